What follows belongs to an exercise in optimizing a design on an open flow for small area; a production flow would make more cautious choices. The RTL was checked by simulation tests, not by an equivalence proof against the original design. The runs stand in the order in which they began. Some may have run side by side, so a run need not build on the results above it, and the first need not be the original design. Not every run is shown, and edits may drop behaviour that the tests do not exercise. No activity file was given, so power comes from the tool's default toggle rates.

File: design/flow/run.sh
#!/bin/bash
# synth_recipe.tcl (not shown) runs the flow's synth.tcl, then flattens the netlist and writes it again
# the make line also repeats each setting of config.mk as NAME=value (left out here)
make -C /OpenROAD-flow-scripts/flow DESIGN_CONFIG=/design/flow/config.mk WORK_HOME=/design/flow/orfs CLKGATE_MAP_FILE= SYNTH_SCRIPT=/design/flow/synth_recipe.tcl finish
File: design/flow/config.mk
export PLATFORM = sky130hd
export DESIGN_NAME = crossroad_pixel_pipe
export DESIGN_NICKNAME = crossroad_pixel_pipe
export VERILOG_FILES = /design/flow/design.v
export SDC_FILE = /design/flow/constraint.sdc
export NUM_CORES = 4
export LEC_CHECK = 0
export CAP_MARGIN = 20
export CORE_MARGIN = 2
export CORE_UTILIZATION = 40
export SLEW_MARGIN = 20
File: design/flow/constraint.sdc
create_clock -name core_clock -period 40.0 [get_ports {clk}]
set_input_delay 8.0000 -clock core_clock [delete_from_list [all_inputs] [get_ports {clk}]]
set_output_delay 8.0000 -clock core_clock [all_outputs]
set_load 0.01 [all_outputs]
File: design/flow/design.v
module crossroad_pattern (
    input  wire [9:0] x,
    input  wire [9:0] y,
    input  wire       video_on,
    input  wire [2:0] light_ns,
    input  wire [2:0] light_ew,
    input  wire [7:0] pip_cam_r,
    input  wire [7:0] pip_cam_g,
    input  wire [7:0] pip_cam_b,
    input  wire       pip_cam_valid,
    input  wire [1:0] pip_zoom,
    input  wire [3:0] ns_tens,
    input  wire [3:0] ns_ones,
    input  wire [3:0] ew_tens,
    input  wire [3:0] ew_ones,
    input  wire [3:0] mode_num,
    input  wire [9:0] car_n_y,   
    input  wire [9:0] car_s_y,   
    input  wire [9:0] car_w_x,   
    input  wire [9:0] car_e_x,   
    input  wire       viol_n,
    input  wire       viol_s,
    input  wire       viol_w,
    input  wire       viol_e,
    input  wire [7:0] anim,
    input  wire [7:0] boom_amp,
    output reg  [7:0] r,
    output reg  [7:0] g,
    output reg  [7:0] b
);
    localparam [9:0] V_ROAD_X_L = 10'd260;
    localparam [9:0] V_ROAD_X_R = 10'd380;    
    localparam [9:0] H_ROAD_Y_T = 10'd180;
    localparam [9:0] H_ROAD_Y_B = 10'd300;    
    localparam [9:0] SIDEWALK_W = 10'd16;
    localparam [9:0] CAR_SIZE = 10'd10;
    localparam [9:0] V_ROAD_CENTER_X = (V_ROAD_X_L + V_ROAD_X_R) >> 1;
    localparam [9:0] H_ROAD_CENTER_Y = (H_ROAD_Y_T + H_ROAD_Y_B) >> 1;
    localparam [9:0] V_LANE_EAST_CENTER_X  =
        V_ROAD_X_L + ((V_ROAD_X_R - V_ROAD_X_L) * 3) / 4;   
    localparam [9:0] H_LANE_SOUTH_CENTER_Y =
        H_ROAD_Y_T + ((H_ROAD_Y_B - H_ROAD_Y_T) * 3) / 4;   
    localparam [9:0] V_LANE_WEST_CENTER_X  =
        V_ROAD_X_L + ((V_ROAD_X_R - V_ROAD_X_L) * 1) / 4;   
    localparam [9:0] H_LANE_NORTH_CENTER_Y =
        H_ROAD_Y_T + ((H_ROAD_Y_B - H_ROAD_Y_T) * 1) / 4;   
    localparam [9:0] CAR_NS_LEN = 10'd20;
    localparam [9:0] CAR_NS_WID = 10'd12;
    localparam [9:0] CAR_EW_LEN = 10'd20;
    localparam [9:0] CAR_EW_WID = 10'd12;
    localparam [9:0] X_MAX = 10'd640;
    localparam [9:0] Y_MAX = 10'd480;
    localparam [9:0] PIP_MARGIN = 10'd8;
    localparam [9:0] ROAD_W     = V_ROAD_X_R - V_ROAD_X_L;   
    localparam [9:0] ROAD_H     = H_ROAD_Y_B - H_ROAD_Y_T;   
    localparam [9:0] STRIPE_PERIOD = 10'd12;
    localparam [9:0] STRIPE_WIDTH  = 10'd6;
    localparam [9:0] TL_LONG   = 10'd30;
    localparam [9:0] TL_SHORT  = 10'd10;
    localparam [9:0] TL_SEG    = 10'd10;
    localparam [9:0] TL_MARGIN = 10'd4;
    localparam [9:0] TLN_X = 10'd320 - (TL_LONG >> 1);
    localparam [9:0] TLN_Y = H_ROAD_Y_T - SIDEWALK_W - TL_SHORT - TL_MARGIN;
    localparam [9:0] TLS_X = 10'd320 - (TL_LONG >> 1);
    localparam [9:0] TLS_Y = H_ROAD_Y_B + SIDEWALK_W + TL_MARGIN;
    localparam [9:0] TLW_X = V_ROAD_X_L - SIDEWALK_W - TL_SHORT - TL_MARGIN;
    localparam [9:0] TLW_Y = 10'd240 - (TL_LONG >> 1);
    localparam [9:0] TLE_X = V_ROAD_X_R + SIDEWALK_W + TL_MARGIN;
    localparam [9:0] TLE_Y = 10'd240 - (TL_LONG >> 1);
    localparam [9:0] HUD_X_MIN = 10'd500;
    localparam [9:0] HUD_X_MAX = 10'd640;
    localparam [9:0] HUD_Y_MIN = 10'd0;
    localparam [9:0] HUD_Y_MAX = 10'd150;
    localparam [9:0] DIGIT_WIDTH   = 10'd14;
    localparam [9:0] DIGIT_HEIGHT  = 10'd22;
    localparam [9:0] DIGIT_GAP     = 10'd4;
    localparam [9:0] DIGIT_SPACING = 10'd16;
    localparam [9:0] SEG_WIDTH     = 10'd4;
    localparam [10:0] TOTAL_DIGIT_AREA_WIDTH = (11'd5 * {1'b0,DIGIT_WIDTH}) + (11'd4 * {1'b0,DIGIT_GAP});
    localparam [10:0] HUD_CENTER_X           = ({1'b0,HUD_X_MIN} + {1'b0,HUD_X_MAX}) >> 1;
    localparam [10:0] START_X                = HUD_CENTER_X - (TOTAL_DIGIT_AREA_WIDTH >> 1);
    localparam [10:0] GLYPH0_X = START_X;
    localparam [10:0] GLYPH1_X = GLYPH0_X + {1'b0,DIGIT_WIDTH} + {1'b0,DIGIT_GAP};
    localparam [10:0] GLYPH2_X = GLYPH1_X + {1'b0,DIGIT_WIDTH} + {1'b0,DIGIT_GAP};
    localparam [10:0] GLYPH3_X = GLYPH2_X + {1'b0,DIGIT_WIDTH} + {1'b0,DIGIT_GAP};
    localparam [10:0] GLYPH4_X = GLYPH3_X + {1'b0,DIGIT_WIDTH} + {1'b0,DIGIT_GAP};
    localparam [9:0] NS_Y    = HUD_Y_MIN + 10'd8;
    localparam [9:0] EW_Y    = NS_Y   + DIGIT_HEIGHT + DIGIT_SPACING;
    localparam [9:0] MODE_Y  = EW_Y   + DIGIT_HEIGHT + DIGIT_SPACING;
    localparam [9:0] ALARM_Y = MODE_Y + DIGIT_HEIGHT + DIGIT_SPACING;
    localparam [10:0] NS_TENS_X   = GLYPH0_X;
    localparam [10:0] NS_ONES_X   = GLYPH1_X;
    localparam [10:0] NS_EW_SEP_X = GLYPH2_X;
    localparam [10:0] EW_TENS_X   = GLYPH3_X;
    localparam [10:0] EW_ONES_X   = GLYPH4_X;
    function [7:0] add_sat8;
        input [7:0] a;
        input [7:0] b2;
        integer sum;
        begin
            sum = a + b2;
            if (sum > 255) add_sat8 = 8'hFF;
            else           add_sat8 = sum[7:0];
        end
    endfunction
    function [7:0] sub_sat8;
        input [7:0] a;
        input [7:0] b2;
        integer diff;
        begin
            diff = a - b2;
            if (diff < 0)  sub_sat8 = 8'h00;
            else           sub_sat8 = diff[7:0];
        end
    endfunction
    function [7:0] tri_wave8;
        input [7:0] t;
        begin
            if (t[7]) tri_wave8 = 8'hFF - t;
            else      tri_wave8 = t;
        end
    endfunction
    function [0:0] segment_a;
        input [9:0] px, py, dx, dy;
        begin
            segment_a = (py >= dy && py < dy + SEG_WIDTH &&
                         px >= dx && px < dx + DIGIT_WIDTH);
        end
    endfunction
    function [0:0] segment_b;
        input [9:0] px, py, dx, dy;
        begin
            segment_b = (px >= dx + DIGIT_WIDTH - SEG_WIDTH && px < dx + DIGIT_WIDTH &&
                         py >= dy && py < dy + (DIGIT_HEIGHT/2) + 1);
        end
    endfunction
    function [0:0] segment_c;
        input [9:0] px, py, dx, dy;
        begin
            segment_c = (px >= dx + DIGIT_WIDTH - SEG_WIDTH && px < dx + DIGIT_WIDTH &&
                         py >= dy + (DIGIT_HEIGHT/2) - 1 && py < dy + DIGIT_HEIGHT);
        end
    endfunction
    function [0:0] segment_d;
        input [9:0] px, py, dx, dy;
        begin
            segment_d = (py >= dy + DIGIT_HEIGHT - SEG_WIDTH && py < dy + DIGIT_HEIGHT &&
                         px >= dx && px < dx + DIGIT_WIDTH);
        end
    endfunction
    function [0:0] segment_e;
        input [9:0] px, py, dx, dy;
        begin
            segment_e = (px >= dx && px < dx + SEG_WIDTH &&
                         py >= dy + (DIGIT_HEIGHT/2) - 1 && py < dy + DIGIT_HEIGHT);
        end
    endfunction
    function [0:0] segment_f;
        input [9:0] px, py, dx, dy;
        begin
            segment_f = (px >= dx && px < dx + SEG_WIDTH &&
                         py >= dy && py < dy + (DIGIT_HEIGHT/2) + 1);
        end
    endfunction
    function [0:0] segment_g;
        input [9:0] px, py, dx, dy;
        begin
            segment_g = (py >= dy + (DIGIT_HEIGHT/2) - (SEG_WIDTH/2) - 1 &&
                         py <  dy + (DIGIT_HEIGHT/2) + (SEG_WIDTH/2) + 1 &&
                         px >= dx && px < dx + DIGIT_WIDTH);
        end
    endfunction
    function [6:0] digit_pattern;
        input [3:0] digit;
        begin
            case(digit)
                4'd0: digit_pattern = 7'b1111110;
                4'd1: digit_pattern = 7'b0110000;
                4'd2: digit_pattern = 7'b1101101;
                4'd3: digit_pattern = 7'b1111001;
                4'd4: digit_pattern = 7'b0110011;
                4'd5: digit_pattern = 7'b1011011;
                4'd6: digit_pattern = 7'b1011111;
                4'd7: digit_pattern = 7'b1110000;
                4'd8: digit_pattern = 7'b1111111;
                4'd9: digit_pattern = 7'b1111011;
                default: digit_pattern = 7'b0000000;
            endcase
        end
    endfunction
    function [6:0] mode_pattern;
        input [3:0] mode;
        begin
            case(mode)
                4'd1: mode_pattern = 7'b0110000;
                4'd2: mode_pattern = 7'b1101101;
                4'd3: mode_pattern = 7'b1111001;
                4'd4: mode_pattern = 7'b0110011;
                default: mode_pattern = 7'b0000000;
            endcase
        end
    endfunction
    function [6:0] char_pattern;
        input [3:0] ch;
        begin
            case (ch)
                4'd0: char_pattern = 7'b1110110;  
                4'd1: char_pattern = 7'b1011011;  
                4'd2: char_pattern = 7'b1001111;  
                4'd3: char_pattern = 7'b0111011;  
                4'd4: char_pattern = 7'b1110110;  
                4'd5: char_pattern = 7'b0111101;  
                4'd6: char_pattern = 7'b1111110;  
                default: char_pattern = 7'b0000000;
            endcase
        end
    endfunction
    function [0:0] draw_digit;
        input [9:0] px, py;
        input [9:0] dx, dy;
        input [3:0] digit;
        reg [6:0] pattern;
        reg seg_a_on, seg_b_on, seg_c_on, seg_d_on, seg_e_on, seg_f_on, seg_g_on;
        begin
            pattern   = digit_pattern(digit);
            seg_a_on  = pattern[6] && segment_a(px, py, dx, dy);
            seg_b_on  = pattern[5] && segment_b(px, py, dx, dy);
            seg_c_on  = pattern[4] && segment_c(px, py, dx, dy);
            seg_d_on  = pattern[3] && segment_d(px, py, dx, dy);
            seg_e_on  = pattern[2] && segment_e(px, py, dx, dy);
            seg_f_on  = pattern[1] && segment_f(px, py, dx, dy);
            seg_g_on  = pattern[0] && segment_g(px, py, dx, dy);
            draw_digit = seg_a_on || seg_b_on || seg_c_on ||
                         seg_d_on || seg_e_on || seg_f_on || seg_g_on;
        end
    endfunction
    function [0:0] draw_mode;
        input [9:0] px, py;
        input [9:0] dx, dy;
        input [3:0] mode;
        reg [6:0] pattern;
        reg seg_a_on, seg_b_on, seg_c_on, seg_d_on, seg_e_on, seg_f_on, seg_g_on;
        begin
            pattern   = mode_pattern(mode);
            seg_a_on  = pattern[6] && segment_a(px, py, dx, dy);
            seg_b_on  = pattern[5] && segment_b(px, py, dx, dy);
            seg_c_on  = pattern[4] && segment_c(px, py, dx, dy);
            seg_d_on  = pattern[3] && segment_d(px, py, dx, dy);
            seg_e_on  = pattern[2] && segment_e(px, py, dx, dy);
            seg_f_on  = pattern[1] && segment_f(px, py, dx, dy);
            seg_g_on  = pattern[0] && segment_g(px, py, dx, dy);
            draw_mode = seg_a_on || seg_b_on || seg_c_on ||
                        seg_d_on || seg_e_on || seg_f_on || seg_g_on;
        end
    endfunction
    function [0:0] draw_char;
        input [9:0] px, py;
        input [9:0] dx, dy;
        input [3:0] ch;
        reg [6:0] pattern;
        reg seg_a_on, seg_b_on, seg_c_on, seg_d_on, seg_e_on, seg_f_on, seg_g_on;
        begin
            pattern   = char_pattern(ch);
            seg_a_on  = pattern[6] && segment_a(px, py, dx, dy);
            seg_b_on  = pattern[5] && segment_b(px, py, dx, dy);
            seg_c_on  = pattern[4] && segment_c(px, py, dx, dy);
            seg_d_on  = pattern[3] && segment_d(px, py, dx, dy);
            seg_e_on  = pattern[2] && segment_e(px, py, dx, dy);
            seg_f_on  = pattern[1] && segment_f(px, py, dx, dy);
            seg_g_on  = pattern[0] && segment_g(px, py, dx, dy);
            draw_char = seg_a_on || seg_b_on || seg_c_on ||
                        seg_d_on || seg_e_on || seg_f_on || seg_g_on;
        end
    endfunction
    function [0:0] draw_colon;
        input [9:0] px, py;
        input [9:0] dx, dy;
        begin
            if (px >= dx + DIGIT_WIDTH/2 - 2 && px < dx + DIGIT_WIDTH/2 + 2 &&
               ((py >= dy + DIGIT_HEIGHT/3 - 2      && py < dy + DIGIT_HEIGHT/3 + 2) ||
                (py >= dy + (2*DIGIT_HEIGHT)/3 - 2 && py < dy + (2*DIGIT_HEIGHT)/3 + 2))) begin
                draw_colon = 1'b1;
            end else begin
                draw_colon = 1'b0;
            end
        end
    endfunction
    function [0:0] draw_char_mod;
        input [9:0] px, py;
        input [9:0] dx, dy;
        input [3:0] ch;
        integer cx, cy;
        integer x0, y0;
        reg [2:0] row;
        reg [2:0] col;
        reg [4:0] row_bits;
        localparam FONT_W = 5;
        localparam FONT_H = 7;
        localparam SCALE  = 2;
        localparam PIX_W  = FONT_W*SCALE;    
        localparam PIX_H  = FONT_H*SCALE;    
        begin
            draw_char_mod = 1'b0;
            cx = 0; cy = 0;
            x0 = 0; y0 = 0;
            row = 3'd0;
            col = 3'd0;
            row_bits = 5'b00000;
            x0 = dx + (DIGIT_WIDTH  - PIX_W)/2;
            y0 = dy + (DIGIT_HEIGHT - PIX_H)/2;
            cx = px - x0;
            cy = py - y0;
            if (cx >= 0 && cx < PIX_W && cy >= 0 && cy < PIX_H) begin
                col = (cx >> 1);
                row = (cy >> 1);
                case (ch)
                    4'd4: begin  
                        case (row)
                            3'd0: row_bits = 5'b11111;
                            3'd1: row_bits = 5'b10001;
                            3'd2: row_bits = 5'b11011;
                            3'd3: row_bits = 5'b10101;
                            3'd4: row_bits = 5'b10001;
                            3'd5: row_bits = 5'b10001;
                            3'd6: row_bits = 5'b10001;
                            default: row_bits = 5'b00000;
                        endcase
                    end
                    4'd6: begin  
                        case (row)
                            3'd0: row_bits = 5'b01110;
                            3'd1: row_bits = 5'b10001;
                            3'd2: row_bits = 5'b10001;
                            3'd3: row_bits = 5'b10001;
                            3'd4: row_bits = 5'b10001;
                            3'd5: row_bits = 5'b10001;
                            3'd6: row_bits = 5'b01110;
                            default: row_bits = 5'b00000;
                        endcase
                    end
                    4'd5: begin  
                        case (row)
                            3'd0: row_bits = 5'b11110;
                            3'd1: row_bits = 5'b10001;
                            3'd2: row_bits = 5'b10001;
                            3'd3: row_bits = 5'b10001;
                            3'd4: row_bits = 5'b10001;
                            3'd5: row_bits = 5'b10001;
                            3'd6: row_bits = 5'b11110;
                            default: row_bits = 5'b00000;
                        endcase
                    end
                    default: row_bits = 5'b00000;
                endcase
                if (row_bits[4-col])
                    draw_char_mod = 1'b1;
            end
        end
    endfunction
    integer dx_i, dy_i, d_i, ring_pos, diff_i;
    reg [7:0] glow_phase;
    reg [7:0] glow_lvl;
    reg [7:0] glow2;
    reg [9:0] pip_w;
    reg [9:0] pip_h;
    reg [9:0] pip_x0;
    reg [9:0] pip_y0;
    reg [9:0] pip_x;
    reg [9:0] pip_y;
    always @* begin
        glow_phase = 8'd0;
        glow_lvl   = 8'd0;
        glow2      = 8'd0;
        pip_w  = 10'd1;
        pip_h  = 10'd1;
        pip_x0 = X_MAX - 10'd1;
        pip_y0 = Y_MAX - 10'd1;
        pip_x  = 10'd0;
        pip_y  = 10'd0;
        dx_i     = 0;
        dy_i     = 0;
        d_i      = 0;
        ring_pos = 0;
        diff_i   = 0;
        if (!video_on) begin
            r = 8'd0; g = 8'd0; b = 8'd0;
        end else begin
            r = 8'd6;  g = 8'd10; b = 8'd18;
            if ( (((x + {2'b0,anim}) & 10'd31) == 10'd0) ||
                 (((y + {2'b0,anim}) & 10'd31) == 10'd0) ) begin
                r = add_sat8(r, 8'd10);
                g = add_sat8(g, 8'd18);
                b = add_sat8(b, 8'd30);
            end
            if ( ((((x ^ y) + {2'b0,anim}) & 10'd63) == 10'd0) ) begin
                b = add_sat8(b, 8'd10);
            end
            glow_phase = tri_wave8(anim);
            glow_lvl   = (glow_phase >> 4);                  
            glow2      = add_sat8((glow_phase >> 2), (boom_amp >> 3));  
            pip_w  = (ROAD_W >> pip_zoom);
            pip_h  = (ROAD_H >> pip_zoom);
            if (pip_w == 10'd0) pip_w = 10'd1;
            if (pip_h == 10'd0) pip_h = 10'd1;
            pip_x0 = X_MAX - pip_w - PIP_MARGIN;
            pip_y0 = Y_MAX - pip_h - PIP_MARGIN;
            if (x >= V_ROAD_X_L - SIDEWALK_W && x < V_ROAD_X_L && y < Y_MAX) begin
                r = 8'd70; g = 8'd80; b = 8'd95;
            end
            if (x >= V_ROAD_X_R && x < V_ROAD_X_R + SIDEWALK_W && y < Y_MAX) begin
                r = 8'd70; g = 8'd80; b = 8'd95;
            end
            if (y >= H_ROAD_Y_T - SIDEWALK_W && y < H_ROAD_Y_T && x < X_MAX) begin
                r = 8'd70; g = 8'd80; b = 8'd95;
            end
            if (y >= H_ROAD_Y_B && y < H_ROAD_Y_B + SIDEWALK_W && x < X_MAX) begin
                r = 8'd70; g = 8'd80; b = 8'd95;
            end
            if (x >= V_ROAD_X_L && x < V_ROAD_X_R) begin
                r = 8'd24; g = 8'd24; b = 8'd26;
            end
            if (y >= H_ROAD_Y_T && y < H_ROAD_Y_B) begin
                r = 8'd24; g = 8'd24; b = 8'd26;
            end
            if (x >= V_ROAD_X_L && x < V_ROAD_X_R &&
                y >= H_ROAD_Y_T - SIDEWALK_W && y < H_ROAD_Y_T) begin
                if ( ((x - V_ROAD_X_L) % STRIPE_PERIOD) < STRIPE_WIDTH ) begin
                    r = 8'd235; g = 8'd240; b = 8'd255;
                end
            end
            if (x >= V_ROAD_X_L && x < V_ROAD_X_R &&
                y >= H_ROAD_Y_B && y < H_ROAD_Y_B + SIDEWALK_W) begin
                if ( ((x - V_ROAD_X_L) % STRIPE_PERIOD) < STRIPE_WIDTH ) begin
                    r = 8'd235; g = 8'd240; b = 8'd255;
                end
            end
            if (x >= V_ROAD_X_L - SIDEWALK_W && x < V_ROAD_X_L &&
                y >= H_ROAD_Y_T && y < H_ROAD_Y_B) begin
                if ( ((y - H_ROAD_Y_T) % STRIPE_PERIOD) < STRIPE_WIDTH ) begin
                    r = 8'd235; g = 8'd240; b = 8'd255;
                end
            end
            if (x >= V_ROAD_X_R && x < V_ROAD_X_R + SIDEWALK_W &&
                y >= H_ROAD_Y_T && y < H_ROAD_Y_B) begin
                if ( ((y - H_ROAD_Y_T) % STRIPE_PERIOD) < STRIPE_WIDTH ) begin
                    r = 8'd235; g = 8'd240; b = 8'd255;
                end
            end
            if (x >= 10'd318 && x < 10'd322 && y < Y_MAX) begin
                r = 8'd20;
                g = add_sat8(8'd180, glow_lvl);
                b = add_sat8(8'd200, glow_lvl);
            end
            if (y >= 10'd238 && y < 10'd242 && x < X_MAX) begin
                r = 8'd20;
                g = add_sat8(8'd180, glow_lvl);
                b = add_sat8(8'd200, glow_lvl);
            end
            if (x >= V_LANE_WEST_CENTER_X - (CAR_NS_WID >> 1) &&
                x <  V_LANE_WEST_CENTER_X + (CAR_NS_WID >> 1) &&
                y >= car_n_y && y < car_n_y + CAR_NS_LEN) begin
                r = 8'd40; g = 8'd90; b = 8'd220;
                if (y < car_n_y + (CAR_NS_LEN/3)) begin
                    r = 8'd170; g = 8'd230; b = 8'd255;
                end
                if ( (y >= car_n_y + (CAR_NS_LEN*2/3)) &&
                     ( (x <  V_LANE_WEST_CENTER_X - (CAR_NS_WID>>1) + 2) ||
                       (x >= V_LANE_WEST_CENTER_X + (CAR_NS_WID>>1) - 2) ) ) begin
                    r = 8'd20; g = 8'd20; b = 8'd20;
                end
            end
            if (x >= V_LANE_EAST_CENTER_X - (CAR_NS_WID >> 1) &&
                x <  V_LANE_EAST_CENTER_X + (CAR_NS_WID >> 1) &&
                y >= car_s_y && y < car_s_y + CAR_NS_LEN) begin
                r = 8'd200; g = 8'd60; b = 8'd220;
                if (y > car_s_y + (CAR_NS_LEN*2/3)) begin
                    r = 8'd255; g = 8'd210; b = 8'd255;
                end
                if ( (y <= car_s_y + (CAR_NS_LEN/3)) &&
                     ( (x <  V_LANE_EAST_CENTER_X - (CAR_NS_WID>>1) + 2) ||
                       (x >= V_LANE_EAST_CENTER_X + (CAR_NS_WID>>1) - 2) ) ) begin
                    r = 8'd20; g = 8'd20; b = 8'd20;
                end
            end
            if (y >= H_LANE_NORTH_CENTER_Y - (CAR_EW_WID >> 1) &&
                y <  H_LANE_NORTH_CENTER_Y + (CAR_EW_WID >> 1) &&
                x >= car_w_x && x < car_w_x + CAR_EW_LEN) begin
                r = 8'd240; g = 8'd120; b = 8'd30;
                if (x < car_w_x + (CAR_EW_LEN/3)) begin
                    r = 8'd255; g = 8'd230; b = 8'd180;
                end
                if ( (x >= car_w_x + (CAR_EW_LEN*2/3)) &&
                     ( (y <  H_LANE_NORTH_CENTER_Y - (CAR_EW_WID>>1) + 2) ||
                       (y >= H_LANE_NORTH_CENTER_Y + (CAR_EW_WID>>1) - 2) ) ) begin
                    r = 8'd20; g = 8'd20; b = 8'd20;
                end
            end
            if (y >= H_LANE_SOUTH_CENTER_Y - (CAR_EW_WID >> 1) &&
                y <  H_LANE_SOUTH_CENTER_Y + (CAR_EW_WID >> 1) &&
                x >= car_e_x && x < car_e_x + CAR_EW_LEN) begin
                r = 8'd60; g = 8'd220; b = 8'd160;
                if (x > car_e_x + (CAR_EW_LEN*2/3)) begin
                    r = 8'd200; g = 8'd255; b = 8'd230;
                end
                if ( (x <= car_e_x + (CAR_EW_LEN/3)) &&
                     ( (y <  H_LANE_SOUTH_CENTER_Y - (CAR_EW_WID>>1) + 2) ||
                       (y >= H_LANE_SOUTH_CENTER_Y + (CAR_EW_WID>>1) - 2) ) ) begin
                    r = 8'd20; g = 8'd20; b = 8'd20;
                end
            end
            if (light_ns[2] &&
                x >= TLN_X - 3 && x < TLN_X + TL_SEG + 3 &&
                y >= TLN_Y - 3 && y < TLN_Y + TL_SHORT + 3) begin
                r = add_sat8(r, 8'd30 + (glow2 >> 1));
            end
            if (light_ns[1] &&
                x >= TLN_X + TL_SEG - 3 && x < TLN_X + (TL_SEG*2) + 3 &&
                y >= TLN_Y - 3 && y < TLN_Y + TL_SHORT + 3) begin
                r = add_sat8(r, 8'd18 + (glow2 >> 2));
                g = add_sat8(g, 8'd18 + (glow2 >> 2));
            end
            if (light_ns[0] &&
                x >= TLN_X + (TL_SEG*2) - 3 && x < TLN_X + (TL_SEG*3) + 3 &&
                y >= TLN_Y - 3 && y < TLN_Y + TL_SHORT + 3) begin
                g = add_sat8(g, 8'd30 + (glow2 >> 1));
            end
            if (light_ns[2] &&
                x >= TLS_X - 3 && x < TLS_X + TL_SEG + 3 &&
                y >= TLS_Y - 3 && y < TLS_Y + TL_SHORT + 3) begin
                r = add_sat8(r, 8'd30 + (glow2 >> 1));
            end
            if (light_ns[1] &&
                x >= TLS_X + TL_SEG - 3 && x < TLS_X + (TL_SEG*2) + 3 &&
                y >= TLS_Y - 3 && y < TLS_Y + TL_SHORT + 3) begin
                r = add_sat8(r, 8'd18 + (glow2 >> 2));
                g = add_sat8(g, 8'd18 + (glow2 >> 2));
            end
            if (light_ns[0] &&
                x >= TLS_X + (TL_SEG*2) - 3 && x < TLS_X + (TL_SEG*3) + 3 &&
                y >= TLS_Y - 3 && y < TLS_Y + TL_SHORT + 3) begin
                g = add_sat8(g, 8'd30 + (glow2 >> 1));
            end
            if (light_ew[2] &&
                x >= TLW_X - 3 && x < TLW_X + TL_SHORT + 3 &&
                y >= TLW_Y - 3 && y < TLW_Y + TL_SEG + 3) begin
                r = add_sat8(r, 8'd30 + (glow2 >> 1));
            end
            if (light_ew[1] &&
                x >= TLW_X - 3 && x < TLW_X + TL_SHORT + 3 &&
                y >= TLW_Y + TL_SEG - 3 && y < TLW_Y + (TL_SEG*2) + 3) begin
                r = add_sat8(r, 8'd18 + (glow2 >> 2));
                g = add_sat8(g, 8'd18 + (glow2 >> 2));
            end
            if (light_ew[0] &&
                x >= TLW_X - 3 && x < TLW_X + TL_SHORT + 3 &&
                y >= TLW_Y + (TL_SEG*2) - 3 && y < TLW_Y + (TL_SEG*3) + 3) begin
                g = add_sat8(g, 8'd30 + (glow2 >> 1));
            end
            if (light_ew[2] &&
                x >= TLE_X - 3 && x < TLE_X + TL_SHORT + 3 &&
                y >= TLE_Y - 3 && y < TLE_Y + TL_SEG + 3) begin
                r = add_sat8(r, 8'd30 + (glow2 >> 1));
            end
            if (light_ew[1] &&
                x >= TLE_X - 3 && x < TLE_X + TL_SHORT + 3 &&
                y >= TLE_Y + TL_SEG - 3 && y < TLE_Y + (TL_SEG*2) + 3) begin
                r = add_sat8(r, 8'd18 + (glow2 >> 2));
                g = add_sat8(g, 8'd18 + (glow2 >> 2));
            end
            if (light_ew[0] &&
                x >= TLE_X - 3 && x < TLE_X + TL_SHORT + 3 &&
                y >= TLE_Y + (TL_SEG*2) - 3 && y < TLE_Y + (TL_SEG*3) + 3) begin
                g = add_sat8(g, 8'd30 + (glow2 >> 1));
            end
            if (x >= TLN_X && x < TLN_X + TL_LONG && y >= TLN_Y && y < TLN_Y + TL_SHORT) begin
                r = 8'd28; g = 8'd28; b = 8'd30;
            end
            if (x >= TLS_X && x < TLS_X + TL_LONG && y >= TLS_Y && y < TLS_Y + TL_SHORT) begin
                r = 8'd28; g = 8'd28; b = 8'd30;
            end
            if (x >= TLW_X && x < TLW_X + TL_SHORT && y >= TLW_Y && y < TLW_Y + TL_LONG) begin
                r = 8'd28; g = 8'd28; b = 8'd30;
            end
            if (x >= TLE_X && x < TLE_X + TL_SHORT && y >= TLE_Y && y < TLE_Y + TL_LONG) begin
                r = 8'd28; g = 8'd28; b = 8'd30;
            end
            if (light_ns[2] &&
                x >= TLN_X + 1 && x < TLN_X + TL_SEG - 1 &&
                y >= TLN_Y + 1 && y < TLN_Y + TL_SHORT - 1) begin
                r = 8'd255; g = 8'd20;  b = 8'd20;
            end
            if (light_ns[1] &&
                x >= TLN_X + TL_SEG + 1 && x < TLN_X + (TL_SEG*2) - 1 &&
                y >= TLN_Y + 1 && y < TLN_Y + TL_SHORT - 1) begin
                r = 8'd255; g = 8'd230; b = 8'd40;
            end
            if (light_ns[0] &&
                x >= TLN_X + (TL_SEG*2) + 1 && x < TLN_X + (TL_SEG*3) - 1 &&
                y >= TLN_Y + 1 && y < TLN_Y + TL_SHORT - 1) begin
                r = 8'd30;  g = 8'd255; b = 8'd80;
            end
            if (light_ns[2] &&
                x >= TLS_X + 1 && x < TLS_X + TL_SEG - 1 &&
                y >= TLS_Y + 1 && y < TLS_Y + TL_SHORT - 1) begin
                r = 8'd255; g = 8'd20;  b = 8'd20;
            end
            if (light_ns[1] &&
                x >= TLS_X + TL_SEG + 1 && x < TLS_X + (TL_SEG*2) - 1 &&
                y >= TLS_Y + 1 && y < TLS_Y + TL_SHORT - 1) begin
                r = 8'd255; g = 8'd230; b = 8'd40;
            end
            if (light_ns[0] &&
                x >= TLS_X + (TL_SEG*2) + 1 && x < TLS_X + (TL_SEG*3) - 1 &&
                y >= TLS_Y + 1 && y < TLS_Y + TL_SHORT - 1) begin
                r = 8'd30;  g = 8'd255; b = 8'd80;
            end
            if (light_ew[2] &&
                x >= TLW_X + 1 && x < TLW_X + TL_SHORT - 1 &&
                y >= TLW_Y + 1 && y < TLW_Y + TL_SEG - 1) begin
                r = 8'd255; g = 8'd20;  b = 8'd20;
            end
            if (light_ew[1] &&
                x >= TLW_X + 1 && x < TLW_X + TL_SHORT - 1 &&
                y >= TLW_Y + TL_SEG + 1 && y < TLW_Y + (TL_SEG*2) - 1) begin
                r = 8'd255; g = 8'd230; b = 8'd40;
            end
            if (light_ew[0] &&
                x >= TLW_X + 1 && x < TLW_X + TL_SHORT - 1 &&
                y >= TLW_Y + (TL_SEG*2) + 1 && y < TLW_Y + (TL_SEG*3) - 1) begin
                r = 8'd30;  g = 8'd255; b = 8'd80;
            end
            if (light_ew[2] &&
                x >= TLE_X + 1 && x < TLE_X + TL_SHORT - 1 &&
                y >= TLE_Y + 1 && y < TLE_Y + TL_SEG - 1) begin
                r = 8'd255; g = 8'd20;  b = 8'd20;
            end
            if (light_ew[1] &&
                x >= TLE_X + 1 && x < TLE_X + TL_SHORT - 1 &&
                y >= TLE_Y + TL_SEG + 1 && y < TLE_Y + (TL_SEG*2) - 1) begin
                r = 8'd255; g = 8'd230; b = 8'd40;
            end
            if (light_ew[0] &&
                x >= TLE_X + 1 && x < TLE_X + TL_SHORT - 1 &&
                y >= TLE_Y + (TL_SEG*2) + 1 && y < TLE_Y + (TL_SEG*3) - 1) begin
                r = 8'd30;  g = 8'd255; b = 8'd80;
            end
            if (x >= HUD_X_MIN && x < HUD_X_MAX &&
                y >= HUD_Y_MIN && y < HUD_Y_MAX) begin
                r = 8'd16; g = 8'd18; b = 8'd22;
                if (x == HUD_X_MIN || x == HUD_X_MAX-1 || y == HUD_Y_MIN || y == HUD_Y_MAX-1) begin
                    r = 8'd60; g = 8'd70; b = 8'd90;
                    if ( (((x + {2'b0,anim}) & 10'd15) == 10'd0) ||
                         (((y + {2'b0,anim}) & 10'd15) == 10'd0) ) begin
                        r = add_sat8(r, 8'd40);
                        g = add_sat8(g, 8'd40);
                        b = add_sat8(b, 8'd60);
                    end
                end
                if ( (((y + {2'b0,anim}) % 10'd6) == 10'd0) ) begin
                    r = add_sat8(r, 8'd10);
                    g = add_sat8(g, 8'd14);
                    b = add_sat8(b, 8'd22);
                end
                if ( ((y + {2'b0,anim}) & 10'd31) == 10'd0 ) begin
                    r = add_sat8(r, 8'd18);
                    g = add_sat8(g, 8'd25);
                    b = add_sat8(b, 8'd35);
                end
                if (draw_char (x, y, NS_TENS_X[9:0], NS_Y, 4'd0)) begin r=8'd220; g=8'd235; b=8'd255; end
                if (draw_char (x, y, NS_ONES_X[9:0], NS_Y, 4'd1)) begin r=8'd220; g=8'd235; b=8'd255; end
                if (draw_colon(x, y, NS_EW_SEP_X[9:0], NS_Y))       begin r=8'd220; g=8'd235; b=8'd255; end
                if (draw_digit(x, y, EW_TENS_X[9:0], NS_Y, ns_tens)) begin r=8'd220; g=8'd235; b=8'd255; end
                if (draw_digit(x, y, EW_ONES_X[9:0], NS_Y, ns_ones)) begin r=8'd220; g=8'd235; b=8'd255; end
                if (draw_char (x, y, NS_TENS_X[9:0], EW_Y, 4'd2)) begin r=8'd220; g=8'd235; b=8'd255; end
                if (draw_char (x, y, NS_ONES_X[9:0], EW_Y, 4'd3)) begin r=8'd220; g=8'd235; b=8'd255; end
                if (draw_colon(x, y, NS_EW_SEP_X[9:0], EW_Y))       begin r=8'd220; g=8'd235; b=8'd255; end
                if (draw_digit(x, y, EW_TENS_X[9:0], EW_Y, ew_tens)) begin r=8'd220; g=8'd235; b=8'd255; end
                if (draw_digit(x, y, EW_ONES_X[9:0], EW_Y, ew_ones)) begin r=8'd220; g=8'd235; b=8'd255; end
                if (draw_char_mod(x, y, NS_TENS_X[9:0], MODE_Y, 4'd4)) begin r=8'd220; g=8'd235; b=8'd255; end
                if (draw_char_mod(x, y, NS_ONES_X[9:0], MODE_Y, 4'd6)) begin r=8'd220; g=8'd235; b=8'd255; end
                if (draw_char_mod(x, y, NS_EW_SEP_X[9:0], MODE_Y, 4'd5)) begin r=8'd220; g=8'd235; b=8'd255; end
                if (draw_colon   (x, y, EW_TENS_X[9:0], MODE_Y)) begin r=8'd220; g=8'd235; b=8'd255; end
                if (draw_mode    (x, y, EW_ONES_X[9:0], MODE_Y, mode_num)) begin r=8'd255; g=8'd120; b=8'd140; end
                if (draw_char(x, y, NS_TENS_X[9:0], ALARM_Y, 4'd0)) begin
                    if (viol_n) begin r=8'd255; g=8'd40;  b=8'd40; end
                    else        begin r=8'd170; g=8'd180; b=8'd200; end
                end
                if (draw_char(x, y, NS_ONES_X[9:0], ALARM_Y, 4'd1)) begin
                    if (viol_s) begin r=8'd255; g=8'd40;  b=8'd40; end
                    else        begin r=8'd170; g=8'd180; b=8'd200; end
                end
                if (draw_char(x, y, EW_TENS_X[9:0], ALARM_Y, 4'd3)) begin
                    if (viol_w) begin r=8'd255; g=8'd40;  b=8'd40; end
                    else        begin r=8'd170; g=8'd180; b=8'd200; end
                end
                if (draw_char(x, y, EW_ONES_X[9:0], ALARM_Y, 4'd2)) begin
                    if (viol_e) begin r=8'd255; g=8'd40;  b=8'd40; end
                    else        begin r=8'd170; g=8'd180; b=8'd200; end
                end
            end
            pip_x = x - pip_x0;
            pip_y = y - pip_y0;
            if (x >= pip_x0 && x < pip_x0 + pip_w &&
                y >= pip_y0 && y < pip_y0 + pip_h) begin
                if (x == pip_x0 || x == pip_x0 + pip_w - 1 ||
                    y == pip_y0 || y == pip_y0 + pip_h - 1) begin
                    r = 8'd60; g = 8'd80; b = 8'd110;
                end else if (pip_cam_valid) begin
                    r = pip_cam_r;
                    g = pip_cam_g;
                    b = pip_cam_b;
                end else begin
                    r = 8'd12; g = 8'd18; b = 8'd26;  
                end
            end
            if (boom_amp != 8'd0) begin
                if ((x >= V_ROAD_X_L && x < V_ROAD_X_R) ||
                    (y >= H_ROAD_Y_T && y < H_ROAD_Y_B)) begin
                    r = add_sat8(r, boom_amp);
                    g = add_sat8(g, (boom_amp >> 2));
                    b = sub_sat8(b, (boom_amp >> 3));
                end
                dx_i = (x >= 10'd320) ? (x - 10'd320) : (10'd320 - x);
                dy_i = (y >= 10'd240) ? (y - 10'd240) : (10'd240 - y);
                d_i  = dx_i + dy_i;
                ring_pos = (anim << 1);  
                diff_i   = (d_i >= ring_pos) ? (d_i - ring_pos) : (ring_pos - d_i);
                if (diff_i < 4) begin
                    r = add_sat8(r, (boom_amp >> 1));
                    g = add_sat8(g, (boom_amp >> 3));
                    b = add_sat8(b, (boom_amp >> 2));
                end
            end
        end
    end
endmodule
module crossroad_pixel_pipe (
    input  wire       clk,
    input  wire [9:0] x,
    input  wire [9:0] y,
    input  wire       video_on,
    input  wire [2:0] light_ns,
    input  wire [2:0] light_ew,
    input  wire [7:0] pip_cam_r,
    input  wire [7:0] pip_cam_g,
    input  wire [7:0] pip_cam_b,
    input  wire       pip_cam_valid,
    input  wire [1:0] pip_zoom,
    input  wire [3:0] ns_tens,
    input  wire [3:0] ns_ones,
    input  wire [3:0] ew_tens,
    input  wire [3:0] ew_ones,
    input  wire [3:0] mode_num,
    input  wire [9:0] car_n_y,
    input  wire [9:0] car_s_y,
    input  wire [9:0] car_w_x,
    input  wire [9:0] car_e_x,
    input  wire       viol_n,
    input  wire       viol_s,
    input  wire       viol_w,
    input  wire       viol_e,
    input  wire [7:0] anim,
    input  wire [7:0] boom_amp,
    output reg  [7:0] r,
    output reg  [7:0] g,
    output reg  [7:0] b
);
    reg [9:0] x_q, y_q;
    reg       video_on_q;
    reg [2:0] light_ns_q, light_ew_q;
    reg [7:0] pip_cam_r_q, pip_cam_g_q, pip_cam_b_q;
    reg       pip_cam_valid_q;
    reg [1:0] pip_zoom_q;
    reg [3:0] ns_tens_q, ns_ones_q, ew_tens_q, ew_ones_q, mode_num_q;
    reg [9:0] car_n_y_q, car_s_y_q, car_w_x_q, car_e_x_q;
    reg       viol_n_q, viol_s_q, viol_w_q, viol_e_q;
    reg [7:0] anim_q, boom_amp_q;
    always @(posedge clk) begin
        x_q             <= x;
        y_q             <= y;
        video_on_q      <= video_on;
        light_ns_q      <= light_ns;
        light_ew_q      <= light_ew;
        pip_cam_r_q     <= pip_cam_r;
        pip_cam_g_q     <= pip_cam_g;
        pip_cam_b_q     <= pip_cam_b;
        pip_cam_valid_q <= pip_cam_valid;
        pip_zoom_q      <= pip_zoom;
        ns_tens_q       <= ns_tens;
        ns_ones_q       <= ns_ones;
        ew_tens_q       <= ew_tens;
        ew_ones_q       <= ew_ones;
        mode_num_q      <= mode_num;
        car_n_y_q       <= car_n_y;
        car_s_y_q       <= car_s_y;
        car_w_x_q       <= car_w_x;
        car_e_x_q       <= car_e_x;
        viol_n_q        <= viol_n;
        viol_s_q        <= viol_s;
        viol_w_q        <= viol_w;
        viol_e_q        <= viol_e;
        anim_q          <= anim;
        boom_amp_q      <= boom_amp;
    end
    wire [7:0] r_c, g_c, b_c;
    crossroad_pattern u_pattern (
        .x            (x_q),
        .y            (y_q),
        .video_on     (video_on_q),
        .light_ns     (light_ns_q),
        .light_ew     (light_ew_q),
        .pip_cam_r    (pip_cam_r_q),
        .pip_cam_g    (pip_cam_g_q),
        .pip_cam_b    (pip_cam_b_q),
        .pip_cam_valid(pip_cam_valid_q),
        .pip_zoom     (pip_zoom_q),
        .ns_tens      (ns_tens_q),
        .ns_ones      (ns_ones_q),
        .ew_tens      (ew_tens_q),
        .ew_ones      (ew_ones_q),
        .mode_num     (mode_num_q),
        .car_n_y      (car_n_y_q),
        .car_s_y      (car_s_y_q),
        .car_w_x      (car_w_x_q),
        .car_e_x      (car_e_x_q),
        .viol_n       (viol_n_q),
        .viol_s       (viol_s_q),
        .viol_w       (viol_w_q),
        .viol_e       (viol_e_q),
        .anim         (anim_q),
        .boom_amp     (boom_amp_q),
        .r            (r_c),
        .g            (g_c),
        .b            (b_c)
    );
    always @(posedge clk) begin
        r <= r_c;
        g <= g_c;
        b <= b_c;
    end
endmodule
==> metrics.cfg, run 1 <==
[worst_setup_path]
cpPeakStageDelay_ns=0.86
crit_buf_inv=19
rr_worst_depth=124
criticalPathCategory=reg2reg
rr_startpoint=y_q[3]
arrival_ns=27.83
r2r_end=r[1]
cp.depth=124
crit_fanout=36
path_common_cell=a21oi_1
slowest_stage=a2111oi_1
critPathLaunchType=flop
required_ns=40.43
crit_family=compound AO/OA/AOI/OAI gates
cp-end-kind=flop
timing.reg2reg.setup_slack_ns=12.59

[cells_and_area]
drive_gt1_share_pct=4.66
nets=4914
multiInputGateArea_sq_mm=0.0255
final_area_sq_mm=0.0341
n_fill_cell=7792
antenna_cells=0
area_growth_pct=11.1
seq_area_sq_mm=0.00341

[global_route]
grt_usage_pct=29.9
grt_max_degree=52
grt_pass1_vias=31000
grt_pass1_wl_mm=184
antenna_found_initial=0
gr-total-overflow=0

[hold_path]
hp-start=pip_cam_b_q[0]
hold_depth=4
whs_endpoint=b[0]
min_path_type=reg2reg

[power_and_ir_drop]
power_density_mw_per_mm2=32.0
power_uw=1090
p_leak_uw=0.0150
vdd_drop_max_uv=36.5

[synth]
muxShareOfSynthArea_pct=1.54
synth-seq-area-share_pct=11.1
synth_top_family_by_area=compound AO/OA/AOI/OAI gates
avgSynthCellArea_sq_um=7.33
synth.top_cells.by_area=ha_1 19%, dfxtp_1 11%, xnor2_1 5.5%
synth_fp_nets=4818
synth_cells=4186
synth-edff-count=0
synth_fa_ha_area_share_pct=21.1
synth_compound_area_share_pct=30.1
synthTopCellsByCount=463 x ha_1, 351 x nor2_1, 331 x nand2_1
synth_top_cell_by_area=ha_1
synth_top_area_share_pct=18.9
synth_cell_types=119
synthXorXnorAreaFrac_pct=7.88
ys_async_sr_fraction_pct=0
ys_seq_elements=170
synth_area_sq_mm=0.0307
yosysMostFrequentCell=ha_1
ys.flop_type=dfxtp_1
yosys_warnings=2
synthSimpleGateAreaFrac_pct=22.5

[cts]
tritoncts=done
cts_max_path_buffers=2
cts_resized=0
htree_num_levels=4
postCtsSetupRepairBufs=0
clk_pin_slew_ns=0.10
cts_root_buf=clkbuf_16
cts_hold_buf=0
numCtsBuffers=17
cts_sinks=170
insertion_delay_ns=0.53

[floorplanning]
rows=101
fp.dieW_um=281
dieArea_sq_mm=0.0789
ios=159
dieHeight_um=281
start_util_pct=40.4
core_sq_mm=0.0759

[sta]
worst_pin_slew_ns=1.15
skew_ns=0.0396
relSlewSlack_pct=22.5
period_needed_ns=27.41
fmax_mhz=36.5
hold_viol_final=0
final.period_utilization_pct=68.5
setup_tns_ns=0
finalSetupViolCount=0
slew_violations=0
rsz0062_at_grt=no

[route]
route.detailed.drc=0
wl_per_cell_um=22.5
totalWireLength_mm=120
drtIter0Drc=3706
ant_nets=0
dr.pass1.iters=10
viasPerCell=6.12
dr_total_vias=32600

[status]
status=no timing/DRC/antenna violations

[job]
drv_cap=0

[placed_design]
port_buffers=158
hpwl_mm=95.6
placed_cell_area_sq_mm=0.0335
gp_congestion=1.01

## area by class of cell
cell class	count	share of cell area [%]
Timing Repair Buffer	220	6.01
Tap cell	1030	3.78
Inverter	317	3.49
Clock buffer	18	1.29
Clock inverter	14	0.496
Sequential cell	170	10.0
Multi-Input combinational cell	3556	74.9
## per-stage QoR
stage / worst slack [ns] / cells / hold WS, ns / utilization (%)
2_1_floorplan: 17.12 / 4186 / 0.540 / -
3_3_place_gp: 13.31 / 5293 / 0.665 / 44.1
3_5_place_dp: 13.24 / 5293 / 0.678 / 44.1
4_1_cts: 13.21 / 5325 / 0.701 / 44.9
5_1_grt: 10.15 / 5325 / 0.736 / 44.9
6_report: 12.59 / 5325 / 0.680 / 44.9
## cell usage in the layout (no fill, tap or decap), types with 47 or more instances in the layout
cell type        netlist  routed
inv_1                305     305
nand4_1               51      51
a21oi_1              330     329
clkdlybuf4s50_1        0     158
and2_1                51      51
nand3_1              112     112
xnor2_1              194     192
nor2_1               351     351
o21ai_0              239     239
nand2_1              331     331
a31oi_1               70      70
o22ai_1               47      47
nor3_1               109     107
o21a_1                57      57
xor2_1                74      73
ha_1                 463     463
o21bai_1              47      47
a21o_1               132     132
nand2b_1              79      79
buf_4                  6      62
nor2b_1               78      78
dfxtp_1              170     166
## worst max path at each step
stage                       to    from
final                     r[1]  y_q[3]
after detailed placement  r[1]  y_q[3]
after global placement    r[1]  y_q[3]
after CTS                 r[1]  y_q[3]
after global routing      r[1]  y_q[3]
after floorplan           r[1]  y_q[3]
## logic make-up (layout without fill, tap and decap cells)
group / count (synthesis) / count (layout)
AO/OA/AOI/OAI: 1361 / 1361
buffers and inverters: 460 / 569
AND/OR/NAND/NOR: 1378 / 1378
multiplexers: 46 / 46
adder cells (fa/ha/maj): 497 / 497
XOR/XNOR: 272 / 272
other: 2 / 2
flip-flops: 170 / 170
## layer usage
layer | GRT usage, % | part of all wire (%)
met1 | 40.1 | 44
met2 | 46.7 | 43
met3 | 5.05 | 8.4
met4 | 13.8 | 4.6
met5 | 0 | 0
## tightest hold or removal path: cells and delay by family, from the launching register on
| kind | cells | cell delay [ns] |
|---|---|---|
| buffers and inverters | 1 | 0.09 |
| and+or+nand+nor | 1 | 0.05 |
| AOI/OAI and AO/OA | 2 | 0.16 |
| DFF | 1 | 0.32 |
## report_power, final
part           internal [uW]  switching [uW]  total [uW]
Sequential               182            11.7         193
Clock                   86.1            92.1         178
Combinational            290             429         718
==> run 2, diff against run 1 <==
==> design/flow/design.v (replaced) <==
module crossroad_pattern (
    input  wire [9:0] x,
    input  wire [9:0] y,
    input  wire       video_on,
    input  wire [2:0] light_ns,
    input  wire [2:0] light_ew,
    input  wire [7:0] pip_cam_r,
    input  wire [7:0] pip_cam_g,
    input  wire [7:0] pip_cam_b,
    input  wire       pip_cam_valid,
    input  wire [1:0] pip_zoom,
    input  wire [3:0] ns_tens,
    input  wire [3:0] ns_ones,
    input  wire [3:0] ew_tens,
    input  wire [3:0] ew_ones,
    input  wire [3:0] mode_num,
    input  wire [9:0] car_n_y,
    input  wire [9:0] car_s_y,
    input  wire [9:0] car_w_x,
    input  wire [9:0] car_e_x,
    input  wire       viol_n,
    input  wire       viol_s,
    input  wire       viol_w,
    input  wire       viol_e,
    input  wire [7:0] anim,
    input  wire [7:0] boom_amp,
    output reg  [7:0] r,
    output reg  [7:0] g,
    output reg  [7:0] b
);
    function lt_c;
        input [9:0] v;
        input [9:0] c;
        integer i;
        reg res;
        begin
            res = 1'b0;
            for (i = 0; i < 10; i = i + 1)
                res = c[i] ? (~v[i] | res) : (~v[i] & res);
            lt_c = res;
        end
    endfunction
    function in_r;
        input [9:0] v;
        input [9:0] lo;
        input [9:0] hi;
        begin
            in_r = ~lt_c(v, lo) & lt_c(v, hi);
        end
    endfunction
    function [11:0] radd;
        input [11:0] a;
        input [11:0] b;
        input        cin;
        integer i;
        reg c;
        begin
            c = cin;
            for (i = 0; i < 12; i = i + 1) begin
                radd[i] = a[i] ^ b[i] ^ c;
                c = (a[i] & b[i]) | (c & (a[i] ^ b[i]));
            end
        end
    endfunction
    function addz;
        input [5:0] a;
        input [5:0] b;
        input integer n;
        integer i;
        reg res;
        begin
            res = ~(a[0] ^ b[0]);
            for (i = 1; i < n; i = i + 1)
                res = res & ((a[i] ^ b[i]) == (a[i-1] | b[i-1]));
            addz = res;
        end
    endfunction
    function [6:0] seg7;
        input [3:0] d;
        begin
            case (d)
                4'd0: seg7 = 7'b1111110;
                4'd1: seg7 = 7'b0110000;
                4'd2: seg7 = 7'b1101101;
                4'd3: seg7 = 7'b1111001;
                4'd4: seg7 = 7'b0110011;
                4'd5: seg7 = 7'b1011011;
                4'd6: seg7 = 7'b1011111;
                4'd7: seg7 = 7'b1110000;
                4'd8: seg7 = 7'b1111111;
                4'd9: seg7 = 7'b1111011;
                default: seg7 = 7'b0000000;
            endcase
        end
    endfunction
    function [1:0] mod3;
        input [8:0] v;
        integer i;
        reg [1:0] m;
        begin
            m = 2'd0;
            for (i = 8; i >= 0; i = i - 1)
                case ({m, v[i]})
                    3'b000: m = 2'd0;
                    3'b001: m = 2'd1;
                    3'b010: m = 2'd2;
                    3'b011: m = 2'd0;
                    3'b100: m = 2'd1;
                    3'b101: m = 2'd2;
                    default: m = 2'd0;
                endcase
            mod3 = m;
        end
    endfunction
    wire gx   = addz({1'b0, x[4:0]}, {1'b0, anim[4:0]}, 5);
    wire gy   = addz({1'b0, y[4:0]}, {1'b0, anim[4:0]}, 5);
    wire gd   = addz(x[5:0] ^ y[5:0], anim[5:0], 6);
    wire grid = gx | gy;
    wire x_in  = lt_c(x, 10'd640);
    wire y_in  = lt_c(y, 10'd480);
    wire vroad = in_r(x, 10'd260, 10'd380);
    wire hroad = in_r(y, 10'd180, 10'd300);
    wire road  = vroad | hroad;
    wire vsw_l = in_r(x, 10'd244, 10'd260);
    wire vsw_r = in_r(x, 10'd380, 10'd396);
    wire hsw_t = in_r(y, 10'd164, 10'd180);
    wire hsw_b = in_r(y, 10'd300, 10'd316);
    wire sidewalk = ((vsw_l | vsw_r) & y_in) | ((hsw_t | hsw_b) & x_in);
    reg zx, zy;
    integer t;
    always @* begin
        zx = 1'b0;
        zy = 1'b0;
        for (t = 0; t < 10; t = t + 1) begin
            if (in_r(x, 260 + 12*t, 266 + 12*t)) zx = 1'b1;
            if (in_r(y, 180 + 12*t, 186 + 12*t)) zy = 1'b1;
        end
    end
    wire zebra = (zx & (hsw_t | hsw_b)) | ((vsw_l | vsw_r) & zy);
    wire cline = (in_r(x, 10'd318, 10'd322) & y_in) | (in_r(y, 10'd238, 10'd242) & x_in);
    wire [2:0] gl    = anim[7] ? ~anim[6:4] : anim[6:4];
    wire [4:0] tp2   = anim[7] ? ~anim[6:2] : anim[6:2];
    wire [11:0] g2w  = radd({7'd0, tp2}, {7'd0, boom_amp[7:3]}, 1'b0);
    wire [5:0] glow2 = g2w[5:0];
    wire [4:0] h1    = glow2[5:1];
    wire [3:0] h2    = glow2[5:2];
    wire [11:0] dn = radd({2'b0, y}, {2'b11, ~car_n_y}, 1'b1);
    wire [11:0] ds = radd({2'b0, y}, {2'b11, ~car_s_y}, 1'b1);
    wire [11:0] dw = radd({2'b0, x}, {2'b11, ~car_w_x}, 1'b1);
    wire [11:0] de = radd({2'b0, x}, {2'b11, ~car_e_x}, 1'b1);
    wire car_n = in_r(x, 10'd284, 10'd296) & (dn[11:5] == 7'd0) & lt_c({5'd0, dn[4:0]}, 10'd20) & lt_c(car_n_y, 10'd1004);
    wire car_s = in_r(x, 10'd344, 10'd356) & (ds[11:5] == 7'd0) & lt_c({5'd0, ds[4:0]}, 10'd20) & lt_c(car_s_y, 10'd1004);
    wire car_w = in_r(y, 10'd204, 10'd216) & (dw[11:5] == 7'd0) & lt_c({5'd0, dw[4:0]}, 10'd20) & lt_c(car_w_x, 10'd1004);
    wire car_e = in_r(y, 10'd264, 10'd276) & (de[11:5] == 7'd0) & lt_c({5'd0, de[4:0]}, 10'd20) & lt_c(car_e_x, 10'd1004);
    wire n_front = lt_c({5'd0, dn[4:0]}, 10'd6);
    wire n_back  = ~lt_c({5'd0, dn[4:0]}, 10'd13) & (lt_c(x, 10'd286) | ~lt_c(x, 10'd294));
    wire s_back  = ~lt_c({5'd0, ds[4:0]}, 10'd14);
    wire s_front = lt_c({5'd0, ds[4:0]}, 10'd7) & (lt_c(x, 10'd346) | ~lt_c(x, 10'd354));
    wire w_front = lt_c({5'd0, dw[4:0]}, 10'd6);
    wire w_back  = ~lt_c({5'd0, dw[4:0]}, 10'd13) & (lt_c(y, 10'd206) | ~lt_c(y, 10'd214));
    wire e_back  = ~lt_c({5'd0, de[4:0]}, 10'd14);
    wire e_front = lt_c({5'd0, de[4:0]}, 10'd7) & (lt_c(y, 10'd266) | ~lt_c(y, 10'd274));
    wire hn_y = in_r(y, 10'd147, 10'd163) | in_r(y, 10'd317, 10'd333);
    wire hw_x = in_r(x, 10'd227, 10'd243) | in_r(x, 10'd397, 10'd413);
    wire halo_r = (light_ns[2] & hn_y & in_r(x, 10'd302, 10'd318)) |
                  (light_ew[2] & hw_x & in_r(y, 10'd222, 10'd238));
    wire halo_y = (light_ns[1] & hn_y & in_r(x, 10'd312, 10'd328)) |
                  (light_ew[1] & hw_x & in_r(y, 10'd232, 10'd248));
    wire halo_g = (light_ns[0] & hn_y & in_r(x, 10'd322, 10'd338)) |
                  (light_ew[0] & hw_x & in_r(y, 10'd242, 10'd258));
    wire house = ((in_r(y, 10'd150, 10'd160) | in_r(y, 10'd320, 10'd330)) & in_r(x, 10'd305, 10'd335)) |
                 ((in_r(x, 10'd230, 10'd240) | in_r(x, 10'd400, 10'd410)) & in_r(y, 10'd225, 10'd255));
    wire ln_y = in_r(y, 10'd151, 10'd159) | in_r(y, 10'd321, 10'd329);
    wire lw_x = in_r(x, 10'd231, 10'd239) | in_r(x, 10'd401, 10'd409);
    wire lamp_r = (light_ns[2] & ln_y & in_r(x, 10'd306, 10'd314)) | (light_ew[2] & lw_x & in_r(y, 10'd226, 10'd234));
    wire lamp_y = (light_ns[1] & ln_y & in_r(x, 10'd316, 10'd324)) | (light_ew[1] & lw_x & in_r(y, 10'd236, 10'd244));
    wire lamp_g = (light_ns[0] & ln_y & in_r(x, 10'd326, 10'd334)) | (light_ew[0] & lw_x & in_r(y, 10'd246, 10'd254));
    wire hud    = in_r(x, 10'd500, 10'd640) & lt_c(y, 10'd150);
    wire border = (x == 10'd500) | (x == 10'd639) | (y == 10'd0) | (y == 10'd149);
    wire hl     = addz({2'b0, x[3:0]}, {2'b0, anim[3:0]}, 4) | addz({2'b0, y[3:0]}, {2'b0, anim[3:0]}, 4);
    wire [11:0] ysum = radd({4'd0, y[7:0]}, {4'd0, anim}, 1'b0);
    wire scan   = ~ysum[0] & (mod3(ysum[8:0]) == 2'd0);
    wire band   = gy;
    wire [3:0] rs;
    wire [4:0] cs;
    assign rs[0] = in_r(y, 10'd8, 10'd30);
    assign rs[1] = in_r(y, 10'd46, 10'd68);
    assign rs[2] = in_r(y, 10'd84, 10'd106);
    assign rs[3] = in_r(y, 10'd122, 10'd144);
    assign cs[0] = in_r(x, 10'd527, 10'd541);
    assign cs[1] = in_r(x, 10'd545, 10'd559);
    assign cs[2] = in_r(x, 10'd563, 10'd577);
    assign cs[3] = in_r(x, 10'd581, 10'd595);
    assign cs[4] = in_r(x, 10'd599, 10'd613);
    reg ya, yb, yc, yd, yg, xl, xr, colon_x, colon_y;
    integer q;
    always @* begin
        ya = 0; yb = 0; yc = 0; yd = 0; yg = 0; xl = 0; xr = 0;
        colon_y = 0;
        for (q = 0; q < 4; q = q + 1) begin
            if (in_r(y, 8 + 38*q,  12 + 38*q)) ya = 1'b1;
            if (in_r(y, 8 + 38*q,  20 + 38*q)) yb = 1'b1;
            if (in_r(y, 18 + 38*q, 30 + 38*q)) yc = 1'b1;
            if (in_r(y, 26 + 38*q, 30 + 38*q)) yd = 1'b1;
            if (in_r(y, 16 + 38*q, 22 + 38*q)) yg = 1'b1;
            if (q < 3 && in_r(y, 13 + 38*q, 17 + 38*q)) colon_y = 1'b1;
            if (q < 3 && in_r(y, 20 + 38*q, 24 + 38*q)) colon_y = 1'b1;
        end
        for (q = 0; q < 5; q = q + 1) begin
            if (in_r(x, 527 + 18*q, 531 + 18*q)) xl = 1'b1;
            if (in_r(x, 537 + 18*q, 541 + 18*q)) xr = 1'b1;
        end
        colon_x = in_r(x, 10'd568, 10'd572) | in_r(x, 10'd586, 10'd590);
    end
    wire xf = |cs;
    wire mode_ok = (mode_num == 4'd1) | (mode_num == 4'd2) | (mode_num == 4'd3) | (mode_num == 4'd4);
    reg  [3:0] dsel;
    reg  [6:0] pat;
    always @* begin
        dsel = 4'd15;
        if (rs[0] & cs[3]) dsel = ns_tens;
        if (rs[0] & cs[4]) dsel = ns_ones;
        if (rs[1] & cs[3]) dsel = ew_tens;
        if (rs[1] & cs[4]) dsel = ew_ones;
        if (rs[2] & cs[4]) dsel = mode_ok ? mode_num : 4'd15;
        pat = seg7(dsel);
        if ((rs[0] | rs[3]) & cs[0]) pat = 7'b1110110;
        if ((rs[0] | rs[3]) & cs[1]) pat = 7'b1011011;
        if (rs[1] & cs[0])           pat = 7'b1001111;
        if (rs[1] & cs[1])           pat = 7'b0111011;
        if (rs[3] & cs[3])           pat = 7'b0111011;
        if (rs[3] & cs[4])           pat = 7'b1001111;
    end
    wire seg_on = |(pat & {ya & xf, xr & yb, xr & yc, yd & xf, xl & yc, xl & yb, yg & xf});
    wire colon_sel = ((rs[0] | rs[1]) & cs[2]) | (rs[2] & cs[3]);
    wire colon_on  = colon_sel & colon_x & colon_y;
    reg dot_on;
    reg [4:0] rowbits;
    integer j, k, c;
    always @* begin
        dot_on = 1'b0;
        rowbits = 5'd0;
        for (c = 0; c < 3; c = c + 1)
            for (j = 0; j < 7; j = j + 1) begin
                case (c)
                    0: case (j)
                           0: rowbits = 5'b11111;
                           2: rowbits = 5'b11011;
                           3: rowbits = 5'b10101;
                           default: rowbits = 5'b10001;
                       endcase
                    1: case (j)
                           0, 6: rowbits = 5'b01110;
                           default: rowbits = 5'b10001;
                       endcase
                    default: case (j)
                           0, 6: rowbits = 5'b11110;
                           default: rowbits = 5'b10001;
                       endcase
                endcase
                for (k = 0; k < 5; k = k + 1)
                    if (rowbits[4-k] && in_r(y, 88 + 2*j, 90 + 2*j) &&
                        in_r(x, 529 + 18*c + 2*k, 531 + 18*c + 2*k))
                        dot_on = 1'b1;
            end
    end
    reg viol_sel;
    always @* begin
        viol_sel = 1'b0;
        if (cs[0]) viol_sel = viol_n;
        if (cs[1]) viol_sel = viol_s;
        if (cs[3]) viol_sel = viol_w;
        if (cs[4]) viol_sel = viol_e;
    end
    reg pip_x, pip_y, pip_bx, pip_by;
    always @* begin
        case (pip_zoom)
            2'd0: begin pip_x = ~lt_c(x, 10'd512); pip_y = ~lt_c(y, 10'd352); pip_bx = (x == 10'd512); pip_by = (y == 10'd352); end
            2'd1: begin pip_x = ~lt_c(x, 10'd572); pip_y = ~lt_c(y, 10'd412); pip_bx = (x == 10'd572); pip_by = (y == 10'd412); end
            2'd2: begin pip_x = ~lt_c(x, 10'd602); pip_y = ~lt_c(y, 10'd442); pip_bx = (x == 10'd602); pip_by = (y == 10'd442); end
            default: begin pip_x = ~lt_c(x, 10'd617); pip_y = ~lt_c(y, 10'd457); pip_bx = (x == 10'd617); pip_by = (y == 10'd457); end
        endcase
    end
    wire pip = pip_x & lt_c(x, 10'd632) & pip_y & lt_c(y, 10'd472);
    wire pip_border = pip_bx | (x == 10'd631) | pip_by | (y == 10'd471);
    wire [11:0] xo = radd({2'b0, x}, 12'hEC0, 1'b0);
    wire [11:0] yo = radd({2'b0, y}, 12'hF10, 1'b0);
    wire sx = xo[10];
    wire sy = yo[10];
    wire [9:0] ax = xo[9:0] ^ {10{sx}};
    wire [9:0] ay = yo[9:0] ^ {10{sy}};
    wire [11:0] dsum = radd({2'b0, ax}, {2'b0, ay}, sx);
    wire [11:0] u1 = radd(dsum, {3'b111, ~anim, 1'b1}, sy);
    wire [11:0] u  = radd(u1, 12'd4, 1'b0);
    wire ring = (u[11:3] == 9'd0) & (u[2:0] != 3'd7);
    reg [7:0] r1, g1, b1;
    reg [11:0] rs_sum, gs_sum, bs_sum, bt;
    always @* begin
        r1 = grid ? 8'd16 : 8'd6;
        g1 = grid ? 8'd28 : 8'd10;
        b1 = grid ? (gd ? 8'd58 : 8'd48) : (gd ? 8'd28 : 8'd18);
        if (sidewalk) begin r1 = 8'd70; g1 = 8'd80; b1 = 8'd95; end
        if (road)     begin r1 = 8'd24; g1 = 8'd24; b1 = 8'd26; end
        if (zebra)    begin r1 = 8'd235; g1 = 8'd240; b1 = 8'd255; end
        if (cline)    begin r1 = 8'd20; g1 = {5'b10110, 3'b100} + gl; b1 = 8'd200 + gl; end
        if (car_n) begin
            r1 = 8'd40; g1 = 8'd90; b1 = 8'd220;
            if (n_front) begin r1 = 8'd170; g1 = 8'd230; b1 = 8'd255; end
            if (n_back)  begin r1 = 8'd20; g1 = 8'd20; b1 = 8'd20; end
        end
        if (car_s) begin
            r1 = 8'd200; g1 = 8'd60; b1 = 8'd220;
            if (s_back)  begin r1 = 8'd255; g1 = 8'd210; b1 = 8'd255; end
            if (s_front) begin r1 = 8'd20; g1 = 8'd20; b1 = 8'd20; end
        end
        if (car_w) begin
            r1 = 8'd240; g1 = 8'd120; b1 = 8'd30;
            if (w_front) begin r1 = 8'd255; g1 = 8'd230; b1 = 8'd180; end
            if (w_back)  begin r1 = 8'd20; g1 = 8'd20; b1 = 8'd20; end
        end
        if (car_e) begin
            r1 = 8'd60; g1 = 8'd220; b1 = 8'd160;
            if (e_back)  begin r1 = 8'd200; g1 = 8'd255; b1 = 8'd230; end
            if (e_front) begin r1 = 8'd20; g1 = 8'd20; b1 = 8'd20; end
        end
        r1 = radd(radd({4'd0, r1}, (halo_r ? 12'd30 + h1 : 12'd0), 1'b0), (halo_y ? 12'd18 + h2 : 12'd0), 1'b0);
        g1 = radd(radd({4'd0, g1}, (halo_g ? 12'd30 + h1 : 12'd0), 1'b0), (halo_y ? 12'd18 + h2 : 12'd0), 1'b0);
        if (house)  begin r1 = 8'd28;  g1 = 8'd28;  b1 = 8'd30; end
        if (lamp_r) begin r1 = 8'd255; g1 = 8'd20;  b1 = 8'd20; end
        if (lamp_y) begin r1 = 8'd255; g1 = 8'd230; b1 = 8'd40; end
        if (lamp_g) begin r1 = 8'd30;  g1 = 8'd255; b1 = 8'd80; end
        if (hud) begin
            case ({border & hl, border, scan, band})
                4'b0000: begin r1 = 8'd16;  g1 = 8'd18;  b1 = 8'd22;  end
                4'b0001: begin r1 = 8'd34;  g1 = 8'd43;  b1 = 8'd57;  end
                4'b0010: begin r1 = 8'd26;  g1 = 8'd32;  b1 = 8'd44;  end
                4'b0011: begin r1 = 8'd44;  g1 = 8'd57;  b1 = 8'd79;  end
                4'b0100: begin r1 = 8'd60;  g1 = 8'd70;  b1 = 8'd90;  end
                4'b0101: begin r1 = 8'd78;  g1 = 8'd95;  b1 = 8'd125; end
                4'b0110: begin r1 = 8'd70;  g1 = 8'd84;  b1 = 8'd112; end
                4'b0111: begin r1 = 8'd88;  g1 = 8'd109; b1 = 8'd147; end
                4'b1100: begin r1 = 8'd100; g1 = 8'd110; b1 = 8'd150; end
                4'b1101: begin r1 = 8'd118; g1 = 8'd135; b1 = 8'd185; end
                4'b1110: begin r1 = 8'd110; g1 = 8'd124; b1 = 8'd172; end
                default: begin r1 = 8'd128; g1 = 8'd149; b1 = 8'd207; end
            endcase
            if (seg_on | colon_on | (dot_on & rs[2])) begin
                if (rs[3]) begin
                    if (viol_sel) begin r1 = 8'd255; g1 = 8'd40;  b1 = 8'd40;  end
                    else          begin r1 = 8'd170; g1 = 8'd180; b1 = 8'd200; end
                end else if (rs[2] & cs[4]) begin
                    r1 = 8'd255; g1 = 8'd120; b1 = 8'd140;
                end else begin
                    r1 = 8'd220; g1 = 8'd235; b1 = 8'd255;
                end
            end
        end
        if (pip) begin
            if (pip_border)         begin r1 = 8'd60; g1 = 8'd80; b1 = 8'd110; end
            else if (pip_cam_valid) begin r1 = pip_cam_r; g1 = pip_cam_g; b1 = pip_cam_b; end
            else                    begin r1 = 8'd12; g1 = 8'd18; b1 = 8'd26; end
        end
        rs_sum = radd(radd({4'd0, r1}, (road ? {4'd0, boom_amp} : 12'd0), 1'b0),
                      (ring ? {5'd0, boom_amp[7:1]} : 12'd0), 1'b0);
        gs_sum = radd(radd({4'd0, g1}, (road ? {6'd0, boom_amp[7:2]} : 12'd0), 1'b0),
                      (ring ? {7'd0, boom_amp[7:3]} : 12'd0), 1'b0);
        bt     = radd({4'd0, b1}, ~(road ? {7'd0, boom_amp[7:3]} : 12'd0), 1'b1);
        if (bt[11]) bt = 12'd0;
        bs_sum = radd(bt, (ring ? {6'd0, boom_amp[7:2]} : 12'd0), 1'b0);
        r = (rs_sum[9:8] != 2'b0) ? 8'hFF : rs_sum[7:0];
        g = (gs_sum[9:8] != 2'b0) ? 8'hFF : gs_sum[7:0];
        b = (bs_sum[9:8] != 2'b0) ? 8'hFF : bs_sum[7:0];
        if (!video_on) begin r = 8'd0; g = 8'd0; b = 8'd0; end
    end
endmodule
module crossroad_pixel_pipe (
    input  wire       clk,
    input  wire [9:0] x,
    input  wire [9:0] y,
    input  wire       video_on,
    input  wire [2:0] light_ns,
    input  wire [2:0] light_ew,
    input  wire [7:0] pip_cam_r,
    input  wire [7:0] pip_cam_g,
    input  wire [7:0] pip_cam_b,
    input  wire       pip_cam_valid,
    input  wire [1:0] pip_zoom,
    input  wire [3:0] ns_tens,
    input  wire [3:0] ns_ones,
    input  wire [3:0] ew_tens,
    input  wire [3:0] ew_ones,
    input  wire [3:0] mode_num,
    input  wire [9:0] car_n_y,
    input  wire [9:0] car_s_y,
    input  wire [9:0] car_w_x,
    input  wire [9:0] car_e_x,
    input  wire       viol_n,
    input  wire       viol_s,
    input  wire       viol_w,
    input  wire       viol_e,
    input  wire [7:0] anim,
    input  wire [7:0] boom_amp,
    output reg  [7:0] r,
    output reg  [7:0] g,
    output reg  [7:0] b
);
    wire [7:0] r_c, g_c, b_c;
    crossroad_pattern u_pattern (
        .x            (x),
        .y            (y),
        .video_on     (video_on),
        .light_ns     (light_ns),
        .light_ew     (light_ew),
        .pip_cam_r    (pip_cam_r),
        .pip_cam_g    (pip_cam_g),
        .pip_cam_b    (pip_cam_b),
        .pip_cam_valid(pip_cam_valid),
        .pip_zoom     (pip_zoom),
        .ns_tens      (ns_tens),
        .ns_ones      (ns_ones),
        .ew_tens      (ew_tens),
        .ew_ones      (ew_ones),
        .mode_num     (mode_num),
        .car_n_y      (car_n_y),
        .car_s_y      (car_s_y),
        .car_w_x      (car_w_x),
        .car_e_x      (car_e_x),
        .viol_n       (viol_n),
        .viol_s       (viol_s),
        .viol_w       (viol_w),
        .viol_e       (viol_e),
        .anim         (anim),
        .boom_amp     (boom_amp),
        .r            (r_c),
        .g            (g_c),
        .b            (b_c)
    );
    reg [7:0] r_q, g_q, b_q;
    always @(posedge clk) begin
        r_q <= r_c;
        g_q <= g_c;
        b_q <= b_c;
        r   <= r_q;
        g   <= g_q;
        b   <= b_q;
    end
endmodule
--- a/design/flow/config.mk
+++ b/design/flow/config.mk
@@ -5,7 +5,8 @@
 export SDC_FILE = /design/flow/constraint.sdc
 export NUM_CORES = 4
 export LEC_CHECK = 0
+export ABC_AREA = 1
 export CAP_MARGIN = 20
 export CORE_MARGIN = 2
-export CORE_UTILIZATION = 40
+export CORE_UTILIZATION = 60
 export SLEW_MARGIN = 20
==> run 2 against run 1 <==
Net effect: critical path depth shrank 76; global-route usage grew 17 points; highest routed layer unchanged; still clean; die area shrank 74%; clock-buffer cell count shrank 13; design area shrank 60%; maximum frequency grew 37%; hold slack lost 0.35 ns; setup slack gained 7.4 ns; sequential cell count shrank 122; non-clock buffer count shrank 50; critical path type is now in2reg.
==> metrics.cfg, run 2 <==
[status]
status=no timing/DRC/antenna violations

[synth]
ys_seq_elements=48
synthTopCellsByCount=325 x nand2_1, 301 x inv_1, 182 x nor2_1
synthSimpleGateAreaFrac_pct=30.1
synth_area_sq_mm=0.0118
ys.flop_type=dfxtp_1
synth_cells=1763
synth_fa_ha_area_share_pct=28.5
synth_top_family_by_area=simple AND/OR/NAND/NOR gates
synth.top_cells.by_area=fa_1 20%, nand2_1 10%, inv_1 9.6%
yosys_warnings=2
synth_cell_types=69
muxShareOfSynthArea_pct=0
synth_top_cell_by_area=fa_1
synth_top_area_share_pct=19.8
synthXorXnorAreaFrac_pct=3.20
ys_async_sr_fraction_pct=0
yosysMostFrequentCell=nand2_1
synth_fp_nets=2096
synth_compound_area_share_pct=17.8
synth-edff-count=0
synth-seq-area-share_pct=8.17
avgSynthCellArea_sq_um=6.67

[cells_and_area]
utilization_pct=71.1
final_common_cell=nand2_1
final_cells=2165
final_cell_mix=325 x nand2_1, 301 x inv_1, 182 x nor2_1
area_growth_pct=16.9
final_area_sq_mm=0.0137
nets=2231
drive_gt1_share_pct=6.16

[sta]
relSlewSlack_pct=24.4
setup_tns_ns=0
fmax_mhz=49.9
hold_viol_final=0
rsz0062_at_grt=no
finalSetupViolCount=0
skew_ns=0.00749
slew_violations=0
final.period_utilization_pct=50.1
worst_pin_slew_ns=1.13
period_needed_ns=20.04
fin_ws_ns=19.96

[worst_setup_path]
slowest_stage=clkdlybuf4s50_1
cpPeakStageDelay_ns=0.84
crit_fanout=8
arrival_ns=20.17
worstSetupEndpoint=r_q[7]
cp-startpoint=x[1]
timing.reg2reg.setup_slack_ns=39.47
rr_worst_depth=0
crit_family=adder cells
criticalPathCategory=in2reg
cp.depth=48
path_common_cell=fa_1
crit_buf_inv=16
rr_startpoint=b_q[0]
cp-end-kind=flop
required_ns=40.13
r2r_end=b[0]
critPathLaunchType=input pin

[route]
viasPerCell=6.41
wl_per_cell_um=22.6
top_layer_used=met4
dr_total_vias=13900
drtIter0Drc=1916
route.detailed.drc=0
m1WireLength_mm=17.4
dr.pass1.iters=9
totalWireLength_mm=48.9
dr_wl_met2_mm=20.6
ant_nets=0
wl_met3_mm=7.16

[cts]
cts_max_path_buffers=2
cts_resized=0
numCtsBuffers=5
postCtsSetupRepairBufs=0
htree_num_levels=2
cts_sinks=48
insertion_delay_ns=0.30
tritoncts=done
cts_root_buf=clkbuf_16
clk_pin_slew_ns=0.07
cts_hold_buf=0

[global_route]
antenna_found_initial=1
grt_pass1_wl_mm=73.9
grt_max_degree=25
gr-total-overflow=0
grt_usage_pct=46.8
grt_pass1_vias=13800

[placed_design]
place_inst=2156
gp_congestion=1.11
placed_cell_area_sq_mm=0.0135
pre_cts_ws_ns=20.14
port_buffers=158
hpwl_mm=38.2

[floorplanning]
dieHeight_um=144
core_sq_mm=0.0193
start_util_pct=60.8
dieArea_sq_mm=0.0207
rows=51
fp.dieW_um=144
ios=159

[power_and_ir_drop]
power_density_mw_per_mm2=23.4
p_leak_uw=0.00651
vdd_drop_max_uv=18.9

[job]
drv_cap=0

[hold_path]
min_path_type=reg2reg

==> run 2: area by class of cell <==
class / instances / area [sq um]
fillers: 1545 / 5600
well taps: 265 / 332
clock inverters: 3 / 68.8
diodes: 1 / 2.50
clock buffers: 5 / 125
flip-flops and latches: 48 / 961
inverters: 324 / 1220
repair buffers: 170 / 1670
multi-input cells: 1349 / 9360
==> run 2: layer usage <==
| metal | track usage (%) | vias to the layer above |
|---|---|---|
| li1 | - | 6047 |
| met1 | 57.1 | 6294 |
| met2 | 71.3 | 1256 |
| met3 | 14.6 | 278 |
| met4 | 30.7 | 0 |
| met5 | 0 | - |
==> run 2: kinds of logic after synthesis <==
group                      after synthesis
buffers and inverters                  366
and+or+nand+nor                        766
AOI/OAI and AO/OA                      342
adders and majority gates              198
xor gates and xnor gates                43
DFF                                     48
==> run 2: per-stage QoR <==
step	hold slack, ns	power [uW]
2_1_floorplan	0.310	181
3_3_place_gp	0.310	241
3_5_place_dp	0.312	254
4_1_cts	0.324	313
5_1_grt	0.324	341
6_report	0.327	322
==> run 2: where the power goes <==
group          total, uW  internal (uW)  switching (uW)
sequential          59.8           56.4            3.41
combinational        206           79.9             127
clock               55.7           36.1            19.7
total                322            172             150
==> run 2: worst min-delay path by stage <==
stage | startpoint | endpoint | slack [ns] | cells after the start
finish | b_q[3] | b[3] | 0.33 | 0
global route | b_q[3] | b[3] | 0.32 | 0
CTS | b_q[3] | b[3] | 0.32 | 0
detailed placement | g_q[2] | g[2] | 0.31 | 0
global placement | b_q[1] | b[1] | 0.31 | 0
floorplan | b_q[0] | b[0] | 0.31 | 0
==> run 3, diff against run 2 <==
--- a/design/flow/design.v
+++ b/design/flow/design.v
@@ -144,22 +144,39 @@
     wire [5:0] glow2 = g2w[5:0];
     wire [4:0] h1    = glow2[5:1];
     wire [3:0] h2    = glow2[5:2];
-    wire [11:0] dn = radd({2'b0, y}, {2'b11, ~car_n_y}, 1'b1);
-    wire [11:0] ds = radd({2'b0, y}, {2'b11, ~car_s_y}, 1'b1);
-    wire [11:0] dw = radd({2'b0, x}, {2'b11, ~car_w_x}, 1'b1);
-    wire [11:0] de = radd({2'b0, x}, {2'b11, ~car_e_x}, 1'b1);
-    wire car_n = in_r(x, 10'd284, 10'd296) & (dn[11:5] == 7'd0) & lt_c({5'd0, dn[4:0]}, 10'd20) & lt_c(car_n_y, 10'd1004);
-    wire car_s = in_r(x, 10'd344, 10'd356) & (ds[11:5] == 7'd0) & lt_c({5'd0, ds[4:0]}, 10'd20) & lt_c(car_s_y, 10'd1004);
-    wire car_w = in_r(y, 10'd204, 10'd216) & (dw[11:5] == 7'd0) & lt_c({5'd0, dw[4:0]}, 10'd20) & lt_c(car_w_x, 10'd1004);
-    wire car_e = in_r(y, 10'd264, 10'd276) & (de[11:5] == 7'd0) & lt_c({5'd0, de[4:0]}, 10'd20) & lt_c(car_e_x, 10'd1004);
-    wire n_front = lt_c({5'd0, dn[4:0]}, 10'd6);
-    wire n_back  = ~lt_c({5'd0, dn[4:0]}, 10'd13) & (lt_c(x, 10'd286) | ~lt_c(x, 10'd294));
-    wire s_back  = ~lt_c({5'd0, ds[4:0]}, 10'd14);
-    wire s_front = lt_c({5'd0, ds[4:0]}, 10'd7) & (lt_c(x, 10'd346) | ~lt_c(x, 10'd354));
-    wire w_front = lt_c({5'd0, dw[4:0]}, 10'd6);
-    wire w_back  = ~lt_c({5'd0, dw[4:0]}, 10'd13) & (lt_c(y, 10'd206) | ~lt_c(y, 10'd214));
-    wire e_back  = ~lt_c({5'd0, de[4:0]}, 10'd14);
-    wire e_front = lt_c({5'd0, de[4:0]}, 10'd7) & (lt_c(y, 10'd266) | ~lt_c(y, 10'd274));
+    wire [11:0] h12w = radd({7'd0, h1}, {8'd0, h2}, 1'b0);
+    wire [11:0] hr_r_w  = radd({7'd0, h1}, 12'd54, 1'b0);
+    wire [11:0] hr_y_w  = radd({8'd0, h2}, 12'd42, 1'b0);
+    wire [11:0] hr_yc_w = radd({8'd0, h2}, 12'd38, 1'b0);
+    wire [11:0] hr_ry_w = radd(h12w, 12'd72, 1'b0);
+    wire [11:0] hg_yc_w = radd(radd({8'd0, h2}, {9'd0, gl}, 1'b0), 12'd198, 1'b0);
+    wire [7:0] hr_r  = hr_r_w[7:0];
+    wire [7:0] hr_y  = hr_y_w[7:0];
+    wire [7:0] hr_yc = hr_yc_w[7:0];
+    wire [7:0] hr_ry = hr_ry_w[7:0];
+    wire [7:0] hg_yc = hg_yc_w[7:0];
+    wire lane_n = in_r(x, 10'd284, 10'd296);
+    wire lane_s = in_r(x, 10'd344, 10'd356);
+    wire lane_w = in_r(y, 10'd204, 10'd216);
+    wire lane_e = in_r(y, 10'd264, 10'd276);
+    wire [9:0]  cv = lane_s ? car_s_y : car_n_y;
+    wire [9:0]  ch = lane_e ? car_e_x : car_w_x;
+    wire [11:0] dv = radd({2'b0, y}, {2'b11, ~cv}, 1'b1);
+    wire [11:0] dh = radd({2'b0, x}, {2'b11, ~ch}, 1'b1);
+    wire v_in = (dv[11:5] == 7'd0) & lt_c({5'd0, dv[4:0]}, 10'd20) & lt_c(cv, 10'd1004);
+    wire h_in = (dh[11:5] == 7'd0) & lt_c({5'd0, dh[4:0]}, 10'd20) & lt_c(ch, 10'd1004);
+    wire car_n = lane_n & v_in;
+    wire car_s = lane_s & v_in;
+    wire car_w = lane_w & h_in;
+    wire car_e = lane_e & h_in;
+    wire n_front = lt_c({5'd0, dv[4:0]}, 10'd6);
+    wire n_back  = ~lt_c({5'd0, dv[4:0]}, 10'd13) & (lt_c(x, 10'd286) | ~lt_c(x, 10'd294));
+    wire s_back  = ~lt_c({5'd0, dv[4:0]}, 10'd14);
+    wire s_front = lt_c({5'd0, dv[4:0]}, 10'd7) & (lt_c(x, 10'd346) | ~lt_c(x, 10'd354));
+    wire w_front = lt_c({5'd0, dh[4:0]}, 10'd6);
+    wire w_back  = ~lt_c({5'd0, dh[4:0]}, 10'd13) & (lt_c(y, 10'd206) | ~lt_c(y, 10'd214));
+    wire e_back  = ~lt_c({5'd0, dh[4:0]}, 10'd14);
+    wire e_front = lt_c({5'd0, dh[4:0]}, 10'd7) & (lt_c(y, 10'd266) | ~lt_c(y, 10'd274));
     wire hn_y = in_r(y, 10'd147, 10'd163) | in_r(y, 10'd317, 10'd333);
     wire hw_x = in_r(x, 10'd227, 10'd243) | in_r(x, 10'd397, 10'd413);
     wire halo_r = (light_ns[2] & hn_y & in_r(x, 10'd302, 10'd318)) |
@@ -181,38 +198,60 @@
     wire [11:0] ysum = radd({4'd0, y[7:0]}, {4'd0, anim}, 1'b0);
     wire scan   = ~ysum[0] & (mod3(ysum[8:0]) == 2'd0);
     wire band   = gy;
+    wire yb1 = ~lt_c(y, 10'd46);
+    wire yb2 = ~lt_c(y, 10'd84);
+    wire yb3 = ~lt_c(y, 10'd122);
+    wire [1:0] rr = yb3 ? 2'd3 : yb2 ? 2'd2 : yb1 ? 2'd1 : 2'd0;
+    reg  [5:0] ky;
+    always @* begin
+        case (rr)
+            2'd0: ky = 6'd56;
+            2'd1: ky = 6'd18;
+            2'd2: ky = 6'd44;
+            default: ky = 6'd6;
+        endcase
+    end
+    wire [11:0] lyw = radd({6'd0, y[5:0]}, {6'd0, ky}, 1'b0);
+    wire [5:0]  ly  = lyw[5:0];
+    wire xb1 = ~lt_c(x, 10'd545);
+    wire xb2 = ~lt_c(x, 10'd563);
+    wire xb3 = ~lt_c(x, 10'd581);
+    wire xb4 = ~lt_c(x, 10'd599);
+    wire [2:0] cc = xb4 ? 3'd4 : xb3 ? 3'd3 : xb2 ? 3'd2 : xb1 ? 3'd1 : 3'd0;
+    reg  [5:0] kx;
+    always @* begin
+        case (cc)
+            3'd0: kx = 6'd49;
+            3'd1: kx = 6'd31;
+            3'd2: kx = 6'd13;
+            3'd3: kx = 6'd59;
+            default: kx = 6'd41;
+        endcase
+    end
+    wire [11:0] lxw = radd({6'd0, x[5:0]}, {6'd0, kx}, 1'b0);
+    wire [5:0]  lx  = lxw[5:0];
+    wire gvalid = lt_c({4'd0, ly}, 10'd22) & lt_c({4'd0, lx}, 10'd14);
     wire [3:0] rs;
     wire [4:0] cs;
-    assign rs[0] = in_r(y, 10'd8, 10'd30);
-    assign rs[1] = in_r(y, 10'd46, 10'd68);
-    assign rs[2] = in_r(y, 10'd84, 10'd106);
-    assign rs[3] = in_r(y, 10'd122, 10'd144);
-    assign cs[0] = in_r(x, 10'd527, 10'd541);
-    assign cs[1] = in_r(x, 10'd545, 10'd559);
-    assign cs[2] = in_r(x, 10'd563, 10'd577);
-    assign cs[3] = in_r(x, 10'd581, 10'd595);
-    assign cs[4] = in_r(x, 10'd599, 10'd613);
-    reg ya, yb, yc, yd, yg, xl, xr, colon_x, colon_y;
-    integer q;
-    always @* begin
-        ya = 0; yb = 0; yc = 0; yd = 0; yg = 0; xl = 0; xr = 0;
-        colon_y = 0;
-        for (q = 0; q < 4; q = q + 1) begin
-            if (in_r(y, 8 + 38*q,  12 + 38*q)) ya = 1'b1;
-            if (in_r(y, 8 + 38*q,  20 + 38*q)) yb = 1'b1;
-            if (in_r(y, 18 + 38*q, 30 + 38*q)) yc = 1'b1;
-            if (in_r(y, 26 + 38*q, 30 + 38*q)) yd = 1'b1;
-            if (in_r(y, 16 + 38*q, 22 + 38*q)) yg = 1'b1;
-            if (q < 3 && in_r(y, 13 + 38*q, 17 + 38*q)) colon_y = 1'b1;
-            if (q < 3 && in_r(y, 20 + 38*q, 24 + 38*q)) colon_y = 1'b1;
-        end
-        for (q = 0; q < 5; q = q + 1) begin
-            if (in_r(x, 527 + 18*q, 531 + 18*q)) xl = 1'b1;
-            if (in_r(x, 537 + 18*q, 541 + 18*q)) xr = 1'b1;
-        end
-        colon_x = in_r(x, 10'd568, 10'd572) | in_r(x, 10'd586, 10'd590);
-    end
-    wire xf = |cs;
+    assign rs[0] = (rr == 2'd0);
+    assign rs[1] = (rr == 2'd1);
+    assign rs[2] = (rr == 2'd2);
+    assign rs[3] = (rr == 2'd3);
+    assign cs[0] = (cc == 3'd0);
+    assign cs[1] = (cc == 3'd1);
+    assign cs[2] = (cc == 3'd2);
+    assign cs[3] = (cc == 3'd3);
+    assign cs[4] = (cc == 3'd4);
+    wire ya = lt_c({4'd0, ly}, 10'd4);
+    wire yb = lt_c({4'd0, ly}, 10'd12);
+    wire yc = ~lt_c({4'd0, ly}, 10'd10);
+    wire yd = ~lt_c({4'd0, ly}, 10'd18);
+    wire yg = in_r({4'd0, ly}, 10'd8, 10'd14);
+    wire xl = lt_c({4'd0, lx}, 10'd4);
+    wire xr = ~lt_c({4'd0, lx}, 10'd10);
+    wire xf = 1'b1;
+    wire colon_x = in_r({4'd0, lx}, 10'd5, 10'd9);
+    wire colon_y = in_r({4'd0, ly}, 10'd5, 10'd9) | in_r({4'd0, ly}, 10'd12, 10'd16);
     wire mode_ok = (mode_num == 4'd1) | (mode_num == 4'd2) | (mode_num == 4'd3) | (mode_num == 4'd4);
     reg  [3:0] dsel;
     reg  [6:0] pat;
@@ -234,36 +273,18 @@
     wire seg_on = |(pat & {ya & xf, xr & yb, xr & yc, yd & xf, xl & yc, xl & yb, yg & xf});
     wire colon_sel = ((rs[0] | rs[1]) & cs[2]) | (rs[2] & cs[3]);
     wire colon_on  = colon_sel & colon_x & colon_y;
-    reg dot_on;
-    reg [4:0] rowbits;
-    integer j, k, c;
-    always @* begin
-        dot_on = 1'b0;
-        rowbits = 5'd0;
-        for (c = 0; c < 3; c = c + 1)
-            for (j = 0; j < 7; j = j + 1) begin
-                case (c)
-                    0: case (j)
-                           0: rowbits = 5'b11111;
-                           2: rowbits = 5'b11011;
-                           3: rowbits = 5'b10101;
-                           default: rowbits = 5'b10001;
-                       endcase
-                    1: case (j)
-                           0, 6: rowbits = 5'b01110;
-                           default: rowbits = 5'b10001;
-                       endcase
-                    default: case (j)
-                           0, 6: rowbits = 5'b11110;
-                           default: rowbits = 5'b10001;
-                       endcase
-                endcase
-                for (k = 0; k < 5; k = k + 1)
-                    if (rowbits[4-k] && in_r(y, 88 + 2*j, 90 + 2*j) &&
-                        in_r(x, 529 + 18*c + 2*k, 531 + 18*c + 2*k))
-                        dot_on = 1'b1;
-            end
-    end
+    wire [2:0] kk = lx[3:1];
+    wire [3:0] jj = ly[4:1];
+    wire d_area = in_r({4'd0, lx}, 10'd2, 10'd12) & in_r({4'd0, ly}, 10'd4, 10'd18);
+    wire d_top  = (jj == 4'd2);
+    wire d_bot  = (jj == 4'd8);
+    wire d_e0   = (kk == 3'd1);
+    wire d_e4   = (kk == 3'd5);
+    wire d_mid  = (kk == 3'd2) | (kk == 3'd3) | (kk == 3'd4);
+    wire d_m = d_e0 | d_e4 | d_top | ((jj == 4'd4) & ((kk == 3'd2) | (kk == 3'd4))) | ((jj == 4'd5) & (kk == 3'd3));
+    wire d_o = ((d_e0 | d_e4) & ~d_top & ~d_bot) | ((d_top | d_bot) & d_mid);
+    wire d_d = ((d_top | d_bot) & ~d_e4) | (~d_top & ~d_bot & (d_e0 | d_e4));
+    wire dot_on = d_area & ((cs[0] & d_m) | (cs[1] & d_o) | (cs[2] & d_d));
     reg viol_sel;
     always @* begin
         viol_sel = 1'b0;
@@ -293,6 +314,8 @@
     wire [11:0] u1 = radd(dsum, {3'b111, ~anim, 1'b1}, sy);
     wire [11:0] u  = radd(u1, 12'd4, 1'b0);
     wire ring = (u[11:3] == 9'd0) & (u[2:0] != 3'd7);
+    wire [11:0] bb_r = radd({4'd0, boom_amp}, {5'd0, boom_amp[7:1]}, 1'b0);
+    wire [11:0] bb_g = radd({6'd0, boom_amp[7:2]}, {7'd0, boom_amp[7:3]}, 1'b0);
     reg [7:0] r1, g1, b1;
     reg [11:0] rs_sum, gs_sum, bs_sum, bt;
     always @* begin
@@ -323,8 +346,14 @@
             if (e_back)  begin r1 = 8'd200; g1 = 8'd255; b1 = 8'd230; end
             if (e_front) begin r1 = 8'd20; g1 = 8'd20; b1 = 8'd20; end
         end
-        r1 = radd(radd({4'd0, r1}, (halo_r ? 12'd30 + h1 : 12'd0), 1'b0), (halo_y ? 12'd18 + h2 : 12'd0), 1'b0);
-        g1 = radd(radd({4'd0, g1}, (halo_g ? 12'd30 + h1 : 12'd0), 1'b0), (halo_y ? 12'd18 + h2 : 12'd0), 1'b0);
+        if (halo_r | halo_y | halo_g) begin
+            if (halo_r & halo_y)  r1 = hr_ry;
+            else if (halo_r)      r1 = hr_r;
+            else if (halo_y)      r1 = cline ? hr_yc : hr_y;
+            if (halo_g & halo_y)  g1 = hr_ry;
+            else if (halo_g)      g1 = hr_r;
+            else if (halo_y)      g1 = cline ? hg_yc : hr_y;
+        end
         if (house)  begin r1 = 8'd28;  g1 = 8'd28;  b1 = 8'd30; end
         if (lamp_r) begin r1 = 8'd255; g1 = 8'd20;  b1 = 8'd20; end
         if (lamp_y) begin r1 = 8'd255; g1 = 8'd230; b1 = 8'd40; end
@@ -344,7 +373,7 @@
                 4'b1110: begin r1 = 8'd110; g1 = 8'd124; b1 = 8'd172; end
                 default: begin r1 = 8'd128; g1 = 8'd149; b1 = 8'd207; end
             endcase
-            if (seg_on | colon_on | (dot_on & rs[2])) begin
+            if (gvalid & (seg_on | colon_on | (dot_on & rs[2]))) begin
                 if (rs[3]) begin
                     if (viol_sel) begin r1 = 8'd255; g1 = 8'd40;  b1 = 8'd40;  end
                     else          begin r1 = 8'd170; g1 = 8'd180; b1 = 8'd200; end
@@ -360,10 +389,8 @@
             else if (pip_cam_valid) begin r1 = pip_cam_r; g1 = pip_cam_g; b1 = pip_cam_b; end
             else                    begin r1 = 8'd12; g1 = 8'd18; b1 = 8'd26; end
         end
-        rs_sum = radd(radd({4'd0, r1}, (road ? {4'd0, boom_amp} : 12'd0), 1'b0),
-                      (ring ? {5'd0, boom_amp[7:1]} : 12'd0), 1'b0);
-        gs_sum = radd(radd({4'd0, g1}, (road ? {6'd0, boom_amp[7:2]} : 12'd0), 1'b0),
-                      (ring ? {7'd0, boom_amp[7:3]} : 12'd0), 1'b0);
+        rs_sum = radd({4'd0, r1}, road ? (ring ? bb_r : {4'd0, boom_amp}) : (ring ? {5'd0, boom_amp[7:1]} : 12'd0), 1'b0);
+        gs_sum = radd({4'd0, g1}, road ? (ring ? bb_g : {6'd0, boom_amp[7:2]}) : (ring ? {7'd0, boom_amp[7:3]} : 12'd0), 1'b0);
         bt     = radd({4'd0, b1}, ~(road ? {7'd0, boom_amp[7:3]} : 12'd0), 1'b1);
         if (bt[11]) bt = 12'd0;
         bs_sum = radd(bt, (ring ? {6'd0, boom_amp[7:2]} : 12'd0), 1'b0);
==> design/flow/flow/run.sh (new file) <==
#!/bin/bash
# Layout flow: the standard synthesis, then the combinational logic
# re-mapped for area by ABC (flip-flops kept as they are), then the
# standard floorplan / place / CTS / route with the smallest buffer on
# the ports.
set -euo pipefail
R=orfs/results/sky130hd/crossroad_pixel_pipe/base
LIB=$FLOW_HOME/platforms/sky130hd/lib/sky130_fd_sc_hd__tt_025C_1v80.lib

# 1. standard synthesis
bash standard.sh ADDER_MAP_FILE= synth > 1_standard_synth.log 2>&1

# 2. area re-mapping of the combinational logic
cp $R/1_2_yosys.v $R/1_2_yosys_standard.v
REOPT_IN=$R/1_2_yosys_standard.v REOPT_OUT=$R/1_2_yosys_reopt.v REOPT_LIB=$LIB \
REOPT_SCRIPT=flow/reopt.abc yosys -c flow/reopt.tcl > 2_reopt.log 2>&1
cp $R/1_2_yosys_reopt.v $R/1_2_yosys.v
rm -f $R/1_synth.odb $R/1_synth.sdc

# 3. layout
bash standard.sh "BUFFER_PORTS_ARGS=-buffer_cell sky130_fd_sc_hd__buf_1" finish > 3_standard_layout.log 2>&1
==> design/flow/flow/reopt.abc (new file) <==
strash
ifraig
scorr
dc2
strash
&get -n
&deepsyn -T 120
&put
dch -f
amap
topo
==> design/flow/flow/reopt.tcl (new file) <==
# Re-map the combinational logic of a mapped sky130hd netlist for area.
# Flip-flops are kept as they are (same instances and names).
# env: REOPT_IN, REOPT_OUT, REOPT_LIB, REOPT_SCRIPT
yosys -import
set lib $::env(REOPT_LIB)
read_liberty -overwrite -ignore_miss_func -setattr liberty_cell $lib
read_verilog -defer $::env(REOPT_IN)
hierarchy -top crossroad_pixel_pipe
# keep sequential cells as black boxes
foreach m [list sky130_fd_sc_hd__dfxtp_1 sky130_fd_sc_hd__dfxtp_2 sky130_fd_sc_hd__dfxtp_4] {
  catch {setattr -mod -set keep_hierarchy 1 $m}
}
flatten
foreach m [list sky130_fd_sc_hd__dfxtp_1 sky130_fd_sc_hd__dfxtp_2 sky130_fd_sc_hd__dfxtp_4] {
  catch {blackbox $m}
}
opt_clean -purge
techmap
opt -fast
set du_args {}
foreach c {sky130_fd_sc_hd__lpflow_bleeder_1 sky130_fd_sc_hd__lpflow_clkbufkapwr_1 sky130_fd_sc_hd__lpflow_clkbufkapwr_16 sky130_fd_sc_hd__lpflow_clkbufkapwr_2 sky130_fd_sc_hd__lpflow_clkbufkapwr_4 sky130_fd_sc_hd__lpflow_clkbufkapwr_8 sky130_fd_sc_hd__lpflow_clkinvkapwr_1 sky130_fd_sc_hd__lpflow_clkinvkapwr_16 sky130_fd_sc_hd__lpflow_clkinvkapwr_2 sky130_fd_sc_hd__lpflow_clkinvkapwr_4 sky130_fd_sc_hd__lpflow_clkinvkapwr_8 sky130_fd_sc_hd__lpflow_decapkapwr_12 sky130_fd_sc_hd__lpflow_decapkapwr_3 sky130_fd_sc_hd__lpflow_decapkapwr_4 sky130_fd_sc_hd__lpflow_decapkapwr_6 sky130_fd_sc_hd__lpflow_decapkapwr_8 sky130_fd_sc_hd__lpflow_inputiso0n_1 sky130_fd_sc_hd__lpflow_inputiso0p_1 sky130_fd_sc_hd__lpflow_inputiso1n_1 sky130_fd_sc_hd__lpflow_inputiso1p_1 sky130_fd_sc_hd__lpflow_inputisolatch_1 sky130_fd_sc_hd__lpflow_isobufsrc_1 sky130_fd_sc_hd__lpflow_isobufsrc_16 sky130_fd_sc_hd__lpflow_isobufsrc_2 sky130_fd_sc_hd__lpflow_isobufsrc_4 sky130_fd_sc_hd__lpflow_isobufsrc_8 sky130_fd_sc_hd__lpflow_isobufsrckapwr_16 sky130_fd_sc_hd__lpflow_lsbuf_lh_hl_isowell_tap_1 sky130_fd_sc_hd__lpflow_lsbuf_lh_hl_isowell_tap_2 sky130_fd_sc_hd__lpflow_lsbuf_lh_hl_isowell_tap_4 sky130_fd_sc_hd__lpflow_lsbuf_lh_isowell_4 sky130_fd_sc_hd__lpflow_lsbuf_lh_isowell_tap_1 sky130_fd_sc_hd__lpflow_lsbuf_lh_isowell_tap_2 sky130_fd_sc_hd__lpflow_lsbuf_lh_isowell_tap_4 sky130_fd_sc_hd__probe_p_8 sky130_fd_sc_hd__probec_p_8} {
  lappend du_args -dont_use $c
}
abc -liberty $lib {*}$du_args -script $::env(REOPT_SCRIPT)
opt_clean -purge
hilomap -singleton -hicell sky130_fd_sc_hd__conb_1 HI -locell sky130_fd_sc_hd__conb_1 LO
splitnets
opt_clean -purge
stat -liberty $lib
write_verilog -noattr -noexpr -nohex -nodec $::env(REOPT_OUT)
==> design/flow/standard.sh (new file) <==
#!/bin/bash
# synth_recipe.tcl (not shown) runs the flow's synth.tcl, then flattens the netlist and writes it again
# the make line also repeats each setting of config.mk as NAME=value (left out here)
make -C /OpenROAD-flow-scripts/flow DESIGN_CONFIG=/design/flow/config.mk WORK_HOME=/design/flow/orfs CLKGATE_MAP_FILE= SYNTH_SCRIPT=/design/flow/synth_recipe.tcl "${@:-finish}"
--- a/design/flow/config.mk
+++ b/design/flow/config.mk
@@ -8,5 +8,5 @@
 export ABC_AREA = 1
 export CAP_MARGIN = 20
 export CORE_MARGIN = 2
-export CORE_UTILIZATION = 60
+export CORE_UTILIZATION = 45
 export SLEW_MARGIN = 20
removed: design/flow/run.sh
==> run 3 against run 2 <==
Net effect: still clean; sequential cell count is the same; cell count shrank 10%; via count is 11% lower; non-clock buffer count is 11 higher; maximum frequency grew 4.6%; synthesized cell count down 13%; setup slack better by 0.89 ns; power down 20%; register-to-register slack better by 0.11 ns; hold slack worse by 0.0054 ns; largest power group unchanged.
==> metrics.cfg, run 3 <==
[status]
status=no timing/DRC/antenna violations

[sta]
fin_ws_ns=20.85
hold_viol_final=0
rsz0062_at_grt=no
finalSetupViolCount=0
fmax_mhz=52.2
slew_violations=0
final.period_utilization_pct=47.9
period_needed_ns=19.15
worst_pin_slew_ns=1.29
setup_tns_ns=0
skew_ns=0.00332
relSlewSlack_pct=12.9

[cells_and_area]
final_cell_mix=394 x nor2_1, 190 x o21ai_0, 169 x clkinv_1
final_cells=1946
n_fill_cell=2006
antenna_cells=0
nets=1851
area_growth_pct=15.2
final_common_cell=nor2_1
drive_gt1_share_pct=1.86

[placed_design]
place_inst=1938
gp_congestion=1.08
port_buffers=158
pre_cts_ws_ns=20.63
hpwl_mm=31.1

[global_route]
gr-total-overflow=0
grt_usage_pct=36.3
grt_pass1_wl_mm=57.2
grt_max_degree=24
antenna_found_initial=0
grt_pass1_vias=10800

[cts]
tritoncts=done
numCtsBuffers=5
cts_resized=0
cts_sinks=48
postCtsSetupRepairBufs=0
clk_pin_slew_ns=0.06
cts_root_buf=clkbuf_16
cts_max_path_buffers=2
cts_hold_buf=0
insertion_delay_ns=0.28
htree_num_levels=2

[floorplanning]
rows=49
fp.dieW_um=140
core_sq_mm=0.0180
ios=159
dieArea_sq_mm=0.0195
start_util_pct=46.0
dieHeight_um=140

[hold_path]
hp-start=g_q[6]
min_path_type=reg2reg

[power_and_ir_drop]
power_density_mw_per_mm2=26.9
p_leak_uw=0.00334
power_uw=257
vdd_drop_max_uv=42.1

[route]
drtIter0Drc=1662
ant_nets=0
viasPerCell=6.32
totalWireLength_mm=37.6
wl_per_cell_um=19.3
dr_total_vias=12300
route.detailed.drc=0
dr.pass1.iters=7

[synth]
synth_fp_nets=1663
synth_area_sq_mm=0.00829
synth_cells=1528
avgSynthCellArea_sq_um=5.43
yosys_warnings=2

[worst_setup_path]
slowest_stage=nor4_1
critPathLaunchType=input pin
cpPeakStageDelay_ns=0.81
path_common_cell=nor2_1
cp-startpoint=x[4]
rr_startpoint=b_q[5]
criticalPathCategory=in2reg
required_ns=40.14
arrival_ns=19.29
cp-end-kind=flop
crit_fanout=15

[job]
drv_cap=0

## run 3: cell type report
| type | instances | area, sq um | area share (%) |
|---|---|---|---|
| multi-input combinational | 1311 | 6710 | 70.3 |
| tap | 229 | 287 | 3.00 |
| sequential | 48 | 961 | 10.1 |
| clock inverter | 3 | 68.8 | 0.720 |
| clock buffer | 5 | 125 | 1.31 |
| inverter | 169 | 634 | 6.64 |
| timing repair buffer | 181 | 766 | 8.02 |
## run 3: worst max-delay path: cells and delay by family
| family | cells | cell delay, ns |
|---|---|---|
| AND/OR/NAND/NOR | 28 | 5.95 |
| AO/OA/AOI/OAI | 17 | 2.93 |
| buffers and inverters | 5 | 2.38 |
## run 3: path summary, 6_finish.rpt
check | end | slack [ns] | cells after the start
setup / recovery | b_q[4] | 20.85 | 50
hold / removal | g[6] | 0.32 | 0
hold reg to reg | g[6] | 0.32 | 0
setup reg to reg | b[5] | 39.58 | 0
## run 3: layer usage
layer | vias up | track usage, % | part of all wire (%)
li1 | 5970 | - | -
met1 | 5325 | 50.3 | 42
met2 | 854 | 54.9 | 41
met3 | 142 | 8.64 | 13
met4 | 0 | 13.1 | 4.3
met5 | - | 0 | 0
## run 3: metrics by stage
| stage | utilization (%) | instance area, sq um | hold slack (ns) |
|---|---|---|---|
| 2_1_floorplan | - | 8290 | 0.310 |
| 6_report | 53.0 | 9550 | 0.321 |
| 5_1_grt | 53.0 | 9550 | 0.327 |
| 3_3_place_gp | 51.9 | 9350 | 0.311 |
| 4_1_cts | 53.0 | 9540 | 0.322 |
| 3_5_place_dp | 51.9 | 9350 | 0.312 |
## run 3: where the power goes
part	leakage (uW)	internal (uW)	switching [uW]
clock network	0.0000944	36.0	16.4
registers	0.000397	55.5	1.66
logic	0.00285	47.1	100
==> run 4, diff against run 3 <==
--- a/design/flow/config.mk
+++ b/design/flow/config.mk
@@ -6,7 +6,9 @@
 export NUM_CORES = 4
 export LEC_CHECK = 0
 export ABC_AREA = 1
-export CAP_MARGIN = 20
+export CAP_MARGIN = 5
 export CORE_MARGIN = 2
-export CORE_UTILIZATION = 45
-export SLEW_MARGIN = 20
+export CORE_UTILIZATION = 50
+export CTS_BUF_LIST = sky130_fd_sc_hd__clkbuf_4 sky130_fd_sc_hd__clkbuf_8
+export GPL_TIMING_DRIVEN = 0
+export SLEW_MARGIN = 5
==> run 4 against run 3 <==
Net effect: sequential power hardly changed; clock-buffer cell count did not move; clock skew rose by 0.0038 ns; synthesized cell count stayed put; largest cell class unchanged; critical endpoint is now b_q[3]; largest power group unchanged.
==> metrics.cfg, run 4 <==
[status]
status=no timing/DRC/antenna violations

[placed_design]
port_buffers=158
hpwl_mm=30.0
gp_congestion=1.06

[synth]
avgSynthCellArea_sq_um=5.43
yosys_warnings=2
synth_area_sq_mm=0.00829
synth_cells=1528
synth_fp_nets=1663

[sta]
relSlewSlack_pct=7.39
rsz0062_at_grt=no
worst_pin_slew_ns=1.39
hold_viol_final=0
fmax_mhz=50.8
period_needed_ns=19.70
setup_tns_ns=0
slew_violations=0
skew_ns=0.00715
final.period_utilization_pct=49.3
finalSetupViolCount=0

[cts]
numCtsBuffers=5
tritoncts=done
cts_sinks=48
postCtsSetupRepairBufs=0
clk_pin_slew_ns=0.09
cts_max_path_buffers=2
htree_num_levels=2
cts_hold_buf=0
insertion_delay_ns=0.30
cts_root_buf=clkbuf_8
cts_resized=0

[cells_and_area]
multiInputGateArea_sq_mm=0.00673
final_common_cell=nor2_1
area_growth_pct=12.8
nets=1832
final_cell_mix=394 x nor2_1, 189 x o21ai_0, 169 x clkinv_1
seq_area_sq_um=961
drive_gt1_share_pct=1.00
n_fill_cell=1814
antenna_cells=0

[route]
dr_total_vias=12400
top_layer_used=met4
viasPerCell=6.45
dr_wl_met2_mm=15.1
drtIter0Drc=1459
route.detailed.drc=0
ant_nets=0
totalWireLength_mm=36.5
m1WireLength_mm=14.8
wl_per_cell_um=19.0
dr.pass1.iters=6
wl_met3_mm=5.04

[global_route]
gr-total-overflow=0
grt_usage_pct=39.6
grt_pass1_vias=10700
grt_pass1_wl_mm=55.7
antenna_found_initial=0
grt_max_degree=24

[worst_setup_path]
slowest_stage=nor3b_1
arrival_ns=19.92
crit_buf_inv=6
critPathLaunchType=input pin
crit_fanout=17
criticalPathCategory=in2reg
required_ns=40.21
path_common_cell=nor2_1
crit_family=simple AND/OR/NAND/NOR gates
cp-end-kind=flop
cpPeakStageDelay_ns=1.08

[power_and_ir_drop]
power_density_mw_per_mm2=25.9
power_uw=242
p_leak_uw=0.00322
vdd_drop_max_uv=31.6

[floorplanning]
fp.dieW_um=133
core_sq_mm=0.0164
rows=47
dieHeight_um=133
dieArea_sq_mm=0.0176
start_util_pct=50.5
ios=159

[hold_path]
min_path_type=reg2reg

[job]
drv_cap=0

-- run 4: metrics by stage --
| step | std cells | util (%) | hold slack [ns] | cell area [sq um] | worst slack, ns |
|---|---|---|---|---|---|
| after floorplan | 1528 | - | 0.310 | 8290 | 23.59 |
| after global placement | 1906 | 55.8 | 0.310 | 9160 | 19.62 |
| after detailed placement | 1909 | 56.1 | 0.312 | 9200 | 20.66 |
| after CTS | 1917 | 56.9 | 0.330 | 9340 | 20.94 |
| after global routing | 1918 | 57.0 | 0.335 | 9360 | 19.37 |
| final | 1918 | 57.0 | 0.331 | 9360 | 20.30 |
-- run 4: final timing paths --
kind	to	slack [ns]	cells past startpoint	startpoint
min reg2reg	g[2]	0.33	0	g_q[2]
min	g[2]	0.33	0	g_q[2]
max	b_q[3]	20.30	49	y[4]
max reg2reg	b[6]	39.58	0	b_q[6]
-- run 4: routing by layer --
layer	global-route usage, %	up-vias
met5	0	-
met4	15.5	0
li1	-	5936
met1	53.6	5465
met3	9.50	131
met2	60.7	831
-- run 4: cell type report --
cell class / count / area share (%)
multi-input combinational: 1311 / 71.9
sequential: 48 / 10.3
inverter: 169 / 6.78
timing repair buffer: 162 / 6.66
tap: 220 / 2.94
clock buffer: 5 / 0.735
clock inverter: 3 / 0.735
-- run 4: where the power goes --
group          switching, uW  internal, uW  leakage [uW]
Sequential              1.61          55.4      0.000397
Clock                   15.5          25.1     0.0000687
Combinational           98.7          46.0       0.00275
Total                    116           126       0.00322
==> run 5, diff against run 4 <==
==> design/flow/flow/run.sh (replaced) <==
#!/bin/bash
# Layout flow: the standard synthesis (without the adder cell mapping),
# then the combinational logic re-mapped for area by ABC with a few
# scripts (flip-flops kept as they are; the smallest result is used),
# then the standard floorplan / place / CTS / route with the smallest
# buffer on the ports.
set -euo pipefail
R=orfs/results/sky130hd/crossroad_pixel_pipe/base
LIB=$FLOW_HOME/platforms/sky130hd/lib/sky130_fd_sc_hd__tt_025C_1v80.lib

# 1. standard synthesis
bash standard.sh ADDER_MAP_FILE= synth > 1_standard_synth.log 2>&1

# 2. area re-mapping of the combinational logic
cp $R/1_2_yosys.v $R/1_2_yosys_standard.v
for s in a b c; do
  REOPT_IN=$R/1_2_yosys_standard.v REOPT_OUT=$R/1_2_yosys_reopt_$s.v REOPT_LIB=$LIB \
  REOPT_SCRIPT=flow/reopt_$s.abc yosys -c flow/reopt.tcl > 2_reopt_$s.log 2>&1 &
done
wait
best=""; best_area=""
for s in a b c; do
  a=$(grep "Chip area" 2_reopt_$s.log | tail -1 | awk '{print $NF}')
  echo "script $s: $a" >> 2_reopt_choice.log
  if [[ -n "$a" && -s $R/1_2_yosys_reopt_$s.v ]]; then
    if [[ -z "$best" ]] || awk -v x="$a" -v y="$best_area" 'BEGIN{exit !(x<y)}'; then
      best=$s; best_area=$a
    fi
  fi
done
echo "chosen: $best ($best_area)" >> 2_reopt_choice.log
cp $R/1_2_yosys_reopt_$best.v $R/1_2_yosys.v
rm -f $R/1_synth.odb $R/1_synth.sdc

# 3. layout
bash standard.sh "BUFFER_PORTS_ARGS=-buffer_cell sky130_fd_sc_hd__buf_1" finish > 3_standard_layout.log 2>&1
==> design/flow/flow/reopt_a.abc (new file) <==
strash
ifraig
scorr
dc2
strash
&get -n
&deepsyn -T 120
&put
dch -f
amap
topo
==> design/flow/flow/reopt_b.abc (new file) <==
strash
ifraig
scorr
dc2
strash
&get -n
&deepsyn -T 120
&put
dch -f
amap
strash
dch -f
amap
topo
==> design/flow/flow/reopt_c.abc (new file) <==
strash
ifraig
scorr
dc2
strash
&get -n
&deepsyn -T 120
&put
dch -f
amap -m
topo
removed: design/flow/flow/reopt.abc
==> run 5 against run 4 <==
Net effect: highest routed layer is now met5; register-to-register slack hardly changed; synthesized cell count is 0.59% higher; sequential power is essentially flat; clock-buffer cell count is the same; sequential share of layout area is 0.052 points higher; first-iteration DRC count increased by 34%; still clean on timing, DRC and antenna; non-clock buffer count up 1; design area down 0.51%; hold slack better by 0.0015 ns.
==> metrics.cfg, run 5 <==
[status]
status=no timing/DRC/antenna violations

[sta]
relSlewSlack_pct=13.4
slew_violations=0
setup_tns_ns=0
hold_viol_final=0
finalSetupViolCount=0
rsz0062_at_grt=no
skew_ns=0.000818
fmax_mhz=51.9
period_needed_ns=19.26
worst_pin_slew_ns=1.30
final.period_utilization_pct=48.1

[cts]
cts_sinks=48
cts_max_path_buffers=2
numCtsBuffers=5
clk_pin_slew_ns=0.08
htree_num_levels=2
insertion_delay_ns=0.31
tritoncts=done
cts_root_buf=clkbuf_8
postCtsSetupRepairBufs=0
cts_resized=0
cts_hold_buf=0

[worst_setup_path]
crit_buf_inv=5
cp-end-kind=flop
cpPeakStageDelay_ns=0.72
path_common_cell=nor2_1
crit_family=compound AO/OA/AOI/OAI gates
slowest_stage=clkinv_1
criticalPathCategory=in2reg
required_ns=40.19
crit_fanout=17
critPathLaunchType=input pin
arrival_ns=19.45

[floorplanning]
ios=159
fp.dieW_um=132
core_sq_mm=0.0160
dieHeight_um=132
dieArea_sq_mm=0.0175
start_util_pct=51.5
rows=46

[route]
drtIter0Drc=1961
route.detailed.drc=0
dr_total_vias=12500
viasPerCell=6.51
totalWireLength_mm=37.2
dr.pass1.iters=6
wl_per_cell_um=19.3
ant_nets=0

[cells_and_area]
final_common_cell=nor2_1
area_growth_pct=12.9
seq_area_sq_um=961
drive_gt1_share_pct=1.05
final_cell_mix=414 x nor2_1, 189 x o21ai_0, 167 x clkinv_1
antenna_cells=0
n_fill_cell=1726
multiInputGateArea_sq_mm=0.00669
nets=1842

[global_route]
grt_pass1_wl_mm=56.9
antenna_found_initial=0
grt_pass1_vias=10900
grt_max_degree=25
gr-total-overflow=0
grt_usage_pct=40.3

[synth]
avgSynthCellArea_sq_um=5.36
synth_fp_nets=1672
synth_cells=1537
yosys_warnings=2
synth_area_sq_mm=0.00825

[job]
drv_cap=0

[power_and_ir_drop]
p_leak_uw=0.00319
power_uw=243
vdd_drop_max_uv=24.6
power_density_mw_per_mm2=26.1

[placed_design]
port_buffers=158
hpwl_mm=30.0
gp_congestion=1.04

[hold_path]
min_path_type=reg2reg

[run 5: final timing paths]
check,from,end,slack (ns),depth (start not counted)
worst max-delay path,y[4],r_q[1],20.74,59
worst min register to register,b_q[1],b[1],0.33,0
worst min-delay path,b_q[1],b[1],0.33,0
worst max register to register,g_q[2],g[2],39.59,0
[run 5: power breakdown]
group | internal (uW) | switching [uW] | leakage, uW
Clock | 24.6 | 16.7 | 0.0000642
Combinational | 45.5 | 99.2 | 0.00273
Sequential | 55.4 | 1.85 | 0.000397
Total | 126 | 118 | 0.00319
[run 5: per-layer routing]
layer	GRT usage, %	wire (um)
met4	10.7	1140
met2	60.9	15200
met3	10.8	5510
met1	56.4	15300
met5	2.22	42
[run 5: per-stage QoR]
step	hold slack [ns]	utilization, %	instances	setup WS [ns]	instance area (sq um)
2_1_floorplan	0.310	-	1537	23.83	8250
3_3_place_gp	0.310	56.9	1911	19.92	9110
3_5_place_dp	0.312	57.3	1915	21.04	9170
4_1_cts	0.334	58.1	1922	21.31	9300
5_1_grt	0.337	58.2	1923	19.69	9310
6_report	0.332	58.2	1923	20.74	9310
[run 5: cell type report]
cell class	instances	area share, %
clock buffers	5	0.739
clock inverters	2	0.645
inverters	167	6.73
multi-input cells	1322	71.9
flip-flops and latches	48	10.3
well taps	216	2.90
repair buffers	163	6.75

==> port drivers added, routing unchanged <==
The results above use ideal ports. As a check the final layouts listed here were re-extracted and re-timed, cells and wires unchanged.
Step 1 assumes that a clkbuf_16 drives the clock port and a buf_2 every other input.
Step 2, shift: input delay + t, output delay - t, t = (earliest + latest rising clock arrival at the registers) / 2. This alone moves slack from input paths to output paths.
Three values: ideal, step 1, step 2; two values: the first two.
run	t (ns)	setup WS [ns]	worst register clock-pin slew, ns	pins driven straight from the clock port
run 1	0.578	12.593 / 12.593 / 12.593	0.10 / 0.10	1
run 2	0.326	19.960 / 19.969 / 19.643	0.07 / 0.07	1
run 3	0.308	20.847 / 20.849 / 20.540	0.06 / 0.06	1
run 4	0.319	20.296 / 20.292 / 19.973	0.09 / 0.09	1
run 5	0.339	20.741 / 20.744 / 20.405	0.09 / 0.09	1
After both steps setup and hold are still met in every run listed. The setup slack of run 5, which loses most, moves by +0.003 ns with the drivers and by -0.336 ns with both steps.
